What follows belongs to an exercise in optimizing a design on an open flow for small area; a production flow would make more cautious choices. RTL that was checked went through simulation tests only; none was proved equivalent to the original. Order is by start time. A run may have started before the one above it ended, and the first run may already hold edits. Not every run is shown, and edits may drop behaviour that the tests do not exercise. No functional check of the RTL was part of runs 3, 4 and 7. No activity file was given, so power comes from the tool's default toggle rates.

File: design.v
module alu_design(clk_i,rst_i,valid_i,ready_o,operand_a,operand_b,operation,result);
	input clk_i,rst_i,valid_i;
	input [31:0]operand_a,operand_b;
	input [2:0]operation;
	output reg ready_o;
	output reg [31:0]result;
	always@(posedge clk_i) begin
		if(rst_i==1)begin
			ready_o=0;
			result=0;
		end
		else begin
			if(valid_i==1)begin
				ready_o=1;
				case(operation)
					3'b000: result = operand_a + operand_b;  
					3'b001: result = operand_a - operand_b;  
					3'b010: result = operand_a * operand_b;  
					3'b011: result = (operand_b == 0) ? 32'hFFFFFFFF : operand_a / operand_b;  
					3'b100: result = (operand_b == 0) ? operand_a : operand_a % operand_b;  
					3'b101: result = operand_a & operand_b;  
					3'b110: result = operand_a | operand_b;  
					3'b111: result = operand_a ^ operand_b;  
				endcase
			end
			else ready_o=0;
		end
	end
endmodule
File: run.sh
#!/bin/bash
# synth_recipe.tcl (not shown) runs the flow's synth.tcl, then flattens the netlist and writes it again
# the make line also repeats each setting of config.mk as NAME=value (left out here)
make -C /OpenROAD-flow-scripts/flow DESIGN_CONFIG=/design/flow/config.mk WORK_HOME=/design/flow/orfs CLKGATE_MAP_FILE= SYNTH_SCRIPT=/design/flow/synth_recipe.tcl finish
File: config.mk
export PLATFORM = sky130hd
export DESIGN_NAME = alu_design
export DESIGN_NICKNAME = alu_design
export VERILOG_FILES = /design/flow/design.v
export SDC_FILE = /design/flow/constraint.sdc
export NUM_CORES = 4
export LEC_CHECK = 0
export CAP_MARGIN = 20
export CORE_MARGIN = 2
export CORE_UTILIZATION = 40
export PLACE_DENSITY = 0.6
export SLEW_MARGIN = 20
File: constraint.sdc
create_clock -name core_clock -period 80.0 [get_ports {clk_i}]
set_input_delay 16.0000 -clock core_clock [delete_from_list [all_inputs] [get_ports {clk_i}]]
set_output_delay 16.0000 -clock core_clock [all_outputs]
set_load 0.01 [all_outputs]
==> flow_summary.ini, run 1 <==
[run_status]
status = timing/DRC/antenna clean

[worst_setup_path]
crit_path_max_incr_delay_ps = 630
reg2reg_to = result[15]
slowest_stage = clkdlybuf4s50_1
critPathMostFrequentCell = buf_4
critPathCaptureType = flip-flop
path_depth = 319
reg2reg_slack_ps = 78460
reg2reg_from = result[15]
crit_start = operand_b[28]
cp.arrival_ps = 78510
reg2regPathDepth = 4
cpLargestDelayFamily = compound AO/OA/AOI/OAI gates
critPathRequiredTime_ps = 80210
worst-path-buf-inv = 55
crit_end = result[12]
critPathMaxFanout = 9
crit_type = in -> reg
start_kind = input port

[sta]
period_share = 0.979
clock-skew-final_ps = 0
fin_crit_ps = 78300
finalWorstSetupSlack_ps = 1700
final_hold_viol_count = 0
slew_headroom = 0.188
tns_ps = 0
tightestPinTransition_ps = 1220
setup_viol = 0
fmax_ghz = 0.0128
finalMaxSlewViolations = 0

[detailed_routing]
wl_um = 284000
drc = 0
drt_iter0_drc = 7386
firstDrtPassIters = 8
detail-route-antenna-nets = 0
via_per_inst = 6.03
num_vias = 66900
wl_per_cell_um = 25.6

[job]
cap_violations = 0

[floorplanning]
coreArea_sq_um = 131000
io_pins = 103
dieArea_sq_um = 135000
initial_core_util = 0.402
die_x_um = 367
num_rows = 133
die_y_um = 367

[synthesis]
ys.flop_type = dfxtp_1
yosysSeqAreaShare = 0.0125
synth_largest_area_cell = ha_1
synthTopCellsByArea = ha_1 18%, fa_1 16%, nand2_1 7.0%, xnor2_1 5.5%, inv_1 4.9%
synth_nets = 8623
synth_cell_types = 116
synth_edf_count = 0
synth.yosys.warnings = 1
synth_top_cell_area_share = 0.178
netlist_instances = 7392
avgSynthCellArea_sq_um = 7.13
async_reset_ff_frac = 0
synth_area_sq_um = 52700
ys_ff_latch = 33

[global_route]
grt_pass1_vias = 64700
grt_max_degree = 78
grtUsageTotal = 0.401
antenna_found_initial = 28
grt_overflow_total = 0
grt_pass1_wl_um = 410000

[clocking]
clkTransAtPathRegs_ps = 70
cts_tree = yes
root_buffer = clkbuf_16
clk-insertion-delay-late_ps = 290
clock_sinks = 33
clockBufferDepth = 2
htree_levels = 2
cts-buffers-inserted = 5

[cells_and_area]
area_delta_synth_final_pct = 40.7
nets = 10600
layout.cells.non_filler = 11100
postLayoutCellArea_sq_um = 74200
drive_gt1_frac = 0.303
nFillCells = 12600

[placement]
portBuffers = 102
placed_cells = 11000
dp_hpwl_um = 226000
routabilityCongestion = 1.10
pre_cts_ws_ps = -3720
placed_cell_area_sq_um = 70200

[worst_hold_path]
hold_path_class = reg -> reg
hold_path.startpoint = result[14]

[power_and_ir_drop]
power_density_nw_per_um2 = 33.1
ir_drop_uv = 145
p_leak_nw = 36.4
[state kept, by name, summed over array words and instances, names as in the netlist]
register  count
result       32
ready_o       1
[cells in the mapped netlist (all sizes together), types with 65 or more instances]
| cell | number |
|---|---|
| nor2 | 669 |
| nand4 | 65 |
| a21oi | 491 |
| a211oi | 101 |
| o211ai | 82 |
| xor2 | 171 |
| or2 | 76 |
| inv | 687 |
| a21o | 179 |
| ha | 751 |
| nand3 | 155 |
| a31oi | 105 |
| nor3 | 203 |
| o21a | 148 |
| clkbuf | 239 |
| o21ai | 425 |
| nand2b | 71 |
| nand2 | 988 |
| fa | 410 |
| buf | 66 |
| xnor2 | 330 |
[worst register-to-register path, stage by stage (launching register included)]
cell and delay, ps:
dfxtp_1 400, a222oi_1 290, o211ai_1 290, a311oi_1 320, a211oi_1 110
[layout make-up]
class | instances | area (sq um) | area share
Clock inverter | 1 | 30.0 | 0.000405
Multi-Input combinational cell | 6366 | 51200 | 0.691
Clock buffer | 7 | 143 | 0.00192
Inverter | 690 | 2590 | 0.0349
Sequential cell | 33 | 661 | 0.00891
Antenna cell | 9 | 22.5 | 0.000304
Timing Repair Buffer | 2234 | 17300 | 0.233
Tap cell | 1755 | 2200 | 0.0296
[through the flow]
stage / util / power, mW / hold WS [ps]
after floorplan: - / 1.55 / 490
after global placement: 0.536 / 2.27 / 479
after detailed placement: 0.536 / 2.29 / 486
after CTS: 0.540 / 2.35 / 496
after global routing: 0.566 / 2.64 / 530
final: 0.566 / 2.45 / 495
[cell families (layout without fill, tap and decap cells)]
family	Yosys count	after routing	synth area share
adders and majority gates	1161	1161	0.334
buffers and inverters	995	2932	0.0715
muxes	93	93	0.0189
xor gates and xnor gates	501	501	0.0832
DFF	33	33	0.0125
AOI/OAI and AO/OA	2032	2032	0.256
and+or+nand+nor	2577	2579	0.224
other	0	9	0
[layout by cell type (no fill, tap or decap), types with 51 or more instances in the layout]
| cell type | count |
|---|---|
| a211oi_1 | 69 |
| a21o_1 | 178 |
| a21oi_1 | 406 |
| a21oi_2 | 75 |
| a31oi_1 | 84 |
| buf_4 | 2084 |
| clkdlybuf4s50_1 | 74 |
| fa_1 | 410 |
| ha_1 | 709 |
| inv_1 | 673 |
| nand2_1 | 962 |
| nand2b_1 | 71 |
| nand3_1 | 146 |
| nand4_1 | 64 |
| nor2_1 | 628 |
| nor2b_1 | 58 |
| nor3_1 | 175 |
| o211ai_1 | 79 |
| o21a_1 | 142 |
| o21ai_0 | 335 |
| o21ai_1 | 58 |
| or2_2 | 65 |
| or3_1 | 51 |
| xnor2_1 | 328 |
| xor2_1 | 171 |
[power by group]
part | switching (mW) | total [mW] | internal, mW
Combinational | 1.39 | 2.40 | 1.01
Clock | 0.00916 | 0.0248 | 0.0156
Sequential | 0.00681 | 0.0278 | 0.0210
[routing by layer]
layer | part of all wire | GRT usage | vias to the layer above
met5 | 0.00068 | 0 | -
met4 | 0.076 | 0.226 | 24
met3 | 0.12 | 0.108 | 1181
met2 | 0.41 | 0.610 | 3857
met1 | 0.39 | 0.511 | 32000
li1 | - | - | 29900
[repair_timing]
action	in CTS	in global routing
gates cloned	0	5
buffers inserted	12	96
setup endpoints to repair	32	32
pin swaps	22	221
hold buffers	0	0
resized for setup	86	571
[how the worst min path moves through the flow]
stage	slack, ps	cells past startpoint	endpoint
floorplan	490	2	result[0]
global placement	480	2	result[14]
CTS	500	2	result[14]
detailed placement	490	2	result[14]
finish	490	2	result[14]
global route	530	1	result[5]
## Run 2: large edit since run 1, in outline
design.v: 29 -> 7263 lines; modules unchanged: 0
  alu_design: edited, 29 -> 7239 lines, shown in part
  c_inv: new, 3 lines
  c_nand2: new, 3 lines
  c_nor2: new, 3 lines
  c_xor2: new, 3 lines
  c_xnor2: new, 3 lines
  c_aoi21: new, 3 lines
  c_oai21: new, 3 lines
  c_mux2i: new, 3 lines
==> module alu_design, changes in run 2, first 56 of 7257 lines <==
@@ -4,26 +4,7236 @@
 	input [2:0]operation;
 	output reg ready_o;
 	output reg [31:0]result;
-	always@(posedge clk_i) begin
-		if(rst_i==1)begin
-			ready_o=0;
-			result=0;
-		end
-		else begin
-			if(valid_i==1)begin
-				ready_o=1;
-				case(operation)
-					3'b000: result = operand_a + operand_b;  
-					3'b001: result = operand_a - operand_b;  
-					3'b010: result = operand_a * operand_b;  
-					3'b011: result = (operand_b == 0) ? 32'hFFFFFFFF : operand_a / operand_b;  
-					3'b100: result = (operand_b == 0) ? operand_a : operand_a % operand_b;  
-					3'b101: result = operand_a & operand_b;  
-					3'b110: result = operand_a | operand_b;  
-					3'b111: result = operand_a ^ operand_b;  
-				endcase
-			end
-			else ready_o=0;
+	wire [31:0] a = operand_a;
+	wire [31:0] b = operand_b;
+	wire op_mul = (operation == 3'b010);
+	wire dv  = (operation == 3'b011) | (operation == 3'b100);
+	wire as  = (operation == 3'b000) | (operation == 3'b001);
+	wire inv = dv | (operation == 3'b001);
+	wire invn = ~inv;
+	wire [31:0] y = b ^ {32{inv}};
+	wire [31:0] yn = ~y;
+	wire [31:0] bz;
+	assign bz[0] = 1'b1;
+	genvar k;
+	generate for (k = 1; k < 32; k = k + 1) begin : g_bz
+		assign bz[k] = bz[k-1] & ~b[32-k];
+	end endgenerate
+	wire [31:0] m = ({32{op_mul}} & a) | {31'd0, as};
+	wire [31:0] e = {32{dv}} & bz;
+	wire [31:0] mn = ~m;
+	wire [31:0] en = ~e;
+	wire [31:0] init = op_mul ? 32'd0 : a;
+	wire [31:0] initn = ~init;
+	wire [31:0] qn;        
+	wire [31:0] r0;        
+	wire [31:0] or_ab;     
+	wire [31:0] xnor_ab;   
+	wire r31_gn0_1;
+	c_nand2 u2 (.a(init[31]), .b(y[0]), .z(r31_gn0_1));
+	wire r31_pn0_3;
+	c_xnor2 u4 (.a(init[31]), .b(y[0]), .z(r31_pn0_3));
+	wire r31_G0_5;
+	c_oai21 u6 (.a1(r31_pn0_3), .a2(invn), .b1(r31_gn0_1), .z(r31_G0_5));
+	wire r31_s0_7;
==> module c_inv as of run 2 <==
module c_inv (input a, output z);
	assign z = ~a;
endmodule
==> module c_nand2 as of run 2 <==
module c_nand2 (input a, input b, output z);
	assign z = ~(a & b);
endmodule
==> module c_nor2 as of run 2 <==
module c_nor2 (input a, input b, output z);
	assign z = ~(a | b);
endmodule
==> module c_xor2 as of run 2 <==
module c_xor2 (input a, input b, output z);
	assign z = a ^ b;
endmodule
==> module c_xnor2 as of run 2 <==
module c_xnor2 (input a, input b, output z);
	assign z = ~(a ^ b);
endmodule
==> module c_aoi21 as of run 2 <==
module c_aoi21 (input a1, input a2, input b1, output z);
	assign z = ~((a1 & a2) | b1);
endmodule
==> module c_oai21 as of run 2 <==
module c_oai21 (input a1, input a2, input b1, output z);
	assign z = ~((a1 | a2) & b1);
endmodule
==> module c_mux2i as of run 2 <==
module c_mux2i (input a0, input a1, input s, output z);
	assign z = ~(s ? a1 : a0);
endmodule
--- a/config.mk
+++ b/config.mk
@@ -10,3 +10,4 @@
 export CORE_UTILIZATION = 40
 export PLACE_DENSITY = 0.6
 export SLEW_MARGIN = 20
+export SYNTH_HIERARCHICAL = 1
==> run 2 against run 1 <==
Against the previous run:
- still clean
- sequential cell count did not move
- first-iteration DRC count is 71% lower
- maximum frequency is 3.6% higher
- worst setup slack better by 2700 ps
- count of clock-buffer cells in the layout is 2 lower
- critical endpoint unchanged
- largest cell class unchanged
==> flow_summary.ini, run 2 <==
[job]
cap_violations = 0

[placement]
dp_hpwl_um = 76900
portBuffers = 102
pre_cts_ws_ps = -1780
routabilityCongestion = 0.936

[clocking]
postCtsHoldBufs = 0
clock_sinks = 33
clkTransAtPathRegs_ps = 70
cts-buffers-inserted = 5
clk-insertion-delay-late_ps = 290
cts_tree = yes
clockBufferDepth = 2
htree_levels = 2
root_buffer = clkbuf_16

[global_route]
grt_max_degree = 66
busiest_layer = met2
gr-usage-met3 = 0.0169
grt_pass1_wl_um = 151000
grt_overflow_total = 0
met1_usage = 0.355
antenna_found_initial = 4
grt_pass1_vias = 27000
grt_use_met2 = 0.464
grtUsageTotal = 0.266

[worst_setup_path]
reg2regPathDepth = 1
reg2reg_from = result[15]
start_kind = input port
worst-path-buf-inv = 59
critPathMaxFanout = 29
reg2reg_slack_ps = 79280
critPathMostFrequentCell = a21oi_2
cp.arrival_ps = 75820
cpLargestDelayFamily = compound AO/OA/AOI/OAI gates
path_depth = 309
crit_type = in -> reg
crit_path_max_incr_delay_ps = 690
slowest_stage = or4_4
critPathCaptureType = flip-flop
crit_end = result[12]
reg2reg_to = result[15]
crit_start = operand_b[20]
critPathRequiredTime_ps = 80220

[sta]
final_hold_viol_count = 0
setup_viol = 0
tightestPinTransition_ps = 1240
clock-skew-final_ps = 0
hold_slack_ps = 467
finalWorstSetupSlack_ps = 4390
fin_crit_ps = 75610
slew_headroom = 0.174
fmax_ghz = 0.0132
finalMaxSlewViolations = 0
period_share = 0.945

[floorplanning]
initial_core_util = 0.405
die_x_um = 268
coreArea_sq_um = 68800
die_y_um = 268
io_pins = 103
num_rows = 96
dieArea_sq_um = 71900

[synthesis]
ys_ff_latch = 33
synth_edf_count = 0
synth_cell_types = 43
synth_nets = 4117
async_reset_ff_frac = 0
synth_top_cell_area_share = 0.294
netlist_instances = 4047
synth_common_cells = 937 x xnor2_1, 650 x nand2_1, 626 x o21ai_1
synth.yosys.warnings = 7
yosysSeqAreaShare = 0.0237
synth_largest_area_cell = xnor2_1
synth_area_sq_um = 27900
yosysMostFrequentCell = xnor2_1
avgSynthCellArea_sq_um = 6.89
synthTopCellsByArea = xnor2_1 29%, mux2i_1 19%, o21ai_1 11%, nand2_1 8.7%, a21oi_2 8.7%
ys.flop_type = dfxtp_1

[detailed_routing]
wl_um = 100000
detail-route-antenna-nets = 0
wl_per_cell_um = 18.8
via_per_inst = 5.57
num_vias = 29700
drc = 0
firstDrtPassIters = 6
drt_iter0_drc = 2121

[cells_and_area]
area_delta_synth_final_pct = 21.8
nFillCells = 6794
layout_commonest_cell = xnor2_1
largest_reg_flops = 32
diodes = 0
drive_gt1_frac = 0.184
nets = 4466
final_cell_mix = 915 x xnor2_1, 650 x nand2_1, 596 x o21ai_1

[worst_hold_path]
hold_path_class = reg -> reg

[run_status]
status = timing/DRC/antenna clean
## run 2: cell types whose count changed in the layout (fill, tap and decap cells not counted), sizes merged, moves of 209 or more
cell / delta
ha: -751
nand2: -338
xnor2: +607
buf: -1840
o21ai: +209
fa: -410
mux2i: +481
inv: -514
nor2: -405
## run 2: worst min-delay path by stage
stage	startpoint	endpoint	slack [ps]	cells after the start
floorplan	result[0]	result[0]	480	2
global placement	result[0]	result[0]	440	2
detailed placement	result[24]	result[24]	450	2
CTS	result[24]	result[24]	470	2
global route	result[27]	result[27]	500	1
finish	result[0]	result[0]	470	2
## run 2: timing repair
item,4_1_cts,5_1_grt
setup endpoints to repair,32,32
gates resized for setup,3,186
pin swaps,4,22
cloned,1,0
endpoints found under the hold margin,0,0
buffers inserted,8,42
## run 2: logic make-up (layout without fill, tap and decap cells)
group                    Yosys count  count (layout)  synth area share
AO/OA/AOI/OAI                   1036            1037             0.237
XOR/XNOR                        1119            1119             0.351
adder cells (fa/ha/maj)            1               1          0.000359
buffers and inverters            230             579            0.0315
flip-flops                        33              33            0.0237
multiplexers                     528             528             0.189
AND/OR/NAND/NOR                 1100            1100             0.167
## run 2: modules after synthesis, one instance, submodules excluded, excerpt
| module | cell area (sq um) | times used | cells inside |
|---|---|---|---|
| alu_design | 3890 | 1 | 517 |
| c_mux2i | 10.0 | 528 | 1 |
| c_xnor2 | 8.76 | 906 | 1 |
| c_aoi21 | 8.76 | 278 | 1 |
| c_oai21 | 5.00 | 626 | 1 |
| c_inv | 3.75 | 170 | 1 |
## run 2: routing by layer
layer | wire length [um] | part of all wire
met1 | 45400 | 0.45
met5 | 41 | 0.00041
met2 | 47100 | 0.47
met3 | 5090 | 0.051
met4 | 2770 | 0.028
## run 2: area by class of cell
cell class	instances	area, sq um	share of cell area
well taps	931	1160	0.0343
flip-flops and latches	33	661	0.0194
clock inverters	3	46.3	0.00136
repair buffers	395	3480	0.102
multi-input cells	3785	27900	0.819
inverters	176	664	0.0195
clock buffers	5	125	0.00368
## run 2: stage by stage
stage / cells / cell area, sq um / TNS [ps] / utilization
2_1_floorplan: 4047 / 28100 / 0 / -
3_3_place_gp: 5269 / 32500 / -132 / 0.472
3_5_place_dp: 5269 / 32500 / -37420 / 0.472
4_1_cts: 5286 / 32800 / 0 / 0.476
5_1_grt: 5328 / 34000 / -1160 / 0.494
6_report: 5328 / 34000 / 0 / 0.494
Power of run 2 is not shown: the default activity estimate is doubtful for this run.
--- run 3: outline of the changes from run 2 ---
design.v: 7263 -> 7133 lines; modules unchanged: 8
  alu_design: edited, 7239 -> 7109 lines, shown in part
==> module alu_design, changes in run 3, first 49 of 14139 lines <==
@@ -9,10 +9,8 @@
 	wire op_mul = (operation == 3'b010);
 	wire dv  = (operation == 3'b011) | (operation == 3'b100);
 	wire as  = (operation == 3'b000) | (operation == 3'b001);
-	wire inv = dv | (operation == 3'b001);
-	wire invn = ~inv;
-	wire [31:0] y = b ^ {32{inv}};
-	wire [31:0] yn = ~y;
+	wire flip = ~(dv | (operation == 3'b001));
+	wire [31:0] bn = ~b;
 	wire [31:0] bz;
 	assign bz[0] = 1'b1;
 	genvar k;
@@ -23,7208 +21,7080 @@
 	wire [31:0] e = {32{dv}} & bz;
 	wire [31:0] mn = ~m;
 	wire [31:0] en = ~e;
-	wire [31:0] init = op_mul ? 32'd0 : a;
+	wire [31:0] init = op_mul ? 32'hFFFFFFFF : (a ^ {32{flip}});
 	wire [31:0] initn = ~init;
 	wire [31:0] qn;        
 	wire [31:0] r0;        
-	wire [31:0] or_ab;     
+	wire [31:0] nand_ab;   
 	wire [31:0] xnor_ab;   
 	wire r31_gn0_1;
-	c_nand2 u2 (.a(init[31]), .b(y[0]), .z(r31_gn0_1));
+	c_nand2 u2 (.a(init[31]), .b(bn[0]), .z(r31_gn0_1));
 	wire r31_pn0_3;
-	c_xnor2 u4 (.a(init[31]), .b(y[0]), .z(r31_pn0_3));
+	c_xnor2 u4 (.a(init[31]), .b(bn[0]), .z(r31_pn0_3));
 	wire r31_G0_5;
-	c_oai21 u6 (.a1(r31_pn0_3), .a2(invn), .b1(r31_gn0_1), .z(r31_G0_5));
-	wire r31_s0_7;
-	c_xnor2 u8 (.a(r31_pn0_3), .b(inv), .z(r31_s0_7));
-	wire r31_sel_9;
-	c_aoi21 u10 (.a1(e[31]), .a2(r31_G0_5), .b1(m[31]), .z(r31_sel_9));
-	assign qn[31] = r31_sel_9;
-	wire r31_r31_11;
-	c_mux2i u12 (.a0(r31_s0_7), .a1(init[31]), .s(r31_sel_9), .z(r31_r31_11));
-	wire r30_gn0_13;
-	c_nand2 u14 (.a(initn[30]), .b(yn[0]), .z(r30_gn0_13));
-	wire r30_pn0_15;
-	c_xnor2 u16 (.a(initn[30]), .b(yn[0]), .z(r30_pn0_15));
-	wire r30_gn1_17;
-	c_nand2 u18 (.a(r31_r31_11), .b(yn[1]), .z(r30_gn1_17));
-	wire r30_pn1_19;
-	c_xnor2 u20 (.a(r31_r31_11), .b(yn[1]), .z(r30_pn1_19));
-	wire r30_G0_21;
==> run 3 against run 2 <==
Against the previous run:
- critical path depth grew 1
- register-to-register slack better by 80 ps
- count of clock-buffer cells in the layout increased by 2
- worst hold slack got worse by 2.9 ps
- worst setup slack got worse by 1100 ps
- die area decreased by 1.8%
- final area decreased by 3.8%
- maximum frequency is 1.4% lower
- non-clock buffer count is 23 lower
- sequential share of layout area grew 0.077 points
- critical path type unchanged
- highest routed layer is now met4
==> flow_summary.ini, run 3 <==
[clocking]
cts-buffers-inserted = 5
clock_sinks = 33
cts_tree = yes
clkTransAtPathRegs_ps = 60
postCtsHoldBufs = 0
clockBufferDepth = 2
clk-insertion-delay-late_ps = 280
htree_levels = 2
root_buffer = clkbuf_16

[cells_and_area]
seq_area_sq_um = 661
multiInputGateArea_sq_um = 26800
final_cell_mix = 839 x xnor2_1, 690 x nand2_1, 565 x o21ai_1
postLayoutCellArea_sq_um = 32700
nets = 4433
finish.utilization = 0.484
drive_gt1_frac = 0.172
largest_reg_flops = 32
area_delta_synth_final_pct = 19.4
layout_commonest_cell = xnor2_1
nFillCells = 6853

[sta]
slew_headroom = 0.326
tightestPinTransition_ps = 1000
final_hold_viol_count = 0
clock-skew-final_ps = 0
fmax_ghz = 0.0130
setup_viol = 0
fin_crit_ps = 76710
period_share = 0.959
finalWorstSetupSlack_ps = 3290
hold_slack_ps = 464
finalMaxSlewViolations = 0

[global_route]
grt_overflow_total = 0
antenna_found_initial = 2
grtUsageTotal = 0.277
grt_max_degree = 49
grt_pass1_vias = 26900
grt_pass1_wl_um = 155000

[worst_setup_path]
cp.arrival_ps = 76940
slowest_stage = mux2i_1
crit_path_max_incr_delay_ps = 750
reg2reg_slack_ps = 79360
reg2regPathDepth = 1
critPathMostFrequentCell = a21oi_2
crit_type = in -> reg
start_kind = input port
critPathCaptureType = flip-flop
critPathRequiredTime_ps = 80230
critPathMaxFanout = 28
reg2reg_to = result[20]
reg2reg_from = result[20]

[synthesis]
yosysSeqAreaShare = 0.0241
synth_top_cell_area_share = 0.269
synth_common_cells = 842 x xnor2_1, 690 x nand2_1, 594 x o21ai_1
synth_largest_area_cell = xnor2_1
synth.yosys.warnings = 7
synth_area_sq_um = 27400
synth_cell_types = 42
ys.flop_type = dfxtp_1
yosysMostFrequentCell = xnor2_1
synth_edf_count = 0
synth_nets = 4110
async_reset_ff_frac = 0
netlist_instances = 4040
synthTopCellsByArea = xnor2_1 27%, mux2i_1 21%, o21ai_1 11%, nand2_1 9.5%, a21oi_2 8.9%
ys_ff_latch = 33
avgSynthCellArea_sq_um = 6.78

[worst_hold_path]
worstHoldEndpoint = result[14]
hold_path.startpoint = result[14]
hold_depth = 2
hold_path_class = reg -> reg

[floorplanning]
die_x_um = 266
die_y_um = 266
io_pins = 103
initial_core_util = 0.406
num_rows = 95
coreArea_sq_um = 67500
dieArea_sq_um = 70600

[detailed_routing]
firstDrtPassIters = 6
detail-route-antenna-nets = 0
wl_per_cell_um = 19.7
drc = 0
wl_um = 103000
drt_iter0_drc = 2723
num_vias = 29700
via_per_inst = 5.68

[placement]
dp_hpwl_um = 78300
placed_cell_area_sq_um = 31100
routabilityCongestion = 0.935
portBuffers = 102
pre_cts_ws_ps = -1450

[run_status]
status = timing/DRC/antenna clean

[job]
cap_violations = 0
[run 3: changes by cell type in the layout (fill, tap and decap cells not counted), sizes merged, moves of 34 or more]
cell    delta
nor2      +65
nand3b    -34
mux2i     +37
nand2     +40
xnor2     -95
[run 3: timing repair]
item                                    4_1_cts  5_1_grt
cloned                                        1        1
pin swaps                                     3       23
resized for setup                            12      209
endpoints found under the setup margin       32       32
buffers inserted                              6       37
[run 3: worst max-delay path, delay by kind of cell]
family                 cells  cell delay, ps
XOR/XNOR                  31            6160
AND/OR/NAND/NOR           28            5110
buffers and inverters     55            8750
multiplexers              33           11420
AO/OA/AOI/OAI            163           29220
[run 3: cell families after synthesis]
| logic type | synth area share |
|---|---|
| flip-flops | 0.0241 |
| AND/OR/NAND/NOR | 0.158 |
| AO/OA/AOI/OAI | 0.248 |
| buffers and inverters | 0.0349 |
| multiplexers | 0.207 |
| XOR/XNOR | 0.328 |
[run 3: how the worst max path moves through the flow]
stage                  startpoint          to  slack, ps  cells after the start
floorplan            operand_b[6]  result[30]         40                    278
global placement    operand_b[21]  result[15]        140                    302
detailed placement  operand_b[10]  result[15]      -1450                    303
CTS                 operand_b[10]  result[11]        380                    306
global route        operand_b[10]  result[31]       -270                    314
finish              operand_b[21]  result[24]       3290                    310
[run 3: through the flow]
step                      TNS [ps]  std cells
after floorplan                  0       4040
after global placement           0       5184
after detailed placement    -34090       5184
after CTS                        0       5199
after global routing         -2330       5237
final                            0       5238
[run 3: routing by layer]
metal / track usage / vias up / part of all wire
met5: 0 / - / 0
met4: 0.0894 / 0 / 0.034
met3: 0.0248 / 160 / 0.061
met2: 0.460 / 1001 / 0.45
met1: 0.375 / 14000 / 0.45
li1: - / 14600 / -
[run 3: layout make-up]
class	instances	share of cell area
repair buffers	372	0.0992
diodes	1	0.0000765
inverters	192	0.0220
multi-input cells	3759	0.820
flip-flops and latches	33	0.0202
clock inverters	1	0.000153
clock buffers	7	0.00467
well taps	873	0.0334
[run 3: modules after synthesis, one instance, submodules excluded]
module / flops+latches / cells
alu_design: 33 / 590
c_inv: 0 / 1
c_mux2i: 0 / 1
c_xnor2: 0 / 1
c_nand2: 0 / 1
c_xor2: 0 / 1
c_nor2: 0 / 1
c_aoi21: 0 / 1
c_oai21: 0 / 1
Power of run 3 is not shown: the default activity estimate is doubtful for this run.
==> inputs of run 4 (changes only) <==
--- a/config.mk
+++ b/config.mk
@@ -7,7 +7,7 @@
 export LEC_CHECK = 0
 export CAP_MARGIN = 20
 export CORE_MARGIN = 2
-export CORE_UTILIZATION = 40
-export PLACE_DENSITY = 0.6
+export CORE_UTILIZATION = 60
+export PLACE_DENSITY = 0.75
 export SLEW_MARGIN = 20
 export SYNTH_HIERARCHICAL = 1
==> run 4 against run 3 <==
Against the previous run:
- still clean on timing, DRC and antenna
- synthesized cell count unchanged
- sequential cell count unchanged
- non-clock buffer count decreased by 34
- maximum frequency decreased by 0.51%
- die area decreased by 33%
- largest cell class unchanged
- highest routed layer unchanged
==> flow_summary.ini, run 4 <==
[floorplanning]
initial_core_util = 0.606
die_y_um = 218
coreArea_sq_um = 45200
num_rows = 78
die_x_um = 218
io_pins = 103
dieArea_sq_um = 47400

[worst_setup_path]
critPathRequiredTime_ps = 80210
critPathCaptureType = flip-flop
cp.arrival_ps = 77320
crit_start = operand_b[7]
reg2reg_to = result[12]
reg2regPathDepth = 1
worst-path-buf-inv = 55
crit_path_max_incr_delay_ps = 590
critPathMostFrequentCell = a21oi_2
slowest_stage = clkdlybuf4s50_1
crit_type = in -> reg
critPathMaxFanout = 31
reg2reg_from = result[12]
reg2reg_slack_ps = 79340
start_kind = input port
cpLargestDelayFamily = compound AO/OA/AOI/OAI gates

[detailed_routing]
firstDrtPassIters = 8
wl_per_cell_um = 19.6
num_vias = 30300
detail-route-antenna-nets = 0
met2WireLength_um = 43000
via_per_inst = 6.15
drt_iter0_drc = 3012
drc = 0
wl_um = 96800
wl_met3_um = 8710
wl_met1_um = 39200
highest_layer = met4

[sta]
finalMaxSlewViolations = 0
slew_headroom = 0.227
setup_viol = 0
fin_crit_ps = 77100
final_hold_viol_count = 0
fmax_ghz = 0.0130
tightestPinTransition_ps = 1150
finalWorstSetupSlack_ps = 2900
tns_ps = 0
clock-skew-final_ps = 0
period_share = 0.964

[placement]
routabilityCongestion = 1.03
portBuffers = 102
pre_cts_ws_ps = -1530
placed_cell_area_sq_um = 30400
dp_hpwl_um = 71100

[synthesis]
synth_area_sq_um = 27400
ys_ff_latch = 33
netlist_instances = 4040
avgSynthCellArea_sq_um = 6.78
async_reset_ff_frac = 0
yosysMostFrequentCell = xnor2_1
synth_common_cells = 842 x xnor2_1, 690 x nand2_1, 594 x o21ai_1
yosysSeqAreaShare = 0.0241
synth_nets = 4110
ys.flop_type = dfxtp_1
synth_edf_count = 0
synthTopCellsByArea = xnor2_1 27%, mux2i_1 21%, o21ai_1 11%, nand2_1 9.5%, a21oi_2 8.9%
synth_cell_types = 42
synth_largest_area_cell = xnor2_1
synth_top_cell_area_share = 0.269
synth.yosys.warnings = 7

[cells_and_area]
nets = 4401
postLayoutCellArea_sq_um = 31900
largest_reg_flops = 32
nFillCells = 3869
area_delta_synth_final_pct = 16.6
final_cell_mix = 840 x xnor2_1, 690 x nand2_1, 565 x o21ai_1
finish.utilization = 0.707
layout_commonest_cell = xnor2_1
drive_gt1_frac = 0.164

[clocking]
cts-buffers-inserted = 5
clkTransAtPathRegs_ps = 60
postCtsHoldBufs = 0
root_buffer = clkbuf_16
clockBufferDepth = 2
clock_sinks = 33
cts_tree = yes
htree_levels = 2
clk-insertion-delay-late_ps = 280

[job]
cap_violations = 0

[global_route]
grt_overflow_total = 0
grt_max_degree = 49
grtUsageTotal = 0.378
antenna_found_initial = 1
grt_pass1_vias = 27200
grt_pass1_wl_um = 145000

[run_status]
status = timing/DRC/antenna clean

[worst_hold_path]
worstHoldEndpoint = result[29]
hold_path_class = reg -> reg
hold_depth = 2
hold_path.startpoint = result[29]
run 4: cell counts after synthesis:
No cell type changed its count.
run 4: cells by family (layout without fill, tap and decap cells):
| family | Yosys count | in the layout | share of synthesized area |
|---|---|---|---|
| AOI/OAI and AO/OA | 1072 | 1075 | 0.248 |
| xor gates and xnor gates | 1024 | 1024 | 0.328 |
| buffers and inverters | 249 | 538 | 0.0349 |
| DFF | 33 | 33 | 0.0241 |
| muxes | 565 | 565 | 0.207 |
| other | 0 | 1 | 0 |
| and+or+nand+nor | 1097 | 1097 | 0.158 |
run 4: metal layers:
layer | vias up | track usage
li1 | 14500 | -
met1 | 14000 | 0.472
met2 | 1471 | 0.630
met3 | 339 | 0.0531
met4 | 0 | 0.200
met5 | - | 0
run 4: area by class of cell:
class / count / area, sq um / area share
antenna: 1 / 2.50 / 0.0000784
clock buffer: 6 / 129 / 0.00404
sequential: 33 / 661 / 0.0207
inverter: 192 / 721 / 0.0226
clock inverter: 2 / 10.0 / 0.000314
tap: 600 / 751 / 0.0235
multi-input combinational: 3761 / 26700 / 0.837
timing repair buffer: 338 / 2940 / 0.0920
run 4: repair_timing:
| item | CTS | global route |
|---|---|---|
| buffers inserted | 8 | 56 |
| endpoints found under the setup margin | 32 | 32 |
| pin swaps | 3 | 27 |
| resized for setup | 0 | 199 |
| cloned | 2 | 1 |
run 4: worst max path at each step:
stage                     cells after the start         end  slack, ps
after floorplan                             278  result[30]         40
after global placement                      301  result[10]        470
after detailed placement                    303  result[10]      -1530
after CTS                                   304  result[10]         60
after global routing                        310  result[26]       -620
final                                       310  result[17]       2900
run 4: per-module statistics from Yosys (local to each module, per instance):
module      flops+latches  cells inside  times used  area [sq um]
alu_design             33           590           1          3870
c_aoi21                 0             1         278          8.76
c_inv                   0             1         154          3.75
c_mux2i                 0             1         528          10.0
c_nand2                 0             1         620          3.75
c_nor2                  0             1         252          3.75
c_oai21                 0             1         594          5.00
c_xnor2                 0             1         842          8.76
c_xor2                  0             1         182          8.76
run 4: stage by stage:
stage	std cells	hold WS [ps]
floorplan	4040	484
global placement	4857	442
detailed placement	4857	449
CTS	4875	457
global route	4932	474
finish	4933	453
Power of run 4 is not shown: the default activity estimate is doubtful for this run.
## Run 5: large edit since run 4, in outline
design.v: 7133 -> 8189 lines; modules unchanged: 8
  alu_design: edited, 7109 -> 8165 lines, shown in part
==> module alu_design, changes in run 5, first 51 of 15194 lines <==
@@ -6,11 +6,11 @@
 	output reg [31:0]result;
 	wire [31:0] a = operand_a;
 	wire [31:0] b = operand_b;
+	wire [31:0] bn = ~b;
 	wire op_mul = (operation == 3'b010);
 	wire dv  = (operation == 3'b011) | (operation == 3'b100);
 	wire as  = (operation == 3'b000) | (operation == 3'b001);
 	wire flip = ~(dv | (operation == 3'b001));
-	wire [31:0] bn = ~b;
 	wire [31:0] bz;
 	assign bz[0] = 1'b1;
 	genvar k;
@@ -25,7075 +25,8131 @@
 	wire [31:0] initn = ~init;
 	wire [31:0] qn;        
 	wire [31:0] r0;        
-	wire [31:0] nand_ab;   
-	wire [31:0] xnor_ab;   
+	wire [31:0] or_ab;     
+	wire [31:0] and_ab;    
+	assign and_ab[0] = a[0] & b[0];
 	wire r31_gn0_1;
 	c_nand2 u2 (.a(init[31]), .b(bn[0]), .z(r31_gn0_1));
-	wire r31_pn0_3;
-	c_xnor2 u4 (.a(init[31]), .b(bn[0]), .z(r31_pn0_3));
-	wire r31_G0_5;
-	c_nand2 u6 (.a(initn[31]), .b(b[0]), .z(r31_G0_5));
-	wire r31_sel_7;
-	c_aoi21 u8 (.a1(e[31]), .a2(r31_G0_5), .b1(m[31]), .z(r31_sel_7));
-	assign qn[31] = r31_sel_7;
-	wire r31_r31_9;
-	c_mux2i u10 (.a0(r31_pn0_3), .a1(init[31]), .s(r31_sel_7), .z(r31_r31_9));
+	wire r31_G0_3;
+	c_nand2 u4 (.a(initn[31]), .b(b[0]), .z(r31_G0_3));
+	wire r31_sel_5;
+	c_aoi21 u6 (.a1(e[31]), .a2(r31_G0_3), .b1(m[31]), .z(r31_sel_5));
+	assign qn[31] = r31_sel_5;
+	wire r31_v0_7;
+	wire r31_x0_8;
+	c_nor2 u9 (.a(r31_sel_5), .b(bn[0]), .z(r31_v0_7));
+	c_xor2 u10 (.a(init[31]), .b(r31_v0_7), .z(r31_x0_8));
 	wire r30_gn0_11;
-	c_nand2 u12 (.a(initn[30]), .b(b[0]), .z(r30_gn0_11));
-	wire r30_pn0_13;
-	c_xor2 u14 (.a(initn[30]), .b(b[0]), .z(r30_pn0_13));
-	wire r30_gn1_15;
-	c_nand2 u16 (.a(r31_r31_9), .b(b[1]), .z(r30_gn1_15));
-	wire r30_pn1_17;
-	c_xnor2 u18 (.a(r31_r31_9), .b(b[1]), .z(r30_pn1_17));
-	wire r30_G_19;
--- a/config.mk
+++ b/config.mk
@@ -9,5 +9,6 @@
 export CORE_MARGIN = 2
 export CORE_UTILIZATION = 60
 export PLACE_DENSITY = 0.75
+export SETUP_SLACK_MARGIN = -1.5
 export SLEW_MARGIN = 20
 export SYNTH_HIERARCHICAL = 1
==> run 5 against run 4 <==
Against the previous run:
- sequential share of layout area increased by 0.23 points
- worst hold slack gained 37 ps
- maximum frequency increased by 1.1%
- cell count up 7.6%
- clock skew unchanged
- register-to-register slack worse by 150 ps
- critical path depth rose by 15
- final area down 9.9%
- count of clock-buffer cells in the layout shrank 1
==> flow_summary.ini, run 5 <==
[synthesis]
ys_ff_latch = 33
avgSynthCellArea_sq_um = 5.70
yosysMostFrequentCell = nor2_1
synth.yosys.warnings = 7
synth_top_cell_area_share = 0.213
ys.flop_type = dfxtp_1
synthTopCellsByArea = xor2_1 21%, nor2_1 17%, xnor2_1 14%, nand2_1 13%, o21ai_1 11%
async_reset_ff_frac = 0
netlist_instances = 4587
synth_cell_types = 45
synth_largest_area_cell = xor2_1
synth_nets = 4657
synth_edf_count = 0
synth_area_sq_um = 26100
yosysSeqAreaShare = 0.0253
synth_common_cells = 1182 x nor2_1, 886 x nand2_1, 634 x xor2_1

[detailed_routing]
detail-route-antenna-nets = 0
drc = 0
via_per_inst = 5.91
firstDrtPassIters = 8
drt_iter0_drc = 3786
wl_um = 96500
num_vias = 31400
wl_per_cell_um = 18.2

[worst_setup_path]
critPathCaptureType = flip-flop
crit_end = result[14]
reg2regPathDepth = 2
cpLargestDelayFamily = compound AO/OA/AOI/OAI gates
start_kind = input port
reg2reg_slack_ps = 79190
crit_path_max_incr_delay_ps = 630
slowest_stage = a22oi_1
reg2reg_from = result[14]
reg2reg_to = result[14]
cp.arrival_ps = 76410
crit_start = operand_b[17]
path_depth = 325
crit_type = in -> reg
critPathMaxFanout = 29
critPathRequiredTime_ps = 80120
worst-path-buf-inv = 40
critPathMostFrequentCell = a21oi_2

[cells_and_area]
drive_gt1_frac = 0.100
largest_reg_flops = 32
nFillCells = 4241
layout_commonest_cell = nor2_1
diodes = 0
multiInputGateArea_sq_um = 24800
final_cell_mix = 1181 x nor2_1, 885 x nand2_1, 630 x xor2_1
nets = 4793
seq_area_sq_um = 661
area_delta_synth_final_pct = 10.1

[floorplanning]
io_pins = 103
coreArea_sq_um = 43000
die_y_um = 213
dieArea_sq_um = 45200
initial_core_util = 0.608
num_rows = 76
die_x_um = 213

[sta]
finalMaxSlewViolations = 0
fmax_ghz = 0.0131
setup_viol = 0
slew_headroom = 0.247
final_hold_viol_count = 0
tightestPinTransition_ps = 1130
tns_ps = 0
clock-skew-final_ps = 0
fin_crit_ps = 76290
period_share = 0.954

[run_status]
status = timing/DRC/antenna clean

[clocking]
cts_tree = yes
clkTransAtPathRegs_ps = 60
cts-buffers-inserted = 5
clock_sinks = 33
htree_levels = 2
root_buffer = clkbuf_16
clk-insertion-delay-late_ps = 280
clockBufferDepth = 2

[power_and_ir_drop]
report.power.total_mw = 1.17
ir_drop_uv = 33.5
p_leak_nw = 12.6
power_density_nw_per_um2 = 40.6

[placement]
routabilityCongestion = 1.01
portBuffers = 102
dp_hpwl_um = 70200

[global_route]
antenna_found_initial = 2
grtUsageTotal = 0.413
grt_max_degree = 74
grt_pass1_wl_um = 149000
grt_overflow_total = 0
grt_pass1_vias = 27800

[job]
cap_violations = 0

[worst_hold_path]
hold_path_class = reg -> reg
run 5: changes by cell type after synthesis, moves of 48 or more:
cell / before / now
a21oi_1: 59 / 11
mux2i_1: 565 / 0
nand2_1: 690 / 886
nor2_1: 328 / 1182
xnor2_1: 842 / 421
xor2_1: 182 / 634
run 5: modules after synthesis (local to each module, per instance):
module	cells inside	cell area, sq um	copies in the design
c_xor2	1	8.76	634
alu_design	624	4010	1
c_xnor2	1	8.76	390
c_nor2	1	3.75	1106
c_aoi21	1	8.76	274
c_nand2	1	3.75	791
c_inv	1	3.75	170
c_oai21	1	5.00	598
run 5: per-stage QoR:
stage | area [sq um] | std cells | hold WS, ps | setup WS, ps | utilization
floorplan | 26100 | 4587 | 503 | 5780 | -
global placement | 28100 | 5288 | 477 | 1610 | 0.655
detailed placement | 28100 | 5288 | 480 | -458 | 0.655
CTS | 28300 | 5296 | 494 | -298 | 0.659
global route | 28800 | 5309 | 509 | -1520 | 0.670
finish | 28800 | 5309 | 490 | 3710 | 0.670
run 5: worst min path at each step:
stage | from | end | slack [ps] | cells past startpoint
floorplan | result[10] | result[10] | 500 | 2
global placement | result[26] | result[26] | 480 | 2
detailed placement | result[25] | result[25] | 480 | 2
CTS | result[26] | result[26] | 490 | 2
global route | result[26] | result[26] | 510 | 2
finish | result[25] | result[25] | 490 | 2
run 5: kinds of logic after synthesis:
kind of cell / after synthesis / synth area share
xor+xnor: 1055 / 0.354
simple gates: 2209 / 0.331
flops: 33 / 0.0253
compound gates: 1016 / 0.247
buf+inv: 262 / 0.0384
mux: 12 / 0.00517
run 5: area by class of cell:
cell class,instances,area share
timing repair buffer,184,0.0557
tap,585,0.0254
multi-input combinational,4296,0.863
clock buffer,5,0.00435
clock inverter,3,0.00161
inverter,203,0.0265
sequential,33,0.0230
run 5: worst reg2reg max path: cells and delay by family (launching register included):
| kind | cells | cell delay, ps |
|---|---|---|
| compound gates | 1 | 250 |
| flops | 1 | 410 |
| simple gates | 1 | 60 |
run 5: layer usage:
metal | wire [um] | GRT usage
met3 | 10100 | 0.0749
met4 | 4800 | 0.193
met2 | 42100 | 0.669
met1 | 39500 | 0.530
met5 | 13 | 0
run 5: where the power goes:
group / switching, mW / internal (mW)
clock network: 0.00801 / 0.0148
logic: 0.721 / 0.401
registers: 0.00264 / 0.0202
total: 0.732 / 0.436
run 5: what timing repair did:
item                                    CTS  global route
endpoints found under the setup margin    0            32
setup buffers                             0            10
resized for setup                         0            54
hold buffers                              0             0
==> inputs of run 6 (changes only) <==
--- a/config.mk
+++ b/config.mk
@@ -9,6 +9,5 @@
 export CORE_MARGIN = 2
 export CORE_UTILIZATION = 60
 export PLACE_DENSITY = 0.75
-export SETUP_SLACK_MARGIN = -1.5
 export SLEW_MARGIN = 20
 export SYNTH_HIERARCHICAL = 1
==> run 6 against run 5 <==
Against the previous run:
- worst setup slack improved by 830 ps
- die area unchanged
- register-to-register slack about the same
- final area increased by 0.85%
- sequential cell count unchanged
- via count increased by 0.35%
- largest power group unchanged
- critical path type unchanged
- clock skew unchanged
- cell count about the same
- first-iteration DRC count decreased by 3.8%
- sequential power about the same
- global-route usage about the same
==> flow_summary.ini, run 6 <==
[synthesis]
synth_nets = 4657
netlist_instances = 4587
ys.flop_type = dfxtp_1
synth_edf_count = 0
synth_area_sq_um = 26100
ys_ff_latch = 33
synth_common_cells = 1182 x nor2_1, 886 x nand2_1, 634 x xor2_1
async_reset_ff_frac = 0
synthTopCellsByArea = xor2_1 21%, nor2_1 17%, xnor2_1 14%, nand2_1 13%, o21ai_1 11%
synth_top_cell_area_share = 0.213
avgSynthCellArea_sq_um = 5.70
yosysMostFrequentCell = nor2_1
yosysSeqAreaShare = 0.0253
synth.yosys.warnings = 7
synth_largest_area_cell = xor2_1
synth_cell_types = 45

[detailed_routing]
wl_per_cell_um = 18.2
via_per_inst = 5.92
firstDrtPassIters = 8
drc = 0
num_vias = 31500
detail-route-antenna-nets = 0
drt_iter0_drc = 3642
wl_um = 96800

[clocking]
clkTransAtPathRegs_ps = 60
clk-insertion-delay-late_ps = 280
clockBufferDepth = 2
root_buffer = clkbuf_16
cts_tree = yes
cts-buffers-inserted = 5
htree_levels = 2
clock_sinks = 33

[worst_hold_path]
hold_path.startpoint = result[25]
hold_depth = 2
worstHoldEndpoint = result[25]
hold_path_class = reg -> reg

[power_and_ir_drop]
internal_power_mw = 0.438
ir_drop_uv = 34.0
clockPowerShare = 0.019
combPwrFrac = 0.961
power_density_nw_per_um2 = 40.4
p_sw_mw = 0.736
report.power.total_mw = 1.17
p_seq_frac = 0.019
p_leak_nw = 12.7
p_sw_frac = 0.627

[placement]
dp_hpwl_um = 70200
portBuffers = 102
pre_cts_ws_ps = -458
routabilityCongestion = 1.01
placed_cell_area_sq_um = 28100
placed_cells = 5288

[sta]
clock-skew-final_ps = 0
tightestPinTransition_ps = 1120
slew_headroom = 0.250
period_share = 0.943
fin_crit_ps = 75460
finalWorstSetupSlack_ps = 4540
setup_viol = 0
hold_slack_ps = 490
final_hold_viol_count = 0
fmax_ghz = 0.0133
tns_ps = 0
finalMaxSlewViolations = 0

[worst_setup_path]
crit_path_max_incr_delay_ps = 680
reg2reg_from = result[14]
reg2reg_to = result[14]
start_kind = input port
critPathMostFrequentCell = a21oi_2
reg2regPathDepth = 2
crit_type = in -> reg
critPathRequiredTime_ps = 80120
slowest_stage = and3b_4
critPathMaxFanout = 73
reg2reg_slack_ps = 79190
critPathCaptureType = flip-flop
cp.arrival_ps = 75580

[floorplanning]
initial_core_util = 0.608
coreArea_sq_um = 43000
num_rows = 76
die_x_um = 213
dieArea_sq_um = 45200
die_y_um = 213
io_pins = 103

[cells_and_area]
finish.utilization = 0.675
layout_commonest_cell = nor2_1
postLayoutCellArea_sq_um = 29000
area_delta_synth_final_pct = 11.1
nets = 4798
diodes = 0
final_cell_mix = 1181 x nor2_1, 885 x nand2_1, 618 x xor2_1
seq_area_sq_um = 661
layout.cells.non_filler = 5314
multiInputGateArea_sq_um = 25000
drive_gt1_frac = 0.107
nFillCells = 4218
largest_reg_flops = 32

[job]
cap_violations = 0

[global_route]
antenna_found_initial = 2
grt_max_degree = 74
grt_pass1_wl_um = 149000
grt_overflow_total = 0
grt_pass1_vias = 27800
grtUsageTotal = 0.413

[run_status]
status = timing/DRC/antenna clean
-- run 6: worst max path at each step --
stage          slack [ps]         end     startpoint
6_report             4540  result[14]   operation[2]
2_1_floorplan        5780  result[31]  operand_b[15]
3_5_place_dp         -460  result[14]  operand_b[15]
3_3_place_gp         1610  result[14]   operation[2]
5_1_grt              -120  result[31]  operand_b[14]
4_1_cts                20  result[14]   operation[2]
-- run 6: Yosys stat by module, one instance, submodules excluded --
module	copies in the design	cell area (sq um)	cells inside	flip-flops and latches
alu_design	1	4010	624	33
c_aoi21	274	8.76	1	0
c_xnor2	390	8.76	1	0
c_xor2	634	8.76	1	0
c_oai21	598	5.00	1	0
c_inv	170	3.75	1	0
c_nand2	791	3.75	1	0
c_nor2	1106	3.75	1	0
-- run 6: logic make-up (layout without fill, tap and decap cells) --
logic type | after synthesis | in the layout | share of synthesized area
simple gates | 2209 | 2209 | 0.331
xor+xnor | 1055 | 1055 | 0.354
compound gates | 1016 | 1020 | 0.247
buf+inv | 262 | 400 | 0.0384
flops | 33 | 33 | 0.0253
mux | 12 | 12 | 0.00517
-- run 6: power groups by stage --
stage / logic, mW / clock network, mW / registers (mW)
final: 1.13 / 0.0227 / 0.0228
after floorplan: 0.861 / 0 / 0.0241
after global placement: 1.06 / 0 / 0.0231
after CTS: 1.07 / 0.0228 / 0.0228
after global routing: 1.23 / 0.0236 / 0.0231
after detailed placement: 1.06 / 0 / 0.0231
-- run 6: repair_timing --
action,in CTS,in global routing
setup endpoints to repair,11,32
setup buffers,0,14
pin swaps,0,9
hold buffers,0,0
cloned,0,4
gates resized for setup,1,89
-- run 6: layout make-up --
| cell class | instances | share of cell area |
|---|---|---|
| Clock buffer | 5 | 0.00431 |
| Clock inverter | 3 | 0.00160 |
| Inverter | 203 | 0.0263 |
| Multi-Input combinational cell | 4296 | 0.863 |
| Sequential cell | 33 | 0.0228 |
| Tap cell | 585 | 0.0252 |
| Timing Repair Buffer | 189 | 0.0570 |
-- run 6: routing by layer --
layer  share of wire  vias to the layer above  wire, um  global-route usage
met4           0.048                        2      4670               0.192
met3            0.11                      268     10700              0.0757
met2            0.44                     1660     42600               0.669
met5         0.00013                        -        13                   0
met1            0.40                    14400     38900               0.530
li1                -                    15200         -                   -
-- run 6: critical path, delay by kind of cell --
family	cells	cell delay, ps
AOI/OAI and AO/OA	172	33740
and+or+nand+nor	80	10350
xor gates and xnor gates	33	9560
buffers and inverters	40	5680
## Run 7: large edit since run 6, in outline
design.v: 8189 -> 8097 lines; modules unchanged: 8
  alu_design: edited, 8165 -> 8070 lines, shown in part
  c_mux4: new, 3 lines
==> module alu_design, changes in run 7, first 53 of 15766 lines <==
@@ -21,8138 +21,8043 @@
 	wire [31:0] e = {32{dv}} & bz;
 	wire [31:0] mn = ~m;
 	wire [31:0] en = ~e;
-	wire [31:0] init = op_mul ? 32'hFFFFFFFF : (a ^ {32{flip}});
-	wire [31:0] initn = ~init;
+	reg [3:0] tt;
+	always @(*) begin
+		case (operation)
+			3'b000: tt = 4'b0011;    
+			3'b010: tt = 4'b1111;    
+			3'b101: tt = 4'b0111;    
+			3'b110: tt = 4'b0001;    
+			3'b111: tt = 4'b1001;    
+			default: tt = 4'b1100;   
+		endcase
+	end
+	wire [31:0] init;
 	wire [31:0] qn;        
 	wire [31:0] r0;        
-	wire [31:0] or_ab;     
-	wire [31:0] and_ab;    
-	assign and_ab[0] = a[0] & b[0];
 	wire r31_gn0_1;
 	c_nand2 u2 (.a(init[31]), .b(bn[0]), .z(r31_gn0_1));
-	wire r31_G0_3;
-	c_nand2 u4 (.a(initn[31]), .b(b[0]), .z(r31_G0_3));
+	wire r31_G0n_3;
+	c_nor2 u4 (.a(init[31]), .b(bn[0]), .z(r31_G0n_3));
 	wire r31_sel_5;
-	c_aoi21 u6 (.a1(e[31]), .a2(r31_G0_3), .b1(m[31]), .z(r31_sel_5));
-	assign qn[31] = r31_sel_5;
+	c_oai21 u6 (.a1(en[31]), .a2(r31_G0n_3), .b1(mn[31]), .z(r31_sel_5));
+	assign qn[31] = ~r31_sel_5;
 	wire r31_v0_7;
 	wire r31_x0_8;
-	c_nor2 u9 (.a(r31_sel_5), .b(bn[0]), .z(r31_v0_7));
-	c_xor2 u10 (.a(init[31]), .b(r31_v0_7), .z(r31_x0_8));
+	c_nand2 u9 (.a(r31_sel_5), .b(b[0]), .z(r31_v0_7));
+	c_xnor2 u10 (.a(init[31]), .b(r31_v0_7), .z(r31_x0_8));
 	wire r30_gn0_11;
 	c_nand2 u12 (.a(init[30]), .b(bn[0]), .z(r30_gn0_11));
 	wire r30_gn1_13;
 	c_nand2 u14 (.a(r31_x0_8), .b(bn[1]), .z(r30_gn1_13));
 	wire r30_tn1_15;
 	c_nor2 u16 (.a(r31_x0_8), .b(bn[1]), .z(r30_tn1_15));
-	wire r30_G0_17;
-	c_nand2 u18 (.a(initn[30]), .b(b[0]), .z(r30_G0_17));
-	wire n_19;
-	c_inv u20 (.a(r30_G0_17), .z(n_19));
-	wire r30_G_21;
-	c_oai21 u22 (.a1(r30_tn1_15), .a2(n_19), .b1(r30_gn1_13), .z(r30_G_21));
-	wire r30_sel_23;
==> module c_mux4 as of run 7 <==
module c_mux4 (input [3:0] d, input s1, input s0, output z);
	assign z = s1 ? (s0 ? d[3] : d[2]) : (s0 ? d[1] : d[0]);
endmodule
removed: run.sh
==> flow/run.sh (new file) <==
#!/bin/bash
# Standard layout, except that after the standard synthesis every a21oi_2 is
# swapped for an a21oi_1 (same function and pins, smaller): synthesis picks
# the larger one for each one-gate module it maps on its own, and the
# layout's timing repair upsizes again wherever timing needs it.
set -euo pipefail
bash standard.sh synth > synth.log 2>&1
NET=orfs/results/sky130hd/alu_design/base/1_2_yosys.v
cp $NET 1_2_yosys.orig.v
sed -i 's/\bsky130_fd_sc_hd__a21oi_2\b/sky130_fd_sc_hd__a21oi_1/g' $NET
rm -f orfs/results/sky130hd/alu_design/base/1_synth.odb orfs/results/sky130hd/alu_design/base/1_synth.sdc
bash standard.sh > layout.log 2>&1
==> standard.sh (new file) <==
#!/bin/bash
# synth_recipe.tcl (not shown) runs the flow's synth.tcl, then flattens the netlist and writes it again
# the make line also repeats each setting of config.mk as NAME=value (left out here)
make -C /OpenROAD-flow-scripts/flow DESIGN_CONFIG=/design/flow/config.mk WORK_HOME=/design/flow/orfs CLKGATE_MAP_FILE= SYNTH_SCRIPT=/design/flow/synth_recipe.tcl "${@:-finish}"
--- a/config.mk
+++ b/config.mk
@@ -9,5 +9,6 @@
 export CORE_MARGIN = 2
 export CORE_UTILIZATION = 60
 export PLACE_DENSITY = 0.75
+export SETUP_SLACK_MARGIN = -1.5
 export SLEW_MARGIN = 20
 export SYNTH_HIERARCHICAL = 1
==> run 7 against run 6 <==
Against the previous run:
- still clean
- worst setup slack worse by 1600 ps
- count of clock-buffer cells in the layout stayed put
- maximum frequency down 2.1%
- synthesized area shrank 6.4%
- sequential cell count is the same
- total power fell by 5.7%
- utilization increased by 1.1 points
- clock skew stayed put
- wire length is 0.65% higher
- first-iteration DRC count increased by 15%
- synthesized cell count shrank 4.5%
- critical endpoint is now result[10]
- highest routed layer unchanged
==> flow_summary.ini, run 7 <==
[synthesis]
synth_area_sq_um = 24400
avgSynthCellArea_sq_um = 5.58
netlist_instances = 4382
synth.yosys.warnings = 7
synth_nets = 4452

[sta]
fmax_ghz = 0.0130
hold_slack_ps = 477
tightestPinTransition_ps = 1170
period_share = 0.964
clock-skew-final_ps = 0
setup_viol = 0
fin_crit_ps = 77080
final_hold_viol_count = 0
slew_headroom = 0.216
finalMaxSlewViolations = 0

[power_and_ir_drop]
power_density_nw_per_um2 = 40.3
ir_drop_uv = 28.8
p_leak_nw = 12.4
report.power.total_mw = 1.11

[detailed_routing]
detail-route-antenna-nets = 0
wl_um = 97400
firstDrtPassIters = 7
wl_per_cell_um = 19.1
num_vias = 30800
via_per_inst = 6.03
drc = 0
drt_iter0_drc = 4195

[floorplanning]
die_x_um = 206
initial_core_util = 0.611
io_pins = 103
coreArea_sq_um = 40000
die_y_um = 206
dieArea_sq_um = 42400
num_rows = 73

[global_route]
antenna_found_initial = 3
grt_pass1_wl_um = 146000
grt_pass1_vias = 26100
grt_overflow_total = 0
grt_max_degree = 66
grtUsageTotal = 0.438

[clocking]
postCtsHoldBufs = 0
htree_levels = 2
clk-insertion-delay-late_ps = 270
cts_tree = yes
clock_sinks = 33
root_buffer = clkbuf_16
clkTransAtPathRegs_ps = 60
clockBufferDepth = 2
cts-buffers-inserted = 5

[placement]
routabilityCongestion = 1.04
dp_hpwl_um = 71000
placed_cell_area_sq_um = 26800
portBuffers = 102

[worst_setup_path]
cpLargestDelayFamily = compound AO/OA/AOI/OAI gates
crit_path_max_incr_delay_ps = 670
critPathRequiredTime_ps = 80130
crit_end = result[10]
cp.arrival_ps = 77220
reg2reg_to = result[14]
critPathMaxFanout = 31
path_depth = 328
crit_start = operand_b[21]
reg2regPathDepth = 2
critPathCaptureType = flip-flop
slowest_stage = clkdlybuf4s50_1
worst-path-buf-inv = 42
reg2reg_from = result[14]
critPathMostFrequentCell = o21ai_1
start_kind = input port
reg2reg_slack_ps = 79280
crit_type = in -> reg

[cells_and_area]
nFillCells = 3790
drive_gt1_frac = 0.0625
final_cell_mix = 1179 x nor2_1, 817 x nand2_1, 614 x xor2_1
nets = 4648
area_delta_synth_final_pct = 12.3
largest_reg_flops = 32
finish.utilization = 0.686
postLayoutCellArea_sq_um = 27500
layout_commonest_cell = nor2_1

[run_status]
status = timing/DRC/antenna clean

[job]
cap_violations = 0

[worst_hold_path]
hold_path_class = reg -> reg
run 7: worst min-delay path by stage:
stage                     depth (start not counted)    endpoint  slack [ps]       start
final                                             2  result[23]         480  result[23]
after global placement                            2  result[17]         470  result[17]
after CTS                                         2  result[23]         480  result[23]
after detailed placement                          2  result[27]         470  result[27]
after global routing                              2  result[27]         500  result[27]
after floorplan                                   2   result[0]         500   result[0]
run 7: per-stage QoR:
step	std cells	TNS, ps	worst slack, ps
after floorplan	4382	-32610	-1200
after global placement	5074	0	457
after detailed placement	5074	-16790	-1380
after CTS	5082	-17640	-1400
after global routing	5104	-44030	-1800
final	5106	0	2920
run 7: routing by layer:
metal  GRT usage  wire length, um
met5           0               23
met4       0.253             5950
met3      0.0777            11600
met2       0.670            40400
met1       0.577            39500
run 7: layout make-up:
cell class                      count  area, sq um  share of cell area
Antenna cell                        2         5.00            0.000182
Clock buffer                        5          125             0.00456
Clock inverter                      3         17.5            0.000638
Inverter                          184          691              0.0251
Multi-Input combinational cell   4134        23400               0.854
Sequential cell                    33          661              0.0241
Tap cell                          525          657              0.0239
Timing Repair Buffer              220         1860              0.0678
run 7: repair_timing:
action	4_1_cts	5_1_grt
setup endpoints to repair	0	32
resized for setup	0	80
setup buffers	0	20
run 7: worst min-delay path: cells and delay by family (launching register included):
kind | cells | cell delay, ps
flops | 1 | 300
simple gates | 2 | 130
run 7: report_power, final:
group | internal, mW | switching, mW
clock | 0.0114 | 0.00731
sequential | 0.0220 | 0.00280
combinational | 0.383 | 0.680
==> inputs of run 8 (changes only) <==
--- a/design.v
+++ b/design.v
@@ -8057,15 +8057,18 @@
 	assign r0[29] = r0_x29_7910;
 	assign r0[30] = r0_x30_7916;
 	assign r0[31] = r0_x31_7922;
-	wire [31:0] res = (operation == 3'b011) ? ~qn : (r0 ^ {32{flip}});
+	wire op_div = (operation == 3'b011);
+	wire [31:0] r0x, resn, nxtn, nxt;
+	genvar i;
+	generate for (i = 0; i < 32; i = i + 1) begin : g_out
+		c_xnor2 u_x (.a(r0[i]), .b(flip), .z(r0x[i]));                  
+		c_mux2i u_r (.a0(r0x[i]), .a1(qn[i]), .s(op_div), .z(resn[i]));   
+		c_mux2i u_h (.a0(result[i]), .a1(resn[i]), .s(valid_i), .z(nxtn[i]));
+		c_nor2  u_z (.a(rst_i), .b(nxtn[i]), .z(nxt[i]));
+	end endgenerate
 	always @(posedge clk_i) begin
-		if (rst_i) begin
-			ready_o <= 1'b0;
-			result <= 32'd0;
-		end else begin
-			ready_o <= valid_i;
-			if (valid_i) result <= res;
-		end
+		ready_o <= valid_i & ~rst_i;
+		result <= nxt;
 	end
 endmodule
 module c_inv (input a, output z);
==> flow/run.sh (replaced) <==
#!/bin/bash
# Standard layout, except that after the standard synthesis each a21oi_2 and
# mux4_2 is swapped for the _1 cell of the same function and pins: synthesis
# picks the larger one for each one-gate module it maps on its own, and the
# layout's timing repair upsizes again wherever timing needs it.
set -euo pipefail
bash standard.sh synth > synth.log 2>&1
NET=orfs/results/sky130hd/alu_design/base/1_2_yosys.v
cp $NET 1_2_yosys.orig.v
sed -i -e 's/\bsky130_fd_sc_hd__a21oi_2\b/sky130_fd_sc_hd__a21oi_1/g' \
       -e 's/\bsky130_fd_sc_hd__mux4_2\b/sky130_fd_sc_hd__mux4_1/g' $NET
rm -f orfs/results/sky130hd/alu_design/base/1_synth.odb orfs/results/sky130hd/alu_design/base/1_synth.sdc
bash standard.sh > layout.log 2>&1
--- a/config.mk
+++ b/config.mk
@@ -7,8 +7,8 @@
 export LEC_CHECK = 0
 export CAP_MARGIN = 20
 export CORE_MARGIN = 2
-export CORE_UTILIZATION = 60
-export PLACE_DENSITY = 0.75
+export CORE_UTILIZATION = 70
+export PLACE_DENSITY = 0.85
 export SETUP_SLACK_MARGIN = -1.5
 export SLEW_MARGIN = 20
 export SYNTH_HIERARCHICAL = 1
==> run 8 against run 7 <==
Against the previous run:
- clock skew stayed put
- non-clock buffer count is 8 lower
- total power is 3.8% higher
==> flow_summary.ini, run 8 <==
[detailed_routing]
detail-route-antenna-nets = 0
drt_iter0_drc = 4572
wl_um = 92400
wl_per_cell_um = 18.7
firstDrtPassIters = 13
via_per_inst = 6.20
num_vias = 30700
drc = 0

[synthesis]
avgSynthCellArea_sq_um = 5.68
synth.yosys.warnings = 7
synth_area_sq_um = 24300
synth_nets = 4346
netlist_instances = 4276

[cells_and_area]
final_cell_mix = 1179 x nor2_1, 775 x nand2_1, 614 x xor2_1
largest_reg_flops = 32
drive_gt1_frac = 0.0507
diodes = 0
area_delta_synth_final_pct = 12.7
layout.cells.non_filler = 4948
nets = 4562
layout_commonest_cell = nor2_1
finish.utilization = 0.796

[clocking]
clockBufferDepth = 2
cts_tree = yes
clk-insertion-delay-late_ps = 290
cts-buffers-inserted = 5
clkTransAtPathRegs_ps = 60
clock_sinks = 33
postCtsHoldBufs = 0
root_buffer = clkbuf_16
htree_levels = 2

[sta]
hold_slack_ps = 510
fin_crit_ps = 77330
clock-skew-final_ps = 0
fmax_ghz = 0.0129
finalWorstSetupSlack_ps = 2670
final_hold_viol_count = 0
setup_viol = 0
finalMaxSlewViolations = 0
slew_headroom = 0.291
period_share = 0.967
tightestPinTransition_ps = 1060

[worst_setup_path]
cp.arrival_ps = 77560
critPathMostFrequentCell = o21ai_1
reg2regPathDepth = 2
start_kind = input port
critPathMaxFanout = 19
slowest_stage = or4_4
crit_type = in -> reg
critPathRequiredTime_ps = 80230
crit_path_max_incr_delay_ps = 620
critPathCaptureType = flip-flop

[global_route]
grt_overflow_total = 0
grt_max_degree = 63
antenna_found_initial = 2
grt_pass1_vias = 26500
grtUsageTotal = 0.479
grt_pass1_wl_um = 139000

[floorplanning]
die_x_um = 190
dieArea_sq_um = 36200
initial_core_util = 0.707
die_y_um = 190
coreArea_sq_um = 34400
io_pins = 103
num_rows = 68

[power_and_ir_drop]
p_sw_frac = 0.620
report.power.total_mw = 1.15
ir_drop_uv = 63.0
internal_power_mw = 0.436
combPwrFrac = 0.957
p_leak_nw = 12.3
power_density_nw_per_um2 = 42.0
clockPowerShare = 0.020
p_sw_mw = 0.712
p_seq_frac = 0.022

[worst_hold_path]
hold_path_class = reg -> reg
hold_depth = 2

[placement]
pre_cts_ws_ps = -1860
portBuffers = 102
placed_cells = 4921
dp_hpwl_um = 66100
routabilityCongestion = 1.10

[run_status]
status = timing/DRC/antenna clean

[job]
cap_violations = 0
## run 8: area by class of cell
type                    instances  area, sq um
multi-input cells            4052        23400
fillers                      2841         7000
repair buffers                212         1830
inverters                     188          706
flip-flops and latches         33          661
well taps                     455          569
clock buffers                   5          125
clock inverters                 3         46.3
## run 8: stage by stage
stage / instance area, sq um / TNS, ps
finish: 27400 / 0
floorplan: 24300 / -37010
detailed placement: 26600 / -47270
CTS: 26800 / -33680
global route: 27400 / -49270
global placement: 26600 / 0
## run 8: critical path: cells and delay by family
kind | cells | cell delay [ps]
AOI/OAI and AO/OA | 180 | 36140
and+or+nand+nor | 72 | 9330
xor gates and xnor gates | 34 | 9180
buffers and inverters | 43 | 6260
muxes | 2 | 530
## run 8: power groups by stage
stage                     registers, mW  logic [mW]  clock network [mW]
after CTS                        0.0254        1.03              0.0235
after global placement           0.0256        1.01                   0
final                            0.0256        1.10              0.0235
after floorplan                  0.0277       0.797                   0
after detailed placement         0.0257        1.02                   0
after global routing             0.0259        1.19              0.0243
## run 8: repair_timing
action,4_1_cts,5_1_grt
setup buffers,0,17
gates cloned,0,3
gates resized for setup,2,86
pin swaps,0,10
endpoints found under the setup margin,16,32
## run 8: final timing paths
| path | to | slack (ps) | startpoint |
|---|---|---|---|
| min reg2reg | result[7] | 510 | result[7] |
| min | result[7] | 510 | result[7] |
| max | result[19] | 2670 | operand_b[22] |
| max reg2reg | result[13] | 79310 | result[13] |
## run 8: metal layers
| layer | share of wire | vias up | routed length (um) | track usage |
|---|---|---|---|---|
| li1 | - | 14400 | - | - |
| met1 | 0.37 | 13600 | 34400 | 0.583 |
| met2 | 0.42 | 2226 | 38700 | 0.753 |
| met3 | 0.14 | 493 | 12600 | 0.118 |
| met4 | 0.072 | 4 | 6640 | 0.313 |
| met5 | 0.00024 | - | 22 | 0 |
==> inputs of run 9 (changes only) <==
--- a/config.mk
+++ b/config.mk
@@ -7,8 +7,8 @@
 export LEC_CHECK = 0
 export CAP_MARGIN = 20
 export CORE_MARGIN = 2
-export CORE_UTILIZATION = 70
-export PLACE_DENSITY = 0.85
+export CORE_UTILIZATION = 60
+export PLACE_DENSITY = 0.75
 export SETUP_SLACK_MARGIN = -1.5
 export SLEW_MARGIN = 20
 export SYNTH_HIERARCHICAL = 1
==> run 9 against run 8 <==
Against the previous run:
- global-route usage is 5.1 points lower
- synthesized area stayed put
- wire length is 1.8% higher
- critical path depth stayed put
- critical path type unchanged
- clock skew stayed put
- sequential share of layout area hardly changed
- clock power hardly changed
- cell count is 1.7% higher
- via count is 3.5% lower
- worst hold slack better by 4.1 ps
==> flow_summary.ini, run 9 <==
[run_status]
status = timing/DRC/antenna clean

[worst_setup_path]
critPathCaptureType = flip-flop
critPathMaxFanout = 29
crit_type = in -> reg
critPathMostFrequentCell = o21ai_1
cp.arrival_ps = 77020
slowest_stage = or4_4
worst-path-buf-inv = 44
start_kind = input port
critPathRequiredTime_ps = 80220
crit_path_max_incr_delay_ps = 610
cpLargestDelayFamily = compound AO/OA/AOI/OAI gates

[placement]
pre_cts_ws_ps = -944
portBuffers = 102
dp_hpwl_um = 68400
placed_cells = 4999
routabilityCongestion = 1.07
placed_cell_area_sq_um = 26800

[floorplanning]
dieArea_sq_um = 42100
num_rows = 73
coreArea_sq_um = 39800
io_pins = 103
die_x_um = 205
initial_core_util = 0.610
die_y_um = 205

[sta]
final_hold_viol_count = 0
finalMaxSlewViolations = 0
tns_ps = 0
fmax_ghz = 0.0130
period_share = 0.960
fin_crit_ps = 76810
setup_viol = 0
hold_slack_ps = 514
clock-skew-final_ps = 0
slew_headroom = 0.255
tightestPinTransition_ps = 1120
finalWorstSetupSlack_ps = 3190

[power_and_ir_drop]
clockPowerShare = 0.021
p_sw_frac = 0.614
ir_drop_uv = 53.2
p_sw_mw = 0.695
combPwrFrac = 0.956
power_density_nw_per_um2 = 41.3
p_leak_nw = 12.3
p_seq_frac = 0.023
report.power.total_mw = 1.13
internal_power_mw = 0.437

[clocking]
clockBufferDepth = 2
clock_sinks = 33
cts_tree = yes
root_buffer = clkbuf_16
cts-buffers-inserted = 5
htree_levels = 2
clk-insertion-delay-late_ps = 280
clkTransAtPathRegs_ps = 60
postCtsHoldBufs = 0

[synthesis]
synth_area_sq_um = 24300
avgSynthCellArea_sq_um = 5.68
netlist_instances = 4276
synth_nets = 4346
synth.yosys.warnings = 7

[cells_and_area]
nFillCells = 3837
postLayoutCellArea_sq_um = 27400
finish.utilization = 0.688
drive_gt1_frac = 0.0484
layout.cells.non_filler = 5031
area_delta_synth_final_pct = 12.8
diodes = 0
nets = 4575
layout_commonest_cell = nor2_1
final_cell_mix = 1179 x nor2_1, 775 x nand2_1, 621 x xor2_1
largest_reg_flops = 32

[detailed_routing]
num_vias = 29600
wl_per_cell_um = 18.7
drc = 0
firstDrtPassIters = 8
wl_um = 94100
drt_iter0_drc = 3293
detail-route-antenna-nets = 0
via_per_inst = 5.89

[global_route]
antenna_found_initial = 1
grtUsageTotal = 0.428
grt_overflow_total = 0
grt_pass1_vias = 25800
grt_max_degree = 63
grt_pass1_wl_um = 142000

[worst_hold_path]
hold_path_class = reg -> reg

[job]
cap_violations = 0
run 9: layout make-up:
cell class | instances | area, sq um | share of cell area
inverter | 188 | 706 | 0.0258
clock buffer | 7 | 143 | 0.00521
timing repair buffer | 226 | 1900 | 0.0695
tap | 525 | 657 | 0.0240
sequential | 33 | 661 | 0.0241
multi-input combinational | 4051 | 23300 | 0.850
clock inverter | 1 | 30.0 | 0.00110
run 9: tightest hold or removal path: cells and delay by family, from the launching register on:
kind | cells | cell delay [ps]
flip-flops | 1 | 320
multiplexers | 1 | 60
AND/OR/NAND/NOR | 1 | 90
run 9: worst paths after layout:
check	slack [ps]	cells past startpoint	start	end
max	3190	331	operand_b[22]	result[9]
min reg2reg	510	2	result[28]	result[28]
max reg2reg	79280	2	result[12]	result[12]
min	510	2	result[28]	result[28]
run 9: power by group through the flow:
stage / clock [mW] / sequential [mW] / combinational (mW)
global route: 0.0244 / 0.0267 / 1.18
global placement: 0 / 0.0265 / 1.02
finish: 0.0235 / 0.0263 / 1.08
CTS: 0.0235 / 0.0262 / 1.03
floorplan: 0 / 0.0277 / 0.797
detailed placement: 0 / 0.0265 / 1.02
run 9: per-layer routing:
layer  vias to the layer above  wire length [um]  part of all wire  GRT usage
met2                      1582             40600              0.43      0.690
met3                       267              9950              0.11     0.0860
met1                     13400             38400              0.41      0.541
met5                         -                 7          0.000074          0
li1                      14400                 -                 -          -
met4                         2              5100             0.054      0.216
run 9: repair_timing:
item                       4_1_cts  5_1_grt
setup endpoints to repair        0       32
setup buffers                    0       20
resized for setup                0       56
==> inputs of run 10 (changes only) <==
--- a/design.v
+++ b/design.v
@@ -34,6 +34,7 @@
 	end
 	wire [31:0] init;
 	wire [31:0] qn;        
+	wire [31:0] q = ~qn;
 	wire [31:0] r0;        
 	wire r31_gn0_1;
 	c_nand2 u2 (.a(init[31]), .b(bn[0]), .z(r31_gn0_1));
@@ -8058,13 +8059,16 @@
 	assign r0[30] = r0_x30_7916;
 	assign r0[31] = r0_x31_7922;
 	wire op_div = (operation == 3'b011);
-	wire [31:0] r0x, resn, nxtn, nxt;
+	wire hold = ~valid_i & ~rst_i;
+	wire ld_q = valid_i & ~rst_i & op_div;
+	wire ld_r = valid_i & ~rst_i & ~op_div;
+	wire [31:0] r0x, nxtn, nxt;
 	genvar i;
 	generate for (i = 0; i < 32; i = i + 1) begin : g_out
-		c_xnor2 u_x (.a(r0[i]), .b(flip), .z(r0x[i]));                  
-		c_mux2i u_r (.a0(r0x[i]), .a1(qn[i]), .s(op_div), .z(resn[i]));   
-		c_mux2i u_h (.a0(result[i]), .a1(resn[i]), .s(valid_i), .z(nxtn[i]));
-		c_nor2  u_z (.a(rst_i), .b(nxtn[i]), .z(nxt[i]));
+		c_xor2   u_x (.a(r0[i]), .b(flip), .z(r0x[i]));
+		c_aoi222 u_o (.a1(ld_q), .a2(q[i]), .b1(ld_r), .b2(r0x[i]),
+			.c1(hold), .c2(result[i]), .z(nxtn[i]));
+		c_inv    u_i (.a(nxtn[i]), .z(nxt[i]));
 	end endgenerate
 	always @(posedge clk_i) begin
 		ready_o <= valid_i & ~rst_i;
@@ -8098,3 +8102,6 @@
 module c_mux4 (input [3:0] d, input s1, input s0, output z);
 	assign z = s1 ? (s0 ? d[3] : d[2]) : (s0 ? d[1] : d[0]);
 endmodule
+module c_aoi222 (input a1, input a2, input b1, input b2, input c1, input c2, output z);
+	assign z = ~((a1 & a2) | (b1 & b2) | (c1 & c2));
+endmodule
==> run 10 against run 9 <==
Against the previous run:
- still clean on timing, DRC and antenna
- combinational power decreased by 6%
- utilization decreased by 0.26 points
- worst hold slack worse by 31 ps
- critical endpoint is now result[8]
- critical path type unchanged
- clock skew unchanged
==> flow_summary.ini, run 10 <==
[sta]
setup_viol = 0
slew_headroom = 0.220
hold_slack_ps = 483
fmax_ghz = 0.0132
final_hold_viol_count = 0
finalWorstSetupSlack_ps = 4000
clock-skew-final_ps = 0
tightestPinTransition_ps = 1160
finalMaxSlewViolations = 0
period_share = 0.950
fin_crit_ps = 76000

[floorplanning]
num_rows = 73
dieArea_sq_um = 41700
coreArea_sq_um = 39600
die_x_um = 204
die_y_um = 204
io_pins = 103
initial_core_util = 0.606

[worst_setup_path]
crit_type = in -> reg
critPathMaxFanout = 32
cp.arrival_ps = 76160
critPathCaptureType = flip-flop
critPathRequiredTime_ps = 80160
start_kind = input port
crit_path_max_incr_delay_ps = 690
slowest_stage = or4_1
critPathMostFrequentCell = o21ai_1

[placement]
dp_hpwl_um = 69300
pre_cts_ws_ps = -1030
routabilityCongestion = 1.02
portBuffers = 102

[detailed_routing]
wl_um = 96800
wl_per_cell_um = 19.4
via_per_inst = 5.98
firstDrtPassIters = 11
num_vias = 29900
detail-route-antenna-nets = 0
drt_iter0_drc = 4023
drc = 0

[cells_and_area]
layout_commonest_cell = nor2_1
nets = 4542
area_delta_synth_final_pct = 13.0
diodes = 0
finish.utilization = 0.685
largest_reg_flops = 32
drive_gt1_frac = 0.0507
final_cell_mix = 1140 x nor2_1, 775 x nand2_1, 644 x xor2_1

[clocking]
postCtsHoldBufs = 0
clockBufferDepth = 2
root_buffer = clkbuf_16
cts_tree = yes
htree_levels = 2
cts-buffers-inserted = 5
clk-insertion-delay-late_ps = 290
clkTransAtPathRegs_ps = 60
clock_sinks = 33

[global_route]
grtUsageTotal = 0.442
grt_pass1_vias = 25700
grt_overflow_total = 0
grt_pass1_wl_um = 144000
antenna_found_initial = 3
grt_max_degree = 61

[synthesis]
netlist_instances = 4258
synth.yosys.warnings = 7
avgSynthCellArea_sq_um = 5.65
synth_area_sq_um = 24000
synth_nets = 4328

[run_status]
status = timing/DRC/antenna clean

[power_and_ir_drop]
p_leak_nw = 12.5
ir_drop_uv = 27.5
power_density_nw_per_um2 = 39.3

[worst_hold_path]
hold_path_class = reg -> reg

[job]
cap_violations = 0
## run 10: through the flow
stage | area [sq um] | power (mW) | cells | TNS (ps)
2_1_floorplan | 24000 | 0.791 | 4258 | -38060
3_3_place_gp | 26500 | 0.990 | 4974 | 0
3_5_place_dp | 26500 | 0.991 | 4974 | -23750
4_1_cts | 26600 | 1.02 | 4982 | -21430
5_1_grt | 27200 | 1.16 | 4998 | -39910
6_report | 27200 | 1.07 | 4998 | 0
## run 10: worst max-delay path, delay by kind of cell
family	cells	cell delay, ps
AND/OR/NAND/NOR	77	9930
buffers and inverters	43	6620
XOR/XNOR	33	8960
AO/OA/AOI/OAI	174	34630
## run 10: path summary, 6_finish.rpt
kind	start	to	slack [ps]	cells past startpoint
min	result[5]	result[5]	480	2
min reg2reg	result[5]	result[5]	480	2
max reg2reg	result[8]	result[8]	78780	2
max	operand_b[22]	result[8]	4000	327
## run 10: layer usage
| layer | up-vias | track usage | wire (um) |
|---|---|---|---|
| li1 | 14300 | - | - |
| met1 | 13400 | 0.579 | 38300 |
| met2 | 1850 | 0.687 | 40700 |
| met3 | 347 | 0.0797 | 11800 |
| met4 | 2 | 0.235 | 5960 |
| met5 | - | 0 | 13 |
## run 10: area by class of cell
class                           instances  area (sq um)
Sequential cell                        33           661
Multi-Input combinational cell       3990         23000
Inverter                              226           848
Tap cell                              525           657
Timing Repair Buffer                  216          1850
Clock inverter                          1          30.0
Clock buffer                            7           143
Fill cell                            3834         12500
## run 10: power breakdown
group	internal [mW]	leakage [nW]	switching, mW
logic	0.369	12.2	0.647
clock network	0.0156	0.0841	0.00913
registers	0.0221	0.272	0.00612
total	0.406	12.5	0.662
## run 10: what timing repair did
action	CTS	global route
buffers inserted	0	16
endpoints found under the setup margin	0	32
gates resized for setup	0	73
## Run 11: large edit since run 10, in outline
design.v: 8107 -> 8139 lines; modules unchanged: 10
  alu_design: edited, 8077 -> 8109 lines, shown in part
==> module alu_design as of run 11, first 56 of 8109 lines <==
module alu_design(clk_i,rst_i,valid_i,ready_o,operand_a,operand_b,operation,result);
	input clk_i,rst_i,valid_i;
	input [31:0]operand_a,operand_b;
	input [2:0]operation;
	output reg ready_o;
	output reg [31:0]result;
	wire [31:0] a = operand_a;
	wire [31:0] b = operand_b;
	wire [31:0] bn = ~b;
	wire op_mul = (operation == 3'b010);
	wire dv  = (operation == 3'b011) | (operation == 3'b100);
	wire as  = (operation == 3'b000) | (operation == 3'b001);
	wire flip = ~(dv | (operation == 3'b001));
	wire [31:0] bz;
	assign bz[0] = 1'b1;
	genvar k;
	generate for (k = 1; k < 32; k = k + 1) begin : g_bz
		assign bz[k] = bz[k-1] & ~b[32-k];
	end endgenerate
	wire [31:0] m = ({32{op_mul}} & a) | {31'd0, as};
	wire [31:0] e = {32{dv}} & bz;
	wire [31:0] mn = ~m;
	wire [31:0] en = ~e;
	reg [3:0] tt;
	always @(*) begin
		case (operation)
			3'b000: tt = 4'b0011;    
			3'b010: tt = 4'b1111;    
			3'b101: tt = 4'b0111;    
			3'b110: tt = 4'b0001;    
			3'b111: tt = 4'b1001;    
			default: tt = 4'b1100;   
		endcase
	end
	wire [31:0] init;
	wire [31:0] qn;        
	wire [31:0] q = ~qn;
	wire [31:0] r0;        
	wire r31_gn0_1;
	c_nand2 u2 (.a(init[31]), .b(bn[0]), .z(r31_gn0_1));
	wire r31_G0n_3;
	c_nor2 u4 (.a(init[31]), .b(bn[0]), .z(r31_G0n_3));
	wire r31_sel_5;
	c_oai21 u6 (.a1(en[31]), .a2(r31_G0n_3), .b1(mn[31]), .z(r31_sel_5));
	assign qn[31] = ~r31_sel_5;
	wire r31_v0_7;
	wire r31_x0_8;
	c_nand2 u9 (.a(r31_sel_5), .b(b[0]), .z(r31_v0_7));
	c_xnor2 u10 (.a(init[31]), .b(r31_v0_7), .z(r31_x0_8));
	wire r30_gn0_11;
	c_nand2 u12 (.a(init[30]), .b(bn[0]), .z(r30_gn0_11));
	wire r30_gn1_13;
	c_nand2 u14 (.a(r31_x0_8), .b(bn[1]), .z(r30_gn1_13));
	wire r30_tn1_15;
	c_nor2 u16 (.a(r31_x0_8), .b(bn[1]), .z(r30_tn1_15));
	wire r30_G0n_17;
--- a/config.mk
+++ b/config.mk
@@ -5,10 +5,10 @@
 export SDC_FILE = /design/flow/constraint.sdc
 export NUM_CORES = 4
 export LEC_CHECK = 0
-export CAP_MARGIN = 20
+export CAP_MARGIN = 30
 export CORE_MARGIN = 2
 export CORE_UTILIZATION = 60
 export PLACE_DENSITY = 0.75
 export SETUP_SLACK_MARGIN = -1.5
-export SLEW_MARGIN = 20
+export SLEW_MARGIN = 30
 export SYNTH_HIERARCHICAL = 1
==> run 11 against run 10 <==
Against the previous run:
- wire length is 1.2% lower
- synthesized cell count is 0.38% higher
- combinational power hardly changed
- critical endpoint is now result[31]
==> flow_summary.ini, run 11 <==
[cells_and_area]
layout_commonest_cell = nor2_1
drive_gt1_frac = 0.0490
final_cell_mix = 1140 x nor2_1, 775 x nand2_1, 654 x xor2_1
postLayoutCellArea_sq_um = 27100
nets = 4563
largest_reg_flops = 32
nFillCells = 3911
finish.utilization = 0.683
area_delta_synth_final_pct = 12.5
layout.cells.non_filler = 5020

[floorplanning]
dieArea_sq_um = 41800
initial_core_util = 0.607
io_pins = 103
num_rows = 73
die_x_um = 205
die_y_um = 205
coreArea_sq_um = 39700

[detailed_routing]
via_per_inst = 5.98
wl_um = 95600
wl_per_cell_um = 19.0
detail-route-antenna-nets = 0
drt_iter0_drc = 4035
num_vias = 30000
drc = 0
firstDrtPassIters = 13

[sta]
fin_crit_ps = 76250
clock-skew-final_ps = 0
final_hold_viol_count = 0
hold_slack_ps = 499
setup_viol = 0
finalMaxSlewViolations = 0
tightestPinTransition_ps = 1390
fmax_ghz = 0.0131
period_share = 0.953
slew_headroom = 0.0647

[power_and_ir_drop]
internal_power_mw = 0.404
combPwrFrac = 0.955
ir_drop_uv = 30.4
p_leak_nw = 12.5
p_sw_frac = 0.623
power_density_nw_per_um2 = 39.5
p_sw_mw = 0.667
clockPowerShare = 0.018
p_seq_frac = 0.027

[placement]
routabilityCongestion = 1.02
placed_cells = 4990
portBuffers = 102
placed_cell_area_sq_um = 26500
dp_hpwl_um = 68200

[clocking]
clkTransAtPathRegs_ps = 60
clk-insertion-delay-late_ps = 290
postCtsHoldBufs = 0
cts_tree = yes
htree_levels = 2
clock_sinks = 33
root_buffer = clkbuf_16
cts-buffers-inserted = 5
clockBufferDepth = 2

[synthesis]
synth_nets = 4344
synth_area_sq_um = 24100
avgSynthCellArea_sq_um = 5.64
netlist_instances = 4274
synth.yosys.warnings = 7

[run_status]
status = timing/DRC/antenna clean

[global_route]
grt_pass1_vias = 25800
antenna_found_initial = 1
grt_max_degree = 61
grtUsageTotal = 0.436
grt_overflow_total = 0
grt_pass1_wl_um = 143000

[worst_setup_path]
reg2reg_slack_ps = 79050
slowest_stage = a21oi_1
critPathCaptureType = flip-flop
cp.arrival_ps = 76430
crit_path_max_incr_delay_ps = 770
start_kind = input port
critPathRequiredTime_ps = 80180
critPathMaxFanout = 16
crit_type = in -> reg
critPathMostFrequentCell = o21ai_1

[worst_hold_path]
hold_path_class = reg -> reg

[job]
cap_violations = 0
==> run 11: cell count changes in the layout (fill, tap and decap cells not counted), moves of 3 or more <==
cell / previous run / this run
a21oi_1: 241 / 248
a21oi_2: 26 / 31
xor2_2: 11 / 1
clkdlybuf4s50_1: 88 / 91
o21ai_1: 576 / 581
buf_4: 112 / 118
xor2_1: 644 / 654
==> run 11: repair_timing <==
action,CTS,global route
gates resized for setup,0,70
endpoints found under the setup margin,0,32
setup buffers,0,19
==> run 11: power groups by stage <==
| stage | registers, mW | clock network [mW] | logic [mW] |
|---|---|---|---|
| global placement | 0.0284 | 0 | 0.964 |
| finish | 0.0285 | 0.0197 | 1.02 |
| global route | 0.0282 | 0.0203 | 1.11 |
| detailed placement | 0.0283 | 0 | 0.967 |
| floorplan | 0.0271 | 0 | 0.767 |
| CTS | 0.0281 | 0.0197 | 0.974 |
==> run 11: through the flow <==
| stage | TNS (ps) | setup slack [ps] | power, mW |
|---|---|---|---|
| after floorplan | 0 | 4250 | 0.794 |
| after global placement | 0 | 207 | 0.992 |
| after detailed placement | -19900 | -998 | 0.995 |
| after CTS | -21310 | -1040 | 1.02 |
| after global routing | -44610 | -1610 | 1.16 |
| final | 0 | 3750 | 1.07 |
==> run 11: worst paths after layout <==
check                                    from         end  cells after the start
worst max-delay path            operand_b[28]  result[31]                    328
worst min-delay path               result[27]  result[27]                      2
worst min register to register     result[27]  result[27]                      2
worst max register to register      result[2]   result[2]                      2
==> run 11: area by class of cell <==
type                    instances  area, sq um  share of cell area
diodes                          1         2.50           0.0000922
clock buffers                   6          129             0.00475
clock inverters                 2         10.0            0.000369
inverters                     226          848              0.0313
multi-input cells            4006        23000               0.846
flip-flops and latches         33          661              0.0243
well taps                     525          657              0.0242
repair buffers                221         1870              0.0688
==> run 11: per-layer routing <==
metal / GRT usage / wire [um]
met1: 0.568 / 38700
met3: 0.0617 / 10400
met2: 0.691 / 40900
met4: 0.239 / 5510
met5: 0 / 0
==> run 11: worst max-delay path: cells and delay by family <==
kind,cells,cell delay [ps]
AO/OA/AOI/OAI,175,36360
AND/OR/NAND/NOR,77,9370
buffers and inverters,41,5320
XOR/XNOR,35,9170

## separate check: timing with driven ports
The results above use ideal ports. As a check the final layouts listed here were re-extracted and re-timed, cells and wires unchanged. Step 1 assumes that a clkbuf_16 drives the clock port and a buf_2 every other input. Step 2 also shifts input and output timing later by t, the mid clock arrival at the registers, as if the neighbouring blocks saw the same clock. Slacks: ideal ports / drivers / drivers and shift; pairs: ideal ports / drivers.
| run | shift t [ns] | setup WS [ns] | worst setup path at the end | worst slew at a driven data input, ns | cell pins on the clock port's net |
|---|---|---|---|---|---|
| run 1 | 0.339 | 1.704 / 1.721 / 1.383 | input to register | 0.21 | 1 |
| run 2 | 0.311 | 4.394 / 4.392 / 4.081 | input to register | 0.05 | 1 |
| run 3 | 0.312 | 3.290 / 3.295 / 2.983 | input to register | 0.07 | 1 |
| run 4 | 0.304 | 2.895 / 2.900 / 2.596 | input to register | 0.05 | 1 |
| run 5 | 0.309 | 3.709 / 3.711 / 3.401 | input to register | 0.08 | 1 |
| run 6 | 0.310 | 4.536 / 4.545 / 4.235 | input to register | 0.08 | 1 |
| run 7 | 0.314 | 2.916 / 2.932 / 2.618 | input to register | 0.07 | 1 |
| run 8 | 0.324 | 2.671 / 2.686 / 2.362 | input to register | 0.06 | 1 |
| run 9 | 0.322 | 3.193 / 3.211 / 2.889 | input to register | 0.07 | 1 |
| run 10 | 0.334 | 4.002 / 4.024 / 3.690 | input to register | 0.07 | 1 |
| run 11 | 0.322 | 3.750 / 3.766 / 3.444 | input to register | 0.09 | 1 |
After both steps every run listed still meets setup and hold. The setup slack of run 1, which loses most, moves by +0.017 ns with the drivers and by -0.321 ns with both steps.
